From an optimization exercise on the open Yosys and OpenROAD flow, aimed at small area and a short achievable clock period; shortcuts taken in it are not production practice. At most, simulation tests tie the RTL to the original design; equivalence was not proved. Runs are listed by start time; runs that overlapped did not see each other's results, and the first one shown may already differ from the original design. Not every run is shown, and edits may drop behaviour that the tests do not exercise. For runs 2 and 3, only the layout was checked, not whether the RTL still works. The flow treats the clock pin as an ideal source, which a real chip does not have. No activity file was given, so power comes from the tool's default toggle rates.

`flow/constraint.sdc`:
```
create_clock -name core_clock -period 11.0 [get_ports {clk}]
set_input_delay 2.2000 -clock core_clock [delete_from_list [all_inputs] [get_ports {clk}]]
set_output_delay 2.2000 -clock core_clock [all_outputs]
set_load 0.01 [all_outputs]
```
`flow/design.v`:
```
module CPU_16_TOP(
    input clk,
    input reset,
    input [15:0] Instruction,
    output [15:0] ALU_out,
    output [15:0] Program_cout, DATA_R1, DATA_R2,
    output [3:0] ALUop, Rd,
    output ALU_z, Read_Memory, B_int
    );
    wire [3:0] op = Instruction[15:12];
    wire [3:0] rd = Instruction[11:8];
    wire [3:0] rs = Instruction[7:4];
    wire [3:0] f  = Instruction[3:0];
    wire [15:0] imm = {{12{f[3]}}, f};
    wire is_r   = (op == 4'd0);
    wire is_lw  = (op == 4'd1);
    wire is_sw  = (op == 4'd2);
    wire is_adi = (op == 4'd3);
    wire is_beq = (op == 4'd4);
    wire is_bne = (op == 4'd5);
    wire is_j   = (op == 4'd6);
    wire use_imm = is_lw | is_sw | is_adi;
    wire [3:0] aluop = is_r ? ((f[3:2] == 2'b00) ? f : 4'd0)
                     : ((is_beq | is_bne) ? 4'd1 : 4'd0);
    wire reg_we = is_r | is_lw | is_adi;
    reg [15:0] R [0:15];
    wire [15:0] A = R[rs];
    wire [15:0] B = R[rd];
    wire [15:0] Bsel = use_imm ? imm : B;
    wire [15:0] sum  = A + Bsel;
    wire [15:0] diff = A - Bsel;
    wire [15:0] shl  = (|A[15:4]) ? 16'd0 : (Bsel << A[3:0]);
    wire [15:0] andv = A & Bsel;
    reg  [15:0] res;
    always @(*) begin
        case (aluop[1:0])
            2'd0: res = sum;
            2'd1: res = diff;
            2'd2: res = shl;
            default: res = andv;
        endcase
    end
    wire zero = (res == 16'd0);
    reg [7:0] E [0:127];    
    reg [7:0] O [0:127];    
    wire [7:0] a  = A[7:0] + imm[7:0];           
    wire [7:0] a1 = A[7:0] + imm[7:0] + 8'd1;    
    wire [6:0] orow = a[7:1];                    
    wire [6:0] erow = a1[7:1];                   
    wire [7:0] ob = O[orow];
    wire [7:0] eb = E[erow];
    wire [15:0] mword = a[0] ? {ob, eb} : {eb, ob};
    always @(posedge clk) begin
        if (is_sw) begin
            O[orow] <= a[0] ? B[15:8] : B[7:0];
            E[erow] <= a[0] ? B[7:0] : B[15:8];
        end
    end
    wire [15:0] wdata = is_lw ? mword : res;
    always @(posedge clk) begin
        if (reg_we)
            R[rd] <= wdata;
    end
    reg [15:0] pc;
    wire [15:0] pc2 = pc + 16'd2;
    wire [15:0] off = is_j ? {{3{Instruction[11]}}, Instruction[11:0], 1'b0}
                           : {{11{f[3]}}, f, 1'b0};
    wire [15:0] target = pc2 + off;
    wire taken = is_j | (is_beq & zero) | (is_bne & ~zero);
    always @(posedge clk) begin
        if (reset)
            pc <= 16'd0;
        else
            pc <= taken ? target : pc2;
    end
    assign ALU_out = res;
    assign Program_cout = pc;
    assign DATA_R1 = A;
    assign DATA_R2 = B;
    assign ALUop = aluop;
    assign Rd = rd;
    assign ALU_z = zero;
    assign Read_Memory = is_lw;
    assign B_int = is_beq;
endmodule
```
`flow/run.sh`:
```
#!/bin/bash
# synth_recipe.tcl (not shown) runs the flow's synth.tcl, then flattens the netlist and writes it again
# the make line also repeats each setting of config.mk as NAME=value (left out here)
make -C /OpenROAD-flow-scripts/flow DESIGN_CONFIG=/design/flow/config.mk WORK_HOME=/design/flow/orfs CLKGATE_MAP_FILE= SYNTH_SCRIPT=/design/flow/synth_recipe.tcl finish
```
`flow/config.mk`:
```
export PLATFORM = sky130hd
export DESIGN_NAME = CPU_16_TOP
export DESIGN_NICKNAME = CPU_16_TOP
export VERILOG_FILES = /design/flow/design.v
export SDC_FILE = /design/flow/constraint.sdc
export NUM_CORES = 4
export LEC_CHECK = 0
export CAP_MARGIN = 20
export CORE_MARGIN = 2
export CORE_UTILIZATION = 30
export PLACE_DENSITY = 0.4
export SLEW_MARGIN = 20
```
==> impl_metrics.env, run 1 <==
export IMPL_status="no timing/DRC/antenna violations"
export IMPL_clk_insertion_delay_late_ps=900
export IMPL_numPortBuffers=89
export IMPL_drive_gt1_frac=0.172
export IMPL_cts_setup_buffers=0
export IMPL_power_switching_mw=8.91
export IMPL_holdWs_ps=658
export IMPL_cts_hold_buffers=0
export IMPL_path_max_fanout=7
export IMPL_p_comb_frac=0.278
export IMPL_initial_core_util=0.301
export IMPL_clockBufferDepth=4
export IMPL_powerDensity_mw_per_mm2=235
export IMPL_die_y_microns=569
export IMPL_antenna_found_initial=15
export IMPL_critPathLaunch="Instruction[15]"
export IMPL_syn_inst=5974
export IMPL_place_gp_congestion=0.912
export IMPL_area_growth_pct=17.4
export IMPL_die_x_microns=569
export IMPL_cts_tree="built"
export IMPL_crit_top_cell="a21oi_1"
export IMPL_die_area_sq_mm=0.324
export IMPL_min_period_ps=10500
export IMPL_dp_slack_ps=280
export IMPL_nNetsFinal=6352
export IMPL_yosys_area_top_type="edfxtp_1"
export IMPL_grt_usage=0.208
export IMPL_ys_flop_type="edfxtp_1"
export IMPL_clk_pin_slew_ps=60
export IMPL_synth_warnings=1
export IMPL_clockRootBuffer="clkbuf_16"
export IMPL_routed_via_density=5.48
export IMPL_grt_ovfl_total=0
export IMPL_synth_seq_area_share=0.725
export IMPL_finalSetupViolCount=0
export IMPL_min_path_type="flop to flop"
export IMPL_final_area_sq_mm=0.112
export IMPL_clock_fmax_mhz=95.3
export IMPL_grt_first_pass_wirelength_microns=479000
export IMPL_final_hold_viol_count=0
export IMPL_routed_wl_microns=344000
export IMPL_fill_cells=30200
export IMPL_ys_ff_latch=2319
export IMPL_worstHoldStart="pc[15]"
export IMPL_ant_nets=0
export IMPL_drt_pass1_iterations=6
export IMPL_async_flop_share=0
export IMPL_setup_slack_ps=503
export IMPL_avgSynthCellArea_sq_um=16.0
export IMPL_slew_viol_final=0
export IMPL_critPathCaptureType="output pin"
export IMPL_pwr_share_seq=0.390
export IMPL_routedWlPerCell_microns=32.2
export IMPL_swShare=0.338
export IMPL_cp_slowest_stage_delay_ps=560
export IMPL_drt_iter0_drc=6262
export IMPL_synthTopCellsByArea="edfxtp_1 (72%), mux4_2 (4.5%), mux2i_1 (2.7%), a22oi_1 (2.0%), a221oi_1 (1.7%)"
export IMPL_cp_cell_sequence="clkdlybuf4s50_1 > or2_1 > o21ai_1 > buf_4 > a21oi_1 > o21ai_0 > a211oi_2 > nor2b_1 > a21oi_1 > xnor2_1 > a21oi_1 > ha_1 > a2111oi_0 > nand3_1 > a41oi_1 > o21bai_1 > xor2_1 > a32oi_1 > nand3_1 > nor4_2 > and4_1 > clkdlybuf4s50_1"
export IMPL_regToRegStartpoint="R[11][2]"
export IMPL_grt_max_degree=89
export IMPL_crit_type="input pin to output pin"
export IMPL_tns_ps=0
export IMPL_multi_input_area_sq_mm=0.0251
export IMPL_h_tree_depth=5
export IMPL_synth_edf_count=2304
export IMPL_crit_path_start_kind="input pin"
export IMPL_place_area_sq_mm=0.104
export IMPL_clock_sinks=2319
export IMPL_synth_top_cell_area_share=0.722
export IMPL_fin_worst_skew_ps=84.4
export IMPL_p_clk_frac=0.332
export IMPL_worst_ep_required_time_ps=8800
export IMPL_seq_area_sq_mm=0.0695
export IMPL_ir_drop_mv=0.126
export IMPL_grt_pass1_vias=58100
export IMPL_crit_arrival_ps=8300
export IMPL_p_int_mw=17.5
export IMPL_slew_headroom=0.235
export IMPL_drcViolationCount=0
export IMPL_rsz0062_at_grt="false"
export IMPL_drv_cap=0
export IMPL_dp_hpwl_microns=221000
export IMPL_final_common_cell="edfxtp_1"
export IMPL_period_share=0.954
export IMPL_crit_slowest_cell="clkdlybuf4s50_1"
export IMPL_rows=207
export IMPL_core_sq_mm=0.318
export IMPL_ctsResizeCount=0
export IMPL_ys_types=105
export IMPL_numCtsBuffers=275
export IMPL_most_common_layout_cells="edfxtp_1 (2304), nand2_1 (398), nor2_1 (391)"
export IMPL_worst_pin_slew_ps=1140
export IMPL_synthesis_area_sq_mm=0.0958
export IMPL_p_leak_nw=35.7
export IMPL_via_count=58500
export IMPL_ios=93
-- sequential cells by signal (all words and copies together) (netlist names) --
name / flops
E: 1024
pc: 15
O: 1024
R: 256
-- through the flow --
step                       util  power [mW]  cells
final                     0.354        26.4  10700
after global routing      0.354        27.3  10700
after CTS                 0.354        26.6  10700
after detailed placement  0.327        17.8  10200
after global placement    0.327        17.8  10200
after floorplan               -        14.1   5976
-- layer usage --
layer / track usage / share of wire / wire length, microns / up-vias
met5: 0 / 0.000099 / 34 / -
met4: 0.0504 / 0.024 / 8360 / 6
met3: 0.0300 / 0.057 / 19500 / 439
met2: 0.332 / 0.47 / 160000 / 2006
met1: 0.296 / 0.45 / 156000 / 31100
li1: - / - / - / 25000
-- kinds of logic after synthesis --
family	Yosys count	share of synthesized area
AOI/OAI and AO/OA	1386	0.109
xor gates and xnor gates	70	0.00670
adders and majority gates	46	0.00624
buffers and inverters	456	0.0205
DFF	2319	0.725
muxes	487	0.0769
other	1	0.0000391
and+or+nand+nor	1209	0.0556
-- power groups by stage --
stage | sequential [mW] | combinational, mW | clock, mW
after detailed placement | 10.5 | 7.35 | 0
after CTS | 10.3 | 7.37 | 8.93
after global routing | 10.3 | 7.71 | 9.26
final | 10.3 | 7.34 | 8.75
after global placement | 10.5 | 7.35 | 0
after floorplan | 10.6 | 3.50 | 0
-- final cells by class --
class                   count  area share
repair buffers            442      0.0352
inverters                  49     0.00168
flip-flops and latches   2319       0.618
diodes                      1   0.0000223
clock inverters           143      0.0112
clock buffers             339      0.0639
well taps                4180      0.0465
multi-input cells        3201       0.223
-- worst max-delay path: cells and delay by family --
kind | cells | cell delay [ps]
adder cells (fa/ha/maj) | 1 | 230
AND/OR/NAND/NOR | 6 | 1960
AO/OA/AOI/OAI | 10 | 2300
XOR/XNOR | 2 | 290
buffers and inverters | 3 | 1300
-- synth_stat cells, types with 39 or more instances --
cell type / count
a222oi_1: 45
nand3_1: 153
nor3_1: 43
a21oi_1: 210
a211oi_1: 39
o22ai_1: 63
a31oi_1: 39
o21ai_0: 111
clkbuf_1: 284
a221oi_1: 189
mux2i_1: 260
buf_1: 60
nand4_1: 47
a22o_1: 110
xnor2_1: 46
mux4_2: 192
edfxtp_1: 2304
a22oi_1: 254
inv_1: 43
ha_1: 43
nor2_1: 427
nand2_1: 404
-- worst paths after layout --
check,to,slack [ps],cells past startpoint
worst max-delay path,ALU_z,500,22
worst min-delay path,pc[15],660,3
worst max register to register,R[10][10],2720,18
worst min register to register,pc[15],660,3
==> run 2: changes to the inputs <==
--- a/flow/design.v
+++ b/flow/design.v
@@ -41,5 +41,19 @@
         endcase
     end
-    wire zero = (res == 16'd0);
+    wire z_add = ((A ^ Bsel) == {A[14:0] | Bsel[14:0], 1'b0});
+    wire z_sub = (A == Bsel);
+    wire [15:0] keep = 16'hffff >> A[3:0];       
+    wire z_shl = (|A[15:4]) | ((Bsel & keep) == 16'd0);
+    wire z_and = (andv == 16'd0);
+    reg zero;
+    always @(*) begin
+        case (aluop[1:0])
+            2'd0: zero = z_add;
+            2'd1: zero = z_sub;
+            2'd2: zero = z_shl;
+            default: zero = z_and;
+        endcase
+    end
+    wire eq = (A == B);                          
     reg [7:0] E [0:127];    
     reg [7:0] O [0:127];    
@@ -67,5 +81,5 @@
                            : {{11{f[3]}}, f, 1'b0};
     wire [15:0] target = pc2 + off;
-    wire taken = is_j | (is_beq & zero) | (is_bne & ~zero);
+    wire taken = is_j | (is_beq & eq) | (is_bne & ~eq);
     always @(posedge clk) begin
         if (reset)
==> flow/flow/run.sh (new file) <==
#!/bin/bash
# Standard synthesis, then the standard ORFS layout with cell resizing not
# limited to same-footprint cells and a capped timing-repair effort.
set -uo pipefail
D=$(pwd)
H=$D/flow/hook.tcl
bash standard.sh synth > $D/synth.log 2>&1 || exit 1
bash standard.sh MATCH_CELL_FOOTPRINT=0 PRE_FLOORPLAN_TCL=$H PRE_CTS_TCL=$H PRE_GLOBAL_ROUTE_TCL=$H finish > $D/layout.log 2>&1
==> flow/flow/hook.tcl (new file) <==
# Timing repair as ORFS does it, with a cap on its iterations so that an
# unreachable setup margin does not keep it searching.
proc repair_timing_helper { args } {
  set additional_args {}
  append_env_var additional_args SETUP_SLACK_MARGIN -setup_margin 1
  append_env_var additional_args HOLD_SLACK_MARGIN -hold_margin 1
  append_env_var additional_args SETUP_MOVE_SEQUENCE -sequence 1
  append_env_var additional_args TNS_END_PERCENT -repair_tns 1
  append_env_var additional_args SKIP_PIN_SWAP -skip_pin_swap 0
  append_env_var additional_args SKIP_GATE_CLONING -skip_gate_cloning 0
  append_env_var additional_args SKIP_BUFFER_REMOVAL -skip_buffer_removal 0
  append_env_var additional_args SKIP_LAST_GASP -skip_last_gasp 0
  append_env_var additional_args SKIP_VT_SWAP -skip_vt_swap 0
  append_env_var additional_args SKIP_CRIT_VT_SWAP -skip_crit_vt_swap 0
  append_env_var additional_args MATCH_CELL_FOOTPRINT -match_cell_footprint 0
  lappend additional_args {*}$args -max_iterations 1500 -verbose
  log_cmd repair_timing {*}$additional_args
}
==> flow/standard.sh (new file) <==
#!/bin/bash
# synth_recipe.tcl (not shown) runs the flow's synth.tcl, then flattens the netlist and writes it again
# the make line also repeats each setting of config.mk as NAME=value (left out here)
make -C /OpenROAD-flow-scripts/flow DESIGN_CONFIG=/design/flow/config.mk WORK_HOME=/design/flow/orfs CLKGATE_MAP_FILE= SYNTH_SCRIPT=/design/flow/synth_recipe.tcl "${@:-finish}"
--- a/flow/config.mk
+++ b/flow/config.mk
@@ -8,5 +8,9 @@
 export CAP_MARGIN = 20
 export CORE_MARGIN = 2
-export CORE_UTILIZATION = 30
-export PLACE_DENSITY = 0.4
+export CORE_UTILIZATION = 55
+export CTS_CLUSTER_DIAMETER = 60
+export CTS_CLUSTER_SIZE = 30
+export PLACE_DENSITY = 0.65
+export SETUP_SLACK_MARGIN = 4
 export SLEW_MARGIN = 20
+export TNS_END_PERCENT = 5
removed: flow/run.sh
==> run 2 against run 1 <==
  * Critical path type unchanged
  * Flip-flop and latch count unchanged
  * Setup slack improved by 2100 ps
  * Utilization increased by 29 points
  * Sequential share of layout area shrank 2.0 points
  * Largest cell class unchanged
  * Clock skew fell by 37 ps
  * Synthesized cell count is 9.4% higher
  * Worst hold slack better by 48 ps
  * Global-route usage up 13 points
==> impl_metrics.env, run 2 <==
export IMPL_grt_usage=0.340
export IMPL_clk_insertion_delay_late_ps=870
export IMPL_crit_top_cell="buf_4"
export IMPL_reg_top3="E: 1024 flops, O: 1024 flops, R: 256 flops"
export IMPL_ios=93
export IMPL_via_count=65500
export IMPL_regToRegStartpoint="R[3][1]"
export IMPL_slew_headroom=0.159
export IMPL_final_common_cell="edfxtp_1"
export IMPL_syn_inst=6537
export IMPL_ir_drop_mv=0.209
export IMPL_die_area_sq_mm=0.186
export IMPL_ant_nets=0
export IMPL_synth_edf_count=2304
export IMPL_final_hold_viol_count=0
export IMPL_core_sq_mm=0.181
export IMPL_drt_pass1_iterations=6
export IMPL_clock_fmax_mhz=118
export IMPL_worstHoldStart="pc[15]"
export IMPL_synth_seq_area_share=0.692
export IMPL_fin_worst_skew_ps=47.2
export IMPL_place_area_sq_mm=0.106
export IMPL_antenna_found_initial=8
export IMPL_rows=156
export IMPL_period_share=0.768
export IMPL_stdcell_count=9516
export IMPL_area_growth_pct=15.7
export IMPL_cp_cell_sequence="buf_16 > buf_4 > buf_6 > clkbuf_16 > buf_4 > mux4_2 > mux2i_1 > o21a_4 > ha_4 > or2_2 > or3_1 > o2111a_2 > or2_4 > a221o_1 > nand2_2 > o221ai_2 > nor2_1 > nor2_2 > buf_2"
export IMPL_total_power_mw=24.5
export IMPL_post_route_util=0.641
export IMPL_avgSynthCellArea_sq_um=15.4
export IMPL_critPathCaptureType="output pin"
export IMPL_async_flop_share=0
export IMPL_numPortBuffers=89
export IMPL_path_max_fanout=9
export IMPL_routedWlPerCell_microns=34.0
export IMPL_drive_gt1_frac=0.242
export IMPL_nNetsFinal=7115
export IMPL_grt_pass1_vias=61700
export IMPL_dp_slack_ps=657
export IMPL_clk_pin_slew_ps=70
export IMPL_initial_core_util=0.554
export IMPL_cts_tree="built"
export IMPL_crit_slowest_cell="mux4_2"
export IMPL_final_area_sq_mm=0.116
export IMPL_die_x_microns=431
export IMPL_min_period_ps=8450
export IMPL_rsz0062_at_grt="true"
export IMPL_drv_cap=0
export IMPL_fill_cells=12900
export IMPL_clock_sinks=2319
export IMPL_grt_first_pass_wirelength_microns=454000
export IMPL_crit_type="input pin to output pin"
export IMPL_dp_cells=8999
export IMPL_ys_types=109
export IMPL_ys_ff_latch=2319
export IMPL_tns_ps=0
export IMPL_most_common_layout_cells="edfxtp_1 (2304), nand2_1 (583), buf_4 (580)"
export IMPL_routed_via_density=6.89
export IMPL_critPathLaunch="Instruction[8]"
export IMPL_slew_viol_final=0
export IMPL_setup_slack_ps=2550
export IMPL_holdWs_ps=706
export IMPL_synthesis_area_sq_mm=0.100
export IMPL_place_gp_congestion=0.979
export IMPL_synth_warnings=1
export IMPL_drt_iter0_drc=9922
export IMPL_yosys_area_top_type="edfxtp_1"
export IMPL_grt_max_degree=129
export IMPL_grt_ovfl_total=0
export IMPL_yosysMostFrequentCell="edfxtp_1"
export IMPL_cp_slowest_stage_delay_ps=500
export IMPL_min_path_type="flop to flop"
export IMPL_status="no timing/DRC/antenna violations"
export IMPL_synthTopCellsByArea="edfxtp_1 (69%), mux4_2 (6.7%), mux2i_1 (3.2%), nand2_1 (2.2%), nor2_1 (1.4%)"
export IMPL_powerDensity_mw_per_mm2=211
export IMPL_dp_hpwl_microns=203000
export IMPL_synth_commonest_cells="edfxtp_1 (2304), nand2_1 (597), nor2_1 (383), mux2i_1 (321), mux4_2 (299)"
export IMPL_numCtsBuffers=140
export IMPL_finalSetupViolCount=0
export IMPL_crit_path_start_kind="input pin"
export IMPL_routed_wl_microns=324000
export IMPL_drcViolationCount=0
export IMPL_worst_ep_required_time_ps=8800
export IMPL_die_y_microns=431
export IMPL_ys_flop_type="edfxtp_1"
export IMPL_synth_top_cell_area_share=0.689
export IMPL_crit_arrival_ps=6250
export IMPL_p_leak_nw=38.5
export IMPL_worst_pin_slew_ps=1250
-- run 2: changes by cell type after synthesis, sizes merged, moves of 42 or more --
cell / previous run / this run
and3: 35 / 81
a22o: 110 / 17
nor2: 429 / 383
a31oi: 39 / 81
nand2: 404 / 597
buf: 123 / 245
nor3: 43 / 145
o21ai: 123 / 215
a22oi: 254 / 64
clkbuf: 284 / 212
a21oi: 213 / 280
mux4: 192 / 306
a221oi: 194 / 54
mux2i: 263 / 323
-- run 2: path summary, 6_finish.rpt --
path	endpoint	slack, ps	cells past startpoint
worst min register to register	pc[15]	710	3
worst max-delay path	ALU_out[10]	2550	19
worst max register to register	R[13][7]	3890	21
worst min-delay path	pc[15]	710	3
-- run 2: power breakdown --
group | switching, mW | internal (mW) | leakage, nW | total (mW)
Clock | 3.22 | 2.82 | 2.42 | 6.04
Sequential | 0.0131 | 10.2 | 20.9 | 10.3
Combinational | 5.40 | 2.79 | 15.2 | 8.19
Total | 8.64 | 15.8 | 38.5 | 24.5
-- run 2: logic make-up (layout without fill, tap and decap cells) --
group	Yosys count	count (layout)	synth area share
flip-flops	2319	2319	0.692
buffers and inverters	533	1131	0.0244
other	1	8	0.0000373
AO/OA/AOI/OAI	1247	1249	0.0863
XOR/XNOR	80	81	0.00755
adder cells (fa/ha/maj)	74	74	0.00944
multiplexers	698	698	0.109
AND/OR/NAND/NOR	1585	1586	0.0713
-- run 2: area by class of cell --
type | count | area (sq um) | share of cell area
Tap cell | 2370 | 2970 | 0.0255
Clock inverter | 116 | 1460 | 0.0126
Clock buffer | 144 | 3560 | 0.0307
Timing Repair Buffer | 795 | 7480 | 0.0643
Multi-Input combinational cell | 3691 | 30900 | 0.266
Inverter | 76 | 312 | 0.00268
Sequential cell | 2319 | 69500 | 0.598
Antenna cell | 5 | 12.5 | 0.000108
-- run 2: routing by layer --
layer  track usage  routed length [microns]
met1         0.494                   124000
met5             0                       57
met2         0.503                   143000
met4         0.135                    14900
met3        0.0799                    41600
-- run 2: worst max-delay path: cells and delay by family --
family	cells	cell delay (ps)
fa+ha+maj	1	240
simple gates	6	1260
buf+inv	6	770
compound gates	4	960
mux	2	770
-- run 2: what timing repair did --
| action | in CTS | in global routing |
|---|---|---|
| setup buffers | 157 | 66 |
| hold buffers | 0 | 0 |
| pin swaps | 93 | 65 |
| resized for setup | 376 | 161 |
| setup endpoints to repair | 2873 | 2098 |
| cloned | 16 | 11 |
==> run 3: changes to the inputs <==
--- a/flow/design.v
+++ b/flow/design.v
@@ -1,2 +1,85 @@
+module g_nand2(input a, b, output y);      assign y = ~(a & b);            endmodule
+module g_nor2(input a, b, output y);       assign y = ~(a | b);            endmodule
+module g_nand2b(input a, bn, output y);    assign y = ~(a & ~bn);          endmodule
+module g_nor2b(input a, bn, output y);     assign y = ~(a | ~bn);          endmodule
+module g_inv(input a, output y);           assign y = ~a;                  endmodule
+module g_xor2(input a, b, output y);       assign y = a ^ b;               endmodule
+module g_xnor2(input a, b, output y);      assign y = ~(a ^ b);            endmodule
+module g_aoi21(input a1, a2, b1, output y); assign y = ~((a1 & a2) | b1);  endmodule
+module g_oai21(input a1, a2, b1, output y); assign y = ~((a1 | a2) & b1);  endmodule
+module g_o221ai(input a1, a2, b1, b2, c1, output y);
+    assign y = ~((a1 | a2) & (b1 | b2) & c1);
+endmodule
+module g_aoi22(input a1, a2, b1, b2, output y);
+    assign y = ~((a1 & a2) | (b1 & b2));
+endmodule
+module ks_adder #(parameter L = 4, parameter CIN = 0, parameter INVB = 0, parameter OUTN = 0) (
+    input  [(1<<L)-1:0] a,
+    input  [(1<<L)-1:0] b,
+    output [(1<<L)-1:0] s
+    );
+    localparam W = 1 << L;
+    wire [W-1:0] gq [0:L];
+    wire [W-1:0] pq [0:L];
+    wire [W-1:0] x;
+    genvar i, k;
+    generate
+        for (i = 0; i < W; i = i + 1) begin : lv0
+            if (INVB) begin : nb
+                if (i == 0 && CIN) begin : c0
+                    g_nor2b ug (.a(a[i]), .bn(b[i]), .y(gq[0][i]));    
+                end else begin : g
+                    g_nand2b ug (.a(a[i]), .bn(b[i]), .y(gq[0][i]));
+                end
+                g_nor2b up (.a(a[i]), .bn(b[i]), .y(pq[0][i]));
+                g_xnor2 ux (.a(a[i]), .b(b[i]), .y(x[i]));
+            end else begin : pb
+                if (i == 0 && CIN) begin : c0
+                    g_nor2 ug (.a(a[i]), .b(b[i]), .y(gq[0][i]));
+                end else begin : g
+                    g_nand2 ug (.a(a[i]), .b(b[i]), .y(gq[0][i]));
+                end
+                g_nor2 up (.a(a[i]), .b(b[i]), .y(pq[0][i]));
+                g_xor2 ux (.a(a[i]), .b(b[i]), .y(x[i]));
+            end
+        end
+        for (k = 1; k <= L; k = k + 1) begin : lv
+            localparam D = 1 << (k - 1);
+            for (i = 0; i < W; i = i + 1) begin : n
+                if (i < D) begin : pass
+                    g_inv ug (.a(gq[k-1][i]), .y(gq[k][i]));
+                    assign pq[k][i] = 1'b0;
+                end else if (k % 2 == 1) begin : odd
+                    g_oai21 ug (.a1(pq[k-1][i]), .a2(gq[k-1][i-D]), .b1(gq[k-1][i]), .y(gq[k][i]));
+                    if (i >= 2 * D) begin : p
+                        g_nor2 up (.a(pq[k-1][i]), .b(pq[k-1][i-D]), .y(pq[k][i]));
+                    end else begin : np
+                        assign pq[k][i] = 1'b0;
+                    end
+                end else begin : even
+                    g_aoi21 ug (.a1(pq[k-1][i]), .a2(gq[k-1][i-D]), .b1(gq[k-1][i]), .y(gq[k][i]));
+                    if (i >= 2 * D) begin : p
+                        g_nand2 up (.a(pq[k-1][i]), .b(pq[k-1][i-D]), .y(pq[k][i]));
+                    end else begin : np
+                        assign pq[k][i] = 1'b1;
+                    end
+                end
+            end
+        end
+        for (i = 0; i < W; i = i + 1) begin : sm
+            if (i == 0) begin : b0
+                if ((CIN != 0) != (OUTN != 0)) begin : f
+                    g_inv ui (.a(x[0]), .y(s[0]));
+                end else begin : t
+                    assign s[0] = x[0];
+                end
+            end else if ((L % 2 == 0) != (OUTN != 0)) begin : xn
+                g_xnor2 us (.a(x[i]), .b(gq[L][i-1]), .y(s[i]));
+            end else begin : xr
+                g_xor2 us (.a(x[i]), .b(gq[L][i-1]), .y(s[i]));
+            end
+        end
+    endgenerate
+endmodule
 module CPU_16_TOP(
     input clk,
@@ -25,22 +108,47 @@
     wire reg_we = is_r | is_lw | is_adi;
     reg [15:0] R [0:15];
-    wire [15:0] A = R[rs];
-    wire [15:0] B = R[rd];
+    wire [15:0] rs_sel = 16'd1 << rs;
+    wire [15:0] rd_sel = 16'd1 << rd;
+    wire [15:0] A, B;
+    genvar gb, gk;
+    generate
+        for (gb = 0; gb < 16; gb = gb + 1) begin : rrd
+            wire [5:0] na, nb;
+            for (gk = 0; gk < 6; gk = gk + 1) begin : t
+                if (gk < 5) begin : full
+                    aoi222 ua (.a0(R[3*gk][gb]), .s0(rs_sel[3*gk]), .a1(R[3*gk+1][gb]), .s1(rs_sel[3*gk+1]),
+                               .a2(R[3*gk+2][gb]), .s2(rs_sel[3*gk+2]), .y(na[gk]));
+                    aoi222 ub (.a0(R[3*gk][gb]), .s0(rd_sel[3*gk]), .a1(R[3*gk+1][gb]), .s1(rd_sel[3*gk+1]),
+                               .a2(R[3*gk+2][gb]), .s2(rd_sel[3*gk+2]), .y(nb[gk]));
+                end else begin : last
+                    assign na[gk] = ~(R[15][gb] & rs_sel[15]);
+                    assign nb[gk] = ~(R[15][gb] & rd_sel[15]);
+                end
+            end
+            assign A[gb] = ~&na;
+            assign B[gb] = ~&nb;
+        end
+    endgenerate
     wire [15:0] Bsel = use_imm ? imm : B;
-    wire [15:0] sum  = A + Bsel;
-    wire [15:0] diff = A - Bsel;
+    wire [15:0] sum_n, diff_n;
+    ks_adder #(.L(4), .CIN(0), .INVB(0), .OUTN(1)) add_u (.a(A), .b(Bsel), .s(sum_n));
+    ks_adder #(.L(4), .CIN(1), .INVB(1), .OUTN(1)) sub_u (.a(A), .b(Bsel), .s(diff_n));
     wire [15:0] shl  = (|A[15:4]) ? 16'd0 : (Bsel << A[3:0]);
     wire [15:0] andv = A & Bsel;
-    reg  [15:0] res;
-    always @(*) begin
-        case (aluop[1:0])
-            2'd0: res = sum;
-            2'd1: res = diff;
-            2'd2: res = shl;
-            default: res = andv;
-        endcase
-    end
-    wire z_add = ((A ^ Bsel) == {A[14:0] | Bsel[14:0], 1'b0});
-    wire z_sub = (A == Bsel);
+    wire sel_add = (aluop[1:0] == 2'd0);
+    wire sel_sub = (aluop[1:0] == 2'd1);
+    wire sel_shl = (aluop[1:0] == 2'd2);
+    wire sel_and = (aluop[1:0] == 2'd3);
+    wire [15:0] other_n, res;
+    genvar gr;
+    generate
+        for (gr = 0; gr < 16; gr = gr + 1) begin : rmux
+            g_aoi22 uo (.a1(shl[gr]), .a2(sel_shl), .b1(andv[gr]), .b2(sel_and), .y(other_n[gr]));
+            g_o221ai ur (.a1(sum_n[gr]), .a2(~sel_add), .b1(diff_n[gr]), .b2(~sel_sub), .c1(other_n[gr]), .y(res[gr]));
+        end
+    endgenerate
+    wire z_add = (((A ^ {A[14:0] | Bsel[14:0], 1'b0}) ^ Bsel) == 16'd0);
+    wire eq = (A == B);            
+    wire z_sub = eq;               
     wire [15:0] keep = 16'hffff >> A[3:0];       
     wire z_shl = (|A[15:4]) | ((Bsel & keep) == 16'd0);
@@ -55,13 +163,32 @@
         endcase
     end
-    wire eq = (A == B);                          
     reg [7:0] E [0:127];    
     reg [7:0] O [0:127];    
-    wire [7:0] a  = A[7:0] + imm[7:0];           
-    wire [7:0] a1 = A[7:0] + imm[7:0] + 8'd1;    
+    wire [7:0] a, a1;                            
+    ks_adder #(.L(3), .CIN(0), .INVB(0), .OUTN(0)) adr_u  (.a(A[7:0]), .b(imm[7:0]), .s(a));
+    ks_adder #(.L(3), .CIN(1), .INVB(0), .OUTN(0)) adr1_u (.a(A[7:0]), .b(imm[7:0]), .s(a1));
     wire [6:0] orow = a[7:1];                    
     wire [6:0] erow = a1[7:1];                   
-    wire [7:0] ob = O[orow];
-    wire [7:0] eb = E[erow];
+    wire [127:0] osel = 128'd1 << orow;
+    wire [127:0] esel = 128'd1 << erow;
+    wire [7:0] ob, eb;
+    generate
+        for (gb = 0; gb < 8; gb = gb + 1) begin : mrd
+            wire [42:0] no, ne;
+            for (gk = 0; gk < 43; gk = gk + 1) begin : t
+                if (gk < 42) begin : full
+                    aoi222 uo (.a0(O[3*gk][gb]), .s0(osel[3*gk]), .a1(O[3*gk+1][gb]), .s1(osel[3*gk+1]),
+                               .a2(O[3*gk+2][gb]), .s2(osel[3*gk+2]), .y(no[gk]));
+                    aoi222 ue (.a0(E[3*gk][gb]), .s0(esel[3*gk]), .a1(E[3*gk+1][gb]), .s1(esel[3*gk+1]),
+                               .a2(E[3*gk+2][gb]), .s2(esel[3*gk+2]), .y(ne[gk]));
+                end else begin : last
+                    assign no[gk] = ~((O[126][gb] & osel[126]) | (O[127][gb] & osel[127]));
+                    assign ne[gk] = ~((E[126][gb] & esel[126]) | (E[127][gb] & esel[127]));
+                end
+            end
+            assign ob[gb] = ~&no;
+            assign eb[gb] = ~&ne;
+        end
+    endgenerate
     wire [15:0] mword = a[0] ? {ob, eb} : {eb, ob};
     always @(posedge clk) begin
@@ -98,2 +225,8 @@
     assign B_int = is_beq;
 endmodule
+module aoi222(
+    input a0, s0, a1, s1, a2, s2,
+    output y
+    );
+    assign y = ~((a0 & s0) | (a1 & s1) | (a2 & s2));
+endmodule
--- a/flow/config.mk
+++ b/flow/config.mk
@@ -14,3 +14,5 @@
 export SETUP_SLACK_MARGIN = 4
 export SLEW_MARGIN = 20
+export SYNTH_HIERARCHICAL = 1
+export SYNTH_MINIMUM_KEEP_SIZE = 0
 export TNS_END_PERCENT = 5
==> run 3 against run 2 <==
  * Largest cell class unchanged
  * Critical path type unchanged
  * Maximum frequency increased by 1.0%
  * Clock-buffer cell count is 1 lower
  * Cell area shrank 9.2%
  * Power fell by 14%
  * Sequential power hardly changed
  * Clock skew hardly changed
  * Still clean on timing, DRC and antenna
==> impl_metrics.env, run 3 <==
export IMPL_status="no timing/DRC/antenna violations"
export IMPL_nNetsFinal=6010
export IMPL_via_count=58200
export IMPL_final_hold_viol_count=0
export IMPL_critPathLaunch="Instruction[10]"
export IMPL_rr_endpoint="R[13][8]"
export IMPL_drive_gt1_frac=0.226
export IMPL_antenna_cells=0
export IMPL_syn_inst=5428
export IMPL_rows=148
export IMPL_reg_top3="E: 1024 flops, O: 1024 flops, R: 256 flops"
export IMPL_critPathCaptureType="output pin"
export IMPL_synth_warnings=11
export IMPL_regToRegStartpoint="R[3][1]"
export IMPL_place_gp_congestion=0.952
export IMPL_period_share=0.760
export IMPL_min_path_cells=2
export IMPL_initial_core_util=0.555
export IMPL_ir_drop_mv=0.161
export IMPL_numPortBuffers=89
export IMPL_total_power_mw=21.0
export IMPL_area_growth_pct=16.6
export IMPL_routed_wl_microns=263000
export IMPL_grt_ovfl_total=0
export IMPL_min_path_type="flop to flop"
export IMPL_powerDensity_mw_per_mm2=199
export IMPL_ios=93
export IMPL_p_leak_nw=33.2
export IMPL_grt_usage=0.306
export IMPL_clock_sinks=2319
export IMPL_drv_cap=0
export IMPL_crit_slowest_cell="a222oi_1"
export IMPL_slew_headroom=0.284
export IMPL_seq_area_sq_mm=0.0695
export IMPL_core_sq_mm=0.163
export IMPL_rsz0062_at_grt="true"
export IMPL_cp_cell_sequence="buf_12 > buf_8 > nand2b_4 > nor2_4 > buf_4 > a222oi_1 > nand3_2 > buf_4 > a211o_4 > o21ai_0 > buf_4 > clkinvlp_4 > nor4_2 > o21ai_1 > or4_4 > o211ai_1 > a21boi_4 > buf_6"
export IMPL_tns_ps=0
export IMPL_dp_hpwl_microns=164000
export IMPL_drt_iter0_drc=12200
export IMPL_antenna_found_initial=8
export IMPL_cts_hold_buffers=0
export IMPL_min_period_ps=8360
export IMPL_drt_pass1_iterations=17
export IMPL_crit_path_start_kind="input pin"
export IMPL_numCtsBuffers=137
export IMPL_multi_input_area_sq_mm=0.0230
export IMPL_grt_max_degree=129
export IMPL_fill_cells=11200
export IMPL_worst_ep_required_time_ps=8800
export IMPL_avgSynthCellArea_sq_um=16.7
export IMPL_die_x_microns=410
export IMPL_path_max_fanout=6
export IMPL_ff2ff_path_depth=23
export IMPL_worst_pin_slew_ps=1070
export IMPL_whs_endpoint="pc[1]"
export IMPL_crit_type="input pin to output pin"
export IMPL_clock_fmax_mhz=120
export IMPL_clk_insertion_delay_late_ps=810
export IMPL_routed_via_density=7.04
export IMPL_cts_tree="built"
export IMPL_final_common_cell="edfxtp_1"
export IMPL_cp_slowest_stage_delay_ps=800
export IMPL_die_area_sq_mm=0.168
export IMPL_ant_nets=0
export IMPL_grt_pass1_vias=55300
export IMPL_path_delay_family="compound AO/OA/AOI/OAI gates"
export IMPL_synthesis_area_sq_mm=0.0905
export IMPL_regToRegSetupSlack_ps=4050
export IMPL_finalSetupViolCount=0
export IMPL_most_common_layout_cells="edfxtp_1 (2304), a222oi_1 (832), nor2_1 (501)"
export IMPL_fin_worst_skew_ps=47.3
export IMPL_slew_viol_final=0
export IMPL_grt_first_pass_wirelength_microns=379000
export IMPL_die_y_microns=410
export IMPL_drcViolationCount=0
export IMPL_worstHoldStart="pc[1]"
export IMPL_cp_num_buf_inv=7
export IMPL_crit_top_cell="buf_4"
export IMPL_clk_pin_slew_ps=70
export IMPL_crit_arrival_ps=6160
export IMPL_routedWlPerCell_microns=31.8
export IMPL_holdWs_ps=655
==> run 3: layer usage <==
layer	global-route usage	wire [microns]	up-vias
met5	0	11	-
met4	0.0967	8680	2
met3	0.0562	31400	451
met2	0.467	121000	3873
met1	0.450	102000	29400
li1	-	-	24500
==> run 3: timing repair <==
action / in CTS / in global routing
buffers inserted: 214 / 95
gates resized for setup: 525 / 214
endpoints found under the setup margin: 3387 / 669
pin swaps: 136 / 111
cloned: 6 / 1
==> run 3: worst reg2reg max path: stages, from the launching register on <==
cell and delay [ps]:
edfxtp_1 390, a222oi_1 840, nand3_2 290, a211oi_4 270, buf_4 170, clkinvlp_4 130, buf_6 150, buf_6 130
nand2_1 90, o21ai_1 150, a21oi_2 130, o21ai_1 100, xor2_2 390, nor2b_4 160, nand3_2 320, buf_4 260
nor2_2 100, a222oi_1 550, nand4_1 420, nor4_1 660, and4_1 470, mux2_2 260, o21ai_4 70, buf_12 180
==> run 3: where the power goes <==
| group | internal [mW] | leakage (nW) | switching (mW) |
|---|---|---|---|
| Combinational | 1.44 | 10.0 | 3.31 |
| Sequential | 10.4 | 20.9 | 0.0155 |
| Clock | 2.74 | 2.36 | 3.10 |
==> run 3: layout make-up <==
cell class,instances,area share
multi-input combinational,2876,0.218
timing repair buffer,544,0.0479
clock inverter,109,0.0129
clock buffer,143,0.0333
inverter,95,0.00394
tap,2175,0.0258
sequential,2319,0.658
==> run 3: worst max-delay path by stage <==
stage / cells past startpoint / to
detailed placement: 23 / R[5][9]
CTS: 18 / ALU_out[15]
global placement: 21 / R[3][9]
floorplan: 15 / ALU_z
global route: 19 / ALU_z
finish: 18 / ALU_z
==> run 3: through the flow <==
stage                     setup WS, ps  std cells  utilization  instance area [sq um]
after floorplan                   3670       5430            -                  91200
after global placement             102       7692        0.584                  95300
after detailed placement           140       7692        0.584                  95300
after CTS                         2790       8164        0.637                 104000
after global routing              2640       8261        0.647                 106000
final                             2640       8261        0.647                 106000
==> run 4: changes to the inputs <==
--- a/flow/design.v
+++ b/flow/design.v
@@ -11,4 +11,13 @@
     assign y = ~((a1 | a2) & (b1 | b2) & c1);
 endmodule
+module g_nand3(input a, b, c, output y);  assign y = ~(a & b & c);        endmodule
+module g_nor3(input a, b, c, output y);   assign y = ~(a | b | c);        endmodule
+module g_or2(input a, b, output y);        assign y = a | b;               endmodule
+module g_a221oi(input a1, a2, b1, b2, c1, output y);
+    assign y = ~((a1 & a2) | (b1 & b2) | c1);
+endmodule
+module g_mux4(input a0, a1, a2, a3, s0, s1, output y);
+    assign y = s1 ? (s0 ? a3 : a2) : (s0 ? a1 : a0);
+endmodule
 module g_aoi22(input a1, a2, b1, b2, output y);
     assign y = ~((a1 & a2) | (b1 & b2));
@@ -17,5 +26,7 @@
     input  [(1<<L)-1:0] a,
     input  [(1<<L)-1:0] b,
-    output [(1<<L)-1:0] s
+    output [(1<<L)-1:0] s,
+    output [(1<<L)-1:0] xo,      
+    output [(1<<L)-1:0] pno      
     );
     localparam W = 1 << L;
@@ -67,4 +78,6 @@
             end
         end
+        assign xo = x;
+        assign pno = pq[0];
         for (i = 0; i < W; i = i + 1) begin : sm
             if (i == 0) begin : b0
@@ -110,47 +123,85 @@
     wire [15:0] rs_sel = 16'd1 << rs;
     wire [15:0] rd_sel = 16'd1 << rd;
-    wire [15:0] A, B;
+    wire [16:0] rcol [0:15];
     genvar gb, gk;
     generate
-        for (gb = 0; gb < 16; gb = gb + 1) begin : rrd
+        for (gk = 0; gk < 16; gk = gk + 1) begin : rc
+            assign rcol[gk] = {|R[gk][15:4], R[gk]};
+        end
+    endgenerate
+    wire nu = ~use_imm;
+    wire [15:0] A, B, Bseln;
+    wire bigA;
+    generate
+        for (gb = 0; gb < 17; gb = gb + 1) begin : rrd
             wire [5:0] na, nb;
+            wire ha1, ha2, hb1, hb2;
             for (gk = 0; gk < 6; gk = gk + 1) begin : t
                 if (gk < 5) begin : full
-                    aoi222 ua (.a0(R[3*gk][gb]), .s0(rs_sel[3*gk]), .a1(R[3*gk+1][gb]), .s1(rs_sel[3*gk+1]),
-                               .a2(R[3*gk+2][gb]), .s2(rs_sel[3*gk+2]), .y(na[gk]));
-                    aoi222 ub (.a0(R[3*gk][gb]), .s0(rd_sel[3*gk]), .a1(R[3*gk+1][gb]), .s1(rd_sel[3*gk+1]),
-                               .a2(R[3*gk+2][gb]), .s2(rd_sel[3*gk+2]), .y(nb[gk]));
+                    aoi222 ua (.a0(rcol[3*gk][gb]), .s0(rs_sel[3*gk]), .a1(rcol[3*gk+1][gb]), .s1(rs_sel[3*gk+1]),
+                               .a2(rcol[3*gk+2][gb]), .s2(rs_sel[3*gk+2]), .y(na[gk]));
+                    if (gb < 16) begin : bp
+                        aoi222 ub (.a0(rcol[3*gk][gb]), .s0(rd_sel[3*gk]), .a1(rcol[3*gk+1][gb]), .s1(rd_sel[3*gk+1]),
+                                   .a2(rcol[3*gk+2][gb]), .s2(rd_sel[3*gk+2]), .y(nb[gk]));
+                    end
                 end else begin : last
-                    assign na[gk] = ~(R[15][gb] & rs_sel[15]);
-                    assign nb[gk] = ~(R[15][gb] & rd_sel[15]);
-                end
-            end
-            assign A[gb] = ~&na;
-            assign B[gb] = ~&nb;
-        end
-    endgenerate
-    wire [15:0] Bsel = use_imm ? imm : B;
-    wire [15:0] sum_n, diff_n;
-    ks_adder #(.L(4), .CIN(0), .INVB(0), .OUTN(1)) add_u (.a(A), .b(Bsel), .s(sum_n));
-    ks_adder #(.L(4), .CIN(1), .INVB(1), .OUTN(1)) sub_u (.a(A), .b(Bsel), .s(diff_n));
-    wire [15:0] shl  = (|A[15:4]) ? 16'd0 : (Bsel << A[3:0]);
-    wire [15:0] andv = A & Bsel;
+                    g_nand2 ua (.a(rcol[15][gb]), .b(rs_sel[15]), .y(na[gk]));
+                    if (gb < 16) begin : bp
+                        g_nand2 ub (.a(rcol[15][gb]), .b(rd_sel[15]), .y(nb[gk]));
+                    end
+                end
+            end
+            g_nand3 ua1 (.a(na[0]), .b(na[1]), .c(na[2]), .y(ha1));
+            g_nand3 ua2 (.a(na[3]), .b(na[4]), .c(na[5]), .y(ha2));
+            if (gb < 16) begin : ab
+                g_or2 uao (.a(ha1), .b(ha2), .y(A[gb]));
+                g_nand3 ub1 (.a(nb[0]), .b(nb[1]), .c(nb[2]), .y(hb1));
+                g_nand3 ub2 (.a(nb[3]), .b(nb[4]), .c(nb[5]), .y(hb2));
+                g_or2 ubo (.a(hb1), .b(hb2), .y(B[gb]));
+                g_a221oi ubs (.a1(hb1), .a2(nu), .b1(hb2), .b2(nu), .c1(imm[gb] & use_imm), .y(Bseln[gb]));
+            end else begin : big
+                g_or2 uao (.a(ha1), .b(ha2), .y(bigA));
+            end
+        end
+    endgenerate
+    wire [15:0] sum_n, diff_n, x_add, pn_add, x_sub, pn_sub;
+    ks_adder #(.L(4), .CIN(0), .INVB(1), .OUTN(1)) add_u (.a(A), .b(Bseln), .s(sum_n), .xo(x_add), .pno(pn_add));
+    ks_adder #(.L(4), .CIN(1), .INVB(1), .OUTN(1)) sub_u (.a(A), .b(B), .s(diff_n), .xo(x_sub), .pno(pn_sub));
+    wire [15:0] sh1, shl;
+    generate
+        for (gb = 0; gb < 16; gb = gb + 1) begin : shf
+            g_mux4 u1 (.a0(B[gb]), .a1(gb >= 1 ? B[(gb+15)%16] : 1'b0),
+                       .a2(gb >= 2 ? B[(gb+14)%16] : 1'b0), .a3(gb >= 3 ? B[(gb+13)%16] : 1'b0),
+                       .s0(A[0]), .s1(A[1]), .y(sh1[gb]));
+            g_mux4 u2 (.a0(sh1[gb]), .a1(gb >= 4 ? sh1[(gb+12)%16] : 1'b0),
+                       .a2(gb >= 8 ? sh1[(gb+8)%16] : 1'b0), .a3(gb >= 12 ? sh1[(gb+4)%16] : 1'b0),
+                       .s0(A[2]), .s1(A[3]), .y(shl[gb]));
+        end
+    endgenerate
+    wire [15:0] andv = A & B;
     wire sel_add = (aluop[1:0] == 2'd0);
     wire sel_sub = (aluop[1:0] == 2'd1);
     wire sel_shl = (aluop[1:0] == 2'd2);
     wire sel_and = (aluop[1:0] == 2'd3);
+    wire shl_on = sel_shl & ~bigA;
     wire [15:0] other_n, res;
-    genvar gr;
-    generate
-        for (gr = 0; gr < 16; gr = gr + 1) begin : rmux
-            g_aoi22 uo (.a1(shl[gr]), .a2(sel_shl), .b1(andv[gr]), .b2(sel_and), .y(other_n[gr]));
-            g_o221ai ur (.a1(sum_n[gr]), .a2(~sel_add), .b1(diff_n[gr]), .b2(~sel_sub), .c1(other_n[gr]), .y(res[gr]));
-        end
-    endgenerate
-    wire z_add = (((A ^ {A[14:0] | Bsel[14:0], 1'b0}) ^ Bsel) == 16'd0);
-    wire eq = (A == B);            
-    wire z_sub = eq;               
+    generate
+        for (gb = 0; gb < 16; gb = gb + 1) begin : rmux
+            g_aoi22 uo (.a1(shl[gb]), .a2(shl_on), .b1(andv[gb]), .b2(sel_and), .y(other_n[gb]));
+            g_o221ai ur (.a1(sum_n[gb]), .a2(~sel_add), .b1(diff_n[gb]), .b2(~sel_sub), .c1(other_n[gb]), .y(res[gb]));
+        end
+    endgenerate
+    wire [15:0] t_add;
+    assign t_add[0] = x_add[0];
+    generate
+        for (gb = 1; gb < 16; gb = gb + 1) begin : za
+            g_xnor2 ut (.a(x_add[gb]), .b(pn_add[gb-1]), .y(t_add[gb]));
+        end
+    endgenerate
+    wire z_add = ~|t_add;
+    wire eq = &x_sub;
+    wire z_sub = eq;
     wire [15:0] keep = 16'hffff >> A[3:0];       
-    wire z_shl = (|A[15:4]) | ((Bsel & keep) == 16'd0);
+    wire z_shl = bigA | ((B & keep) == 16'd0);
     wire z_and = (andv == 16'd0);
     reg zero;
@@ -187,6 +238,6 @@
                 end
             end
-            assign ob[gb] = ~&no;
-            assign eb[gb] = ~&ne;
+            mor43 co (.n(no), .y(ob[gb]));
+            mor43 ce (.n(ne), .y(eb[gb]));
         end
     endgenerate
@@ -231,2 +282,23 @@
     assign y = ~((a0 & s0) | (a1 & s1) | (a2 & s2));
 endmodule
+module mor43(
+    input [42:0] n,
+    output y
+    );
+    wire [14:0] h;
+    wire [4:0] m;
+    wire [1:0] q;
+    genvar i;
+    generate
+        for (i = 0; i < 14; i = i + 1) begin : l1
+            g_nand3 u (.a(n[3*i]), .b(n[3*i+1]), .c(n[3*i+2]), .y(h[i]));
+        end
+        g_inv u14 (.a(n[42]), .y(h[14]));
+        for (i = 0; i < 5; i = i + 1) begin : l2
+            g_nor3 u (.a(h[3*i]), .b(h[3*i+1]), .c(h[3*i+2]), .y(m[i]));
+        end
+    endgenerate
+    g_nand3 u30 (.a(m[0]), .b(m[1]), .c(m[2]), .y(q[0]));
+    g_nand2 u31 (.a(m[3]), .b(m[4]), .y(q[1]));
+    g_or2 u4 (.a(q[0]), .b(q[1]), .y(y));
+endmodule
==> run 4 against run 3 <==
  * Die area rose by 0.37%
  * Via count fell by 1.2%
  * Clock skew rose by 7.6 ps
==> impl_metrics.env, run 4 <==
export IMPL_status="no timing/DRC/antenna violations"
export IMPL_slew_viol_final=0
export IMPL_numPortBuffers=89
export IMPL_cts_tree="built"
export IMPL_grt_ovfl_total=0
export IMPL_dp_hpwl_microns=165000
export IMPL_worst_ep_required_time_ps=8800
export IMPL_min_path_type="flop to flop"
export IMPL_synthesis_area_sq_mm=0.0908
export IMPL_die_area_sq_mm=0.168
export IMPL_grt_first_pass_wirelength_microns=375000
export IMPL_slew_headroom=0.195
export IMPL_reg_top3="E: 1024 flops, O: 1024 flops, R: 256 flops"
export IMPL_drive_gt1_frac=0.176
export IMPL_drt_iter0_drc=11300
export IMPL_power_switching_mw=5.99
export IMPL_rows=149
export IMPL_antenna_found_initial=1
export IMPL_swShare=0.296
export IMPL_via_count=57500
export IMPL_synth_warnings=11
export IMPL_clk_pin_slew_ps=80
export IMPL_period_share=0.722
export IMPL_total_power_mw=20.2
export IMPL_critPathCaptureType="output pin"
export IMPL_crit_type="input pin to output pin"
export IMPL_numCtsBuffers=139
export IMPL_nNetsFinal=5869
export IMPL_p_leak_nw=33.0
export IMPL_most_common_layout_cells="edfxtp_1 (2304), a222oi_1 (837), nor2_1 (631)"
export IMPL_grt_usage=0.304
export IMPL_grt_max_degree=129
export IMPL_syn_inst=5365
export IMPL_p_int_mw=14.2
export IMPL_p_clk_frac=0.292
export IMPL_clk_insertion_delay_late_ps=830
export IMPL_ios=93
export IMPL_die_x_microns=410
export IMPL_ant_nets=0
export IMPL_ir_drop_mv=0.175
export IMPL_pwr_share_seq=0.512
export IMPL_worst_pin_slew_ps=1210
export IMPL_drcViolationCount=0
export IMPL_p_comb_frac=0.196
export IMPL_area_growth_pct=13.8
export IMPL_avgSynthCellArea_sq_um=16.9
export IMPL_place_gp_congestion=1.00
export IMPL_final_common_cell="edfxtp_1"
export IMPL_routed_via_density=7.06
export IMPL_drv_cap=0
export IMPL_powerDensity_mw_per_mm2=195
export IMPL_rsz0062_at_grt="true"
export IMPL_clock_sinks=2319
export IMPL_final_hold_viol_count=0
export IMPL_core_sq_mm=0.164
export IMPL_crit_path_start_kind="input pin"
export IMPL_routed_wl_microns=260000
export IMPL_grt_pass1_vias=54600
export IMPL_die_y_microns=410
export IMPL_clock_fmax_mhz=126
export IMPL_finalSetupViolCount=0
export IMPL_tns_ps=0
export IMPL_min_period_ps=7940
export IMPL_routedWlPerCell_microns=31.9
export IMPL_initial_core_util=0.552
export IMPL_crit_arrival_ps=5740
export IMPL_path_max_fanout=7
export IMPL_fin_worst_skew_ps=54.9
export IMPL_drt_pass1_iterations=20
-- run 4: per-layer routing --
metal,GRT usage,vias up,part of all wire
met4,0.118,0,0.043
met3,0.0631,642,0.12
met5,0,-,0
met2,0.461,3916,0.46
met1,0.436,28900,0.38
li1,-,24000,-
-- run 4: critical path: stages --
cell,delay [ps]
buf_12,100
or2_4,180
buf_6,110
nor2_4,50
buf_6,140
a222oi_1,520
nand3_2,300
a221oi_4,430
buf_4,180
nor2b_4,210
xnor2_2,80
nor4_2,310
nand4_1,330
nor2_1,200
a211oi_1,80
a21oi_2,150
buf_2,150
-- run 4: area by class of cell --
class                           count  area [sq um]
Inverter                           85           319
Antenna cell                        1          2.50
Tap cell                         2189          2740
Multi-Input combinational cell   2884         22200
Sequential cell                  2319         69500
Clock buffer                      151          3630
Clock inverter                    106          1320
Fill cell                       11800         61100
Timing Repair Buffer              407          3670
-- run 4: stage by stage --
| step | instances | instance area (sq um) | hold slack (ps) | utilization | worst slack [ps] |
|---|---|---|---|---|---|
| 6_report | 8142 | 103000 | 666 | 0.629 | 3060 |
| 5_1_grt | 8142 | 103000 | 667 | 0.629 | 3080 |
| 4_1_cts | 8135 | 103000 | 652 | 0.627 | 3230 |
| 3_5_place_dp | 7755 | 96000 | 638 | 0.584 | 970 |
| 3_3_place_gp | 7752 | 96000 | 642 | 0.584 | 1120 |
| 2_1_floorplan | 5397 | 91200 | 613 | - | 3950 |
-- run 4: final timing paths --
kind,slack [ps],cells past startpoint,endpoint,start
setup / recovery,3060,17,ALU_z,Instruction[11]
hold / removal,670,3,pc[14],pc[14]
setup reg to reg,4870,19,R[0][1],R[9][6]
hold reg to reg,670,3,pc[14],pc[14]
-- run 4: repair_timing --
item	4_1_cts	5_1_grt
setup endpoints to repair	1604	274
resized for setup	327	27
hold buffers	0	0
cloned	2	0
setup buffers	121	5
pin swaps	114	29
-- run 4: power by group through the flow --
stage | registers [mW] | logic (mW) | clock network (mW)
after floorplan | 10.6 | 1.81 | 0
after global placement | 10.6 | 3.44 | 0
after detailed placement | 10.6 | 3.51 | 0
after CTS | 10.3 | 3.84 | 5.95
after global routing | 10.4 | 4.11 | 6.25
final | 10.3 | 3.96 | 5.89
==> run 5: changes to the inputs <==
--- a/flow/design.v
+++ b/flow/design.v
@@ -20,15 +20,20 @@
     assign y = s1 ? (s0 ? a3 : a2) : (s0 ? a1 : a0);
 endmodule
+module g_a2bb2oi(input a1n, a2n, b1, b2, output y);
+    assign y = ~((~a1n & ~a2n) | (b1 & b2));
+endmodule
 module g_aoi22(input a1, a2, b1, b2, output y);
     assign y = ~((a1 & a2) | (b1 & b2));
 endmodule
-module ks_adder #(parameter L = 4, parameter CIN = 0, parameter INVB = 0, parameter OUTN = 0) (
+module ks_adder #(parameter L = 4, parameter CIN = 0, parameter INVA = 0, parameter INVB = 0,
+                  parameter OUTN = 0) (
     input  [(1<<L)-1:0] a,
     input  [(1<<L)-1:0] b,
     output [(1<<L)-1:0] s,
-    output [(1<<L)-1:0] xo,      
-    output [(1<<L)-1:0] pno      
+    output [(1<<L)-1:0] xo,
+    output [(1<<L)-1:0] pq0o
     );
     localparam W = 1 << L;
+    localparam POL0 = (INVA != 0 && INVB != 0) ? 0 : 1;
     wire [W-1:0] gq [0:L];
     wire [W-1:0] pq [0:L];
@@ -37,13 +42,23 @@
     generate
         for (i = 0; i < W; i = i + 1) begin : lv0
-            if (INVB) begin : nb
+            if (INVA != 0 && INVB != 0) begin : nn
                 if (i == 0 && CIN) begin : c0
-                    g_nor2b ug (.a(a[i]), .bn(b[i]), .y(gq[0][i]));    
+                    g_nand2 ug (.a(a[i]), .b(b[i]), .y(gq[0][i]));
                 end else begin : g
-                    g_nand2b ug (.a(a[i]), .bn(b[i]), .y(gq[0][i]));
+                    g_nor2 ug (.a(a[i]), .b(b[i]), .y(gq[0][i]));
                 end
-                g_nor2b up (.a(a[i]), .bn(b[i]), .y(pq[0][i]));
-                g_xnor2 ux (.a(a[i]), .b(b[i]), .y(x[i]));
-            end else begin : pb
+                g_nand2 up (.a(a[i]), .b(b[i]), .y(pq[0][i]));
+                g_xor2 ux (.a(a[i]), .b(b[i]), .y(x[i]));
+            end else if (INVA != 0 || INVB != 0) begin : np
+                wire u = INVA ? b[i] : a[i];
+                wire v = INVA ? a[i] : b[i];
+                if (i == 0 && CIN) begin : c0
+                    g_nor2b ug (.a(u), .bn(v), .y(gq[0][i]));
+                end else begin : g
+                    g_nand2b ug (.a(u), .bn(v), .y(gq[0][i]));
+                end
+                g_nor2b up (.a(u), .bn(v), .y(pq[0][i]));
+                g_xnor2 ux (.a(u), .b(v), .y(x[i]));
+            end else begin : pp
                 if (i == 0 && CIN) begin : c0
                     g_nor2 ug (.a(a[i]), .b(b[i]), .y(gq[0][i]));
@@ -57,9 +72,10 @@
         for (k = 1; k <= L; k = k + 1) begin : lv
             localparam D = 1 << (k - 1);
+            localparam INV_IN = POL0 ^ ((k - 1) % 2);
             for (i = 0; i < W; i = i + 1) begin : n
                 if (i < D) begin : pass
                     g_inv ug (.a(gq[k-1][i]), .y(gq[k][i]));
                     assign pq[k][i] = 1'b0;
-                end else if (k % 2 == 1) begin : odd
+                end else if (INV_IN) begin : odd
                     g_oai21 ug (.a1(pq[k-1][i]), .a2(gq[k-1][i-D]), .b1(gq[k-1][i]), .y(gq[k][i]));
                     if (i >= 2 * D) begin : p
@@ -79,5 +95,6 @@
         end
         assign xo = x;
-        assign pno = pq[0];
+        assign pq0o = pq[0];
+        localparam CINV = POL0 ^ (L % 2);    
         for (i = 0; i < W; i = i + 1) begin : sm
             if (i == 0) begin : b0
@@ -87,5 +104,5 @@
                     assign s[0] = x[0];
                 end
-            end else if ((L % 2 == 0) != (OUTN != 0)) begin : xn
+            end else if ((CINV != 0) != (OUTN != 0)) begin : xn
                 g_xnor2 us (.a(x[i]), .b(gq[L][i-1]), .y(s[i]));
             end else begin : xr
@@ -95,4 +112,25 @@
     endgenerate
 endmodule
+module g_and16(
+    input [15:0] a,
+    output y
+    );
+    wire [7:0] l1;
+    wire [3:0] l2;
+    wire [1:0] l3;
+    genvar i;
+    generate
+        for (i = 0; i < 8; i = i + 1) begin : a1
+            g_nand2 u (.a(a[2*i]), .b(a[2*i+1]), .y(l1[i]));
+        end
+        for (i = 0; i < 4; i = i + 1) begin : a2
+            g_nor2 u (.a(l1[2*i]), .b(l1[2*i+1]), .y(l2[i]));
+        end
+        for (i = 0; i < 2; i = i + 1) begin : a3
+            g_nand2 u (.a(l2[2*i]), .b(l2[2*i+1]), .y(l3[i]));
+        end
+    endgenerate
+    g_nor2 u4 (.a(l3[0]), .b(l3[1]), .y(y));
+endmodule
 module CPU_16_TOP(
     input clk,
@@ -131,5 +169,5 @@
     endgenerate
     wire nu = ~use_imm;
-    wire [15:0] A, B, Bseln;
+    wire [15:0] A, B, An, Bn, Bseln;
     wire bigA;
     generate
@@ -155,8 +193,10 @@
             g_nand3 ua2 (.a(na[3]), .b(na[4]), .c(na[5]), .y(ha2));
             if (gb < 16) begin : ab
-                g_or2 uao (.a(ha1), .b(ha2), .y(A[gb]));
+                g_nor2 uao (.a(ha1), .b(ha2), .y(An[gb]));
+                g_inv uai (.a(An[gb]), .y(A[gb]));
                 g_nand3 ub1 (.a(nb[0]), .b(nb[1]), .c(nb[2]), .y(hb1));
                 g_nand3 ub2 (.a(nb[3]), .b(nb[4]), .c(nb[5]), .y(hb2));
-                g_or2 ubo (.a(hb1), .b(hb2), .y(B[gb]));
+                g_nor2 ubo (.a(hb1), .b(hb2), .y(Bn[gb]));
+                g_inv ubi (.a(Bn[gb]), .y(B[gb]));
                 g_a221oi ubs (.a1(hb1), .a2(nu), .b1(hb2), .b2(nu), .c1(imm[gb] & use_imm), .y(Bseln[gb]));
             end else begin : big
@@ -165,58 +205,64 @@
         end
     endgenerate
-    wire [15:0] sum_n, diff_n, x_add, pn_add, x_sub, pn_sub;
-    ks_adder #(.L(4), .CIN(0), .INVB(1), .OUTN(1)) add_u (.a(A), .b(Bseln), .s(sum_n), .xo(x_add), .pno(pn_add));
-    ks_adder #(.L(4), .CIN(1), .INVB(1), .OUTN(1)) sub_u (.a(A), .b(B), .s(diff_n), .xo(x_sub), .pno(pn_sub));
-    wire [15:0] sh1, shl;
+    wire [15:0] sum_n, diff_n, x_add, p_add, x_sub, pn_sub;
+    ks_adder #(.L(4), .CIN(0), .INVA(1), .INVB(1), .OUTN(1)) add_u (.a(An), .b(Bseln), .s(sum_n), .xo(x_add), .pq0o(p_add));
+    ks_adder #(.L(4), .CIN(1), .INVA(1), .INVB(0), .OUTN(1)) sub_u (.a(An), .b(Bn), .s(diff_n), .xo(x_sub), .pq0o(pn_sub));
+    wire [15:0] sh1n, shln;
     generate
         for (gb = 0; gb < 16; gb = gb + 1) begin : shf
-            g_mux4 u1 (.a0(B[gb]), .a1(gb >= 1 ? B[(gb+15)%16] : 1'b0),
-                       .a2(gb >= 2 ? B[(gb+14)%16] : 1'b0), .a3(gb >= 3 ? B[(gb+13)%16] : 1'b0),
-                       .s0(A[0]), .s1(A[1]), .y(sh1[gb]));
-            g_mux4 u2 (.a0(sh1[gb]), .a1(gb >= 4 ? sh1[(gb+12)%16] : 1'b0),
-                       .a2(gb >= 8 ? sh1[(gb+8)%16] : 1'b0), .a3(gb >= 12 ? sh1[(gb+4)%16] : 1'b0),
-                       .s0(A[2]), .s1(A[3]), .y(shl[gb]));
+            g_mux4 u1 (.a3(Bn[gb]), .a2(gb >= 1 ? Bn[(gb+15)%16] : 1'b1),
+                       .a1(gb >= 2 ? Bn[(gb+14)%16] : 1'b1), .a0(gb >= 3 ? Bn[(gb+13)%16] : 1'b1),
+                       .s0(An[0]), .s1(An[1]), .y(sh1n[gb]));
+            g_mux4 u2 (.a3(sh1n[gb]), .a2(gb >= 4 ? sh1n[(gb+12)%16] : 1'b1),
+                       .a1(gb >= 8 ? sh1n[(gb+8)%16] : 1'b1), .a0(gb >= 12 ? sh1n[(gb+4)%16] : 1'b1),
+                       .s0(An[2]), .s1(An[3]), .y(shln[gb]));
         end
     endgenerate
-    wire [15:0] andv = A & B;
+    wire [15:0] andv;
     wire sel_add = (aluop[1:0] == 2'd0);
     wire sel_sub = (aluop[1:0] == 2'd1);
     wire sel_shl = (aluop[1:0] == 2'd2);
     wire sel_and = (aluop[1:0] == 2'd3);
-    wire shl_on = sel_shl & ~bigA;
+    wire shl_off = ~sel_shl | bigA;
     wire [15:0] other_n, res;
     generate
         for (gb = 0; gb < 16; gb = gb + 1) begin : rmux
-            g_aoi22 uo (.a1(shl[gb]), .a2(shl_on), .b1(andv[gb]), .b2(sel_and), .y(other_n[gb]));
+            g_nor2 ua (.a(An[gb]), .b(Bn[gb]), .y(andv[gb]));
+            g_a2bb2oi uo (.a1n(shln[gb]), .a2n(shl_off), .b1(andv[gb]), .b2(sel_and), .y(other_n[gb]));
             g_o221ai ur (.a1(sum_n[gb]), .a2(~sel_add), .b1(diff_n[gb]), .b2(~sel_sub), .c1(other_n[gb]), .y(res[gb]));
         end
     endgenerate
-    wire [15:0] t_add;
-    assign t_add[0] = x_add[0];
+    wire [15:0] t_add_n, w_shl, w_and;
+    g_inv ut0 (.a(x_add[0]), .y(t_add_n[0]));
     generate
         for (gb = 1; gb < 16; gb = gb + 1) begin : za
-            g_xnor2 ut (.a(x_add[gb]), .b(pn_add[gb-1]), .y(t_add[gb]));
+            g_xnor2 ut (.a(x_add[gb]), .b(p_add[gb-1]), .y(t_add_n[gb]));
         end
     endgenerate
-    wire z_add = ~|t_add;
-    wire eq = &x_sub;
+    wire z_add;
+    g_and16 uza (.a(t_add_n), .y(z_add));
+    wire eq;
+    g_and16 uzs (.a(x_sub), .y(eq));
     wire z_sub = eq;
-    wire [15:0] keep = 16'hffff >> A[3:0];       
-    wire z_shl = bigA | ((B & keep) == 16'd0);
-    wire z_and = (andv == 16'd0);
-    reg zero;
-    always @(*) begin
-        case (aluop[1:0])
-            2'd0: zero = z_add;
-            2'd1: zero = z_sub;
-            2'd2: zero = z_shl;
-            default: zero = z_and;
-        endcase
-    end
+    wire [15:0] keep = 16'hffff >> ~An[3:0];
+    wire z_shl_lo, z_and;
+    generate
+        for (gb = 0; gb < 16; gb = gb + 1) begin : zs
+            g_nand2b uk (.a(keep[gb]), .bn(Bn[gb]), .y(w_shl[gb]));
+            g_or2 un (.a(An[gb]), .b(Bn[gb]), .y(w_and[gb]));
+        end
+    endgenerate
+    g_and16 uzh (.a(w_shl), .y(z_shl_lo));
+    g_and16 uzn (.a(w_and), .y(z_and));
+    wire z_shl = bigA | z_shl_lo;
+    wire zn1, zn2, zero;
+    g_aoi22 uz1 (.a1(z_add), .a2(sel_add), .b1(z_sub), .b2(sel_sub), .y(zn1));
+    assign zn2 = ~((z_shl & sel_shl) | (z_and & sel_and));
+    g_nand2 uz (.a(zn1), .b(zn2), .y(zero));
     reg [7:0] E [0:127];    
     reg [7:0] O [0:127];    
     wire [7:0] a, a1;                            
-    ks_adder #(.L(3), .CIN(0), .INVB(0), .OUTN(0)) adr_u  (.a(A[7:0]), .b(imm[7:0]), .s(a));
-    ks_adder #(.L(3), .CIN(1), .INVB(0), .OUTN(0)) adr1_u (.a(A[7:0]), .b(imm[7:0]), .s(a1));
+    ks_adder #(.L(3), .CIN(0), .INVA(1), .OUTN(0)) adr_u  (.a(An[7:0]), .b(imm[7:0]), .s(a), .xo(), .pq0o());
+    ks_adder #(.L(3), .CIN(1), .INVA(1), .OUTN(0)) adr1_u (.a(An[7:0]), .b(imm[7:0]), .s(a1), .xo(), .pq0o());
     wire [6:0] orow = a[7:1];                    
     wire [6:0] erow = a1[7:1];                   
--- a/flow/config.mk
+++ b/flow/config.mk
@@ -8,8 +8,8 @@
 export CAP_MARGIN = 20
 export CORE_MARGIN = 2
-export CORE_UTILIZATION = 55
+export CORE_UTILIZATION = 65
 export CTS_CLUSTER_DIAMETER = 60
 export CTS_CLUSTER_SIZE = 30
-export PLACE_DENSITY = 0.65
+export PLACE_DENSITY = 0.75
 export SETUP_SLACK_MARGIN = 4
 export SLEW_MARGIN = 20
==> run 5 against run 4 <==
  * Area after synthesis increased by 0.52%
  * Sequential power is essentially flat
  * Synthesized cell count is 2.2% higher
  * Critical path type unchanged
==> impl_metrics.env, run 5 <==
export IMPL_drive_gt1_frac=0.205
export IMPL_nNetsFinal=5996
export IMPL_ant_nets=0
export IMPL_grt_first_pass_wirelength_microns=369000
export IMPL_min_period_ps=7660
export IMPL_ff2ff_path_depth=21
export IMPL_final_common_cell="edfxtp_1"
export IMPL_rr_endpoint="R[9][12]"
export IMPL_status="no timing/DRC/antenna violations"
export IMPL_p_clk_frac=0.274
export IMPL_tns_ps=0
export IMPL_dp_hpwl_microns=159000
export IMPL_swShare=0.302
export IMPL_ios=93
export IMPL_clk_pin_slew_ps=80
export IMPL_synthesis_area_sq_mm=0.0913
export IMPL_crit_path_start_kind="input pin"
export IMPL_final_hold_viol_count=0
export IMPL_path_max_fanout=8
export IMPL_place_gp_congestion=0.977
export IMPL_final_area_sq_mm=0.104
export IMPL_drcViolationCount=0
export IMPL_place_area_sq_mm=0.0956
export IMPL_p_int_mw=14.2
export IMPL_reg_top3="E: 1024 flops, O: 1024 flops, R: 256 flops"
export IMPL_whs_endpoint="pc[15]"
export IMPL_numCtsBuffers=131
export IMPL_rows=137
export IMPL_cp_num_buf_inv=5
export IMPL_die_x_microns=379
export IMPL_crit_arrival_ps=5460
export IMPL_slew_viol_final=0
export IMPL_p_leak_nw=33.6
export IMPL_clock_fmax_mhz=131
export IMPL_drt_iter0_drc=12900
export IMPL_die_area_sq_mm=0.143
export IMPL_routed_wl_microns=257000
export IMPL_regToRegStartpoint="R[0][0]"
export IMPL_core_sq_mm=0.140
export IMPL_routedWlPerCell_microns=32.3
export IMPL_post_route_util=0.747
export IMPL_cp_slowest_stage_delay_ps=540
export IMPL_grt_pass1_vias=56000
export IMPL_cts_tree="built"
export IMPL_finalSetupViolCount=0
export IMPL_fin_worst_skew_ps=53.9
export IMPL_grt_usage=0.351
export IMPL_avgSynthCellArea_sq_um=16.7
export IMPL_routed_via_density=7.44
export IMPL_syn_inst=5483
export IMPL_min_path_cells=3
export IMPL_cp_cell_sequence="buf_8 > nand2b_4 > nor3_4 > a222oi_1 > nand3_2 > nor2_4 > buf_12 > buf_4 > mux4_2 > mux4_2 > a2bb2oi_2 > o221ai_2 > buf_6 > buf_6"
export IMPL_antenna_found_initial=3
export IMPL_slew_headroom=0.239
export IMPL_worst_ep_required_time_ps=8800
export IMPL_regToRegSetupSlack_ps=4860
export IMPL_worst_pin_slew_ps=1140
export IMPL_drv_cap=0
export IMPL_path_delay_family="multiplexers"
export IMPL_crit_slowest_cell="mux4_2"
export IMPL_cts_hold_buffers=0
export IMPL_grt_ovfl_total=0
export IMPL_area_growth_pct=14.1
export IMPL_worstHoldStart="pc[15]"
export IMPL_min_path_type="flop to flop"
export IMPL_via_count=59200
export IMPL_stdcell_count=7948
export IMPL_p_comb_frac=0.218
export IMPL_clock_sinks=2319
export IMPL_pwr_share_seq=0.508
export IMPL_numPortBuffers=89
export IMPL_critPathCaptureType="output pin"
export IMPL_clk_insertion_delay_late_ps=820
export IMPL_powerDensity_mw_per_mm2=195
export IMPL_die_y_microns=379
export IMPL_initial_core_util=0.654
export IMPL_crit_type="input pin to output pin"
export IMPL_drt_pass1_iterations=22
export IMPL_synth_warnings=11
export IMPL_rsz0062_at_grt="true"
export IMPL_dp_cells=7508
export IMPL_ir_drop_mv=0.165
export IMPL_period_share=0.696
export IMPL_most_common_layout_cells="edfxtp_1 (2304), a222oi_1 (837), nor2_1 (517)"
export IMPL_grt_max_degree=96
export IMPL_power_switching_mw=6.15
[run 5: cell type report]
type | instances | area, sq um
fillers | 8179 | 35300
diodes | 3 | 7.51
clock buffers | 143 | 3430
clock inverters | 96 | 1110
well taps | 1876 | 2350
multi-input cells | 2970 | 23300
inverters | 117 | 439
flip-flops and latches | 2319 | 69500
repair buffers | 424 | 4100
[run 5: worst max-delay path by stage]
stage	from	endpoint	slack, ps	depth (start not counted)
floorplan	Instruction[7]	ALU_out[1]	3730	10
finish	Instruction[6]	ALU_out[10]	3340	14
detailed placement	Instruction[4]	R[6][13]	1210	22
global route	Instruction[11]	ALU_out[14]	3300	15
CTS	Instruction[4]	ALU_out[13]	3490	13
global placement	Instruction[4]	R[8][13]	1320	22
[run 5: repair_timing]
action	in CTS	in global routing
pin swaps	114	59
buffers inserted	132	53
endpoints found under the setup margin	1961	274
cloned	9	3
gates resized for setup	531	105
[run 5: metrics by stage]
stage	power, mW	setup slack, ps	hold WS [ps]
CTS	20.0	3490	657
detailed placement	14.1	1210	630
finish	20.4	3340	648
global placement	14.0	1320	605
global route	20.8	3300	702
floorplan	12.4	3730	615
[run 5: per-layer routing]
metal	vias up	global-route usage	share of wire
met3	718	0.0877	0.15
met4	4	0.139	0.045
met2	4990	0.523	0.45
li1	24300	-	-
met5	-	0	0.00053
met1	29200	0.505	0.35
[run 5: worst register-to-register path, delay by kind of cell (launching register included)]
kind	cells	cell delay (ps)
flops	1	420
xor+xnor	1	350
mux	1	420
compound gates	4	1350
simple gates	10	2570
buf+inv	5	710
[run 5: power groups by stage]
stage	registers (mW)	clock network, mW	logic (mW)
floorplan	10.6	0	1.87
global placement	10.5	0	3.47
detailed placement	10.6	0	3.53
CTS	10.3	5.58	4.05
global route	10.4	5.89	4.56
finish	10.3	5.57	4.44
==> run 6: changes to the inputs <==
--- a/flow/design.v
+++ b/flow/design.v
@@ -208,13 +208,16 @@
     ks_adder #(.L(4), .CIN(0), .INVA(1), .INVB(1), .OUTN(1)) add_u (.a(An), .b(Bseln), .s(sum_n), .xo(x_add), .pq0o(p_add));
     ks_adder #(.L(4), .CIN(1), .INVA(1), .INVB(0), .OUTN(1)) sub_u (.a(An), .b(Bn), .s(diff_n), .xo(x_sub), .pq0o(pn_sub));
-    wire [15:0] sh1n, shln;
+    wire [3:0] d1 = 4'd1 << ~An[1:0];
+    wire [3:0] d2 = (4'd1 << ~An[3:2]) & {4{~bigA}};
+    wire [15:0] sh1, shl, bz = B;
     generate
         for (gb = 0; gb < 16; gb = gb + 1) begin : shf
-            g_mux4 u1 (.a3(Bn[gb]), .a2(gb >= 1 ? Bn[(gb+15)%16] : 1'b1),
-                       .a1(gb >= 2 ? Bn[(gb+14)%16] : 1'b1), .a0(gb >= 3 ? Bn[(gb+13)%16] : 1'b1),
-                       .s0(An[0]), .s1(An[1]), .y(sh1n[gb]));
-            g_mux4 u2 (.a3(sh1n[gb]), .a2(gb >= 4 ? sh1n[(gb+12)%16] : 1'b1),
-                       .a1(gb >= 8 ? sh1n[(gb+8)%16] : 1'b1), .a0(gb >= 12 ? sh1n[(gb+4)%16] : 1'b1),
-                       .s0(An[2]), .s1(An[3]), .y(shln[gb]));
+            wire p0, p1, q0, q1;
+            g_aoi22 u1a (.a1(bz[gb]), .a2(d1[0]), .b1(gb >= 1 ? bz[(gb+15)%16] : 1'b0), .b2(d1[1]), .y(p0));
+            g_aoi22 u1b (.a1(gb >= 2 ? bz[(gb+14)%16] : 1'b0), .a2(d1[2]), .b1(gb >= 3 ? bz[(gb+13)%16] : 1'b0), .b2(d1[3]), .y(p1));
+            g_nand2 u1 (.a(p0), .b(p1), .y(sh1[gb]));
+            g_aoi22 u2a (.a1(sh1[gb]), .a2(d2[0]), .b1(gb >= 4 ? sh1[(gb+12)%16] : 1'b0), .b2(d2[1]), .y(q0));
+            g_aoi22 u2b (.a1(gb >= 8 ? sh1[(gb+8)%16] : 1'b0), .a2(d2[2]), .b1(gb >= 12 ? sh1[(gb+4)%16] : 1'b0), .b2(d2[3]), .y(q1));
+            g_nand2 u2 (.a(q0), .b(q1), .y(shl[gb]));
         end
     endgenerate
@@ -224,10 +227,9 @@
     wire sel_shl = (aluop[1:0] == 2'd2);
     wire sel_and = (aluop[1:0] == 2'd3);
-    wire shl_off = ~sel_shl | bigA;
     wire [15:0] other_n, res;
     generate
         for (gb = 0; gb < 16; gb = gb + 1) begin : rmux
             g_nor2 ua (.a(An[gb]), .b(Bn[gb]), .y(andv[gb]));
-            g_a2bb2oi uo (.a1n(shln[gb]), .a2n(shl_off), .b1(andv[gb]), .b2(sel_and), .y(other_n[gb]));
+            g_aoi22 uo (.a1(shl[gb]), .a2(sel_shl), .b1(andv[gb]), .b2(sel_and), .y(other_n[gb]));
             g_o221ai ur (.a1(sum_n[gb]), .a2(~sel_add), .b1(diff_n[gb]), .b2(~sel_sub), .c1(other_n[gb]), .y(res[gb]));
         end
==> run 6 against run 5 <==
  * Maximum frequency is 0.56% higher
  * Cell area is 0.33% higher
  * Still clean on timing, DRC and antenna
  * Die area is 0.23% higher
  * Largest cell class unchanged
  * Highest routed layer unchanged
==> impl_metrics.env, run 6 <==
export IMPL_crit_slowest_cell="a222oi_1"
export IMPL_worst_ep_required_time_ps=8800
export IMPL_fill_cells=8138
export IMPL_tns_ps=0
export IMPL_dp_hpwl_microns=159000
export IMPL_via_count=59300
export IMPL_drcViolationCount=0
export IMPL_min_period_ps=7610
export IMPL_numPortBuffers=89
export IMPL_ir_drop_mv=0.163
export IMPL_ff2ff_path_depth=22
export IMPL_cp_slowest_stage_delay_ps=490
export IMPL_place_area_sq_mm=0.0960
export IMPL_routed_via_density=7.35
export IMPL_p_clk_frac=0.278
export IMPL_worstHoldStart="pc[1]"
export IMPL_cp_num_buf_inv=5
export IMPL_rr_endpoint="R[10][9]"
export IMPL_regToRegStartpoint="R[6][1]"
export IMPL_worst_path_stages=18
export IMPL_place_gp_congestion=0.980
export IMPL_synthesis_area_sq_mm=0.0915
export IMPL_p_comb_frac=0.205
export IMPL_final_common_cell="edfxtp_1"
export IMPL_antenna_found_initial=3
export IMPL_final_hold_viol_count=0
export IMPL_cts_tree="built"
export IMPL_swShare=0.299
export IMPL_ios=93
export IMPL_drv_cap=0
export IMPL_rows=137
export IMPL_grt_max_degree=99
export IMPL_period_share=0.692
export IMPL_cp_cell_sequence="buf_12 > nand2b_4 > nor2_1 > buf_6 > a222oi_1 > nand3_1 > buf_4 > a221oi_4 > buf_4 > xor2_2 > xnor2_2 > nand2_1 > nor2_2 > nand2_1 > nor2_2 > a22oi_2 > nand2_2 > buf_6"
export IMPL_numCtsBuffers=130
export IMPL_slew_headroom=0.223
export IMPL_nNetsFinal=6116
export IMPL_most_common_layout_cells="edfxtp_1 (2304), a222oi_1 (837), nor2_1 (584)"
export IMPL_drive_gt1_frac=0.208
export IMPL_reg_top3="E: 1024 flops, O: 1024 flops, R: 256 flops"
export IMPL_drt_iter0_drc=13500
export IMPL_syn_inst=5546
export IMPL_powerDensity_mw_per_mm2=191
export IMPL_ant_nets=0
export IMPL_final_area_sq_mm=0.105
export IMPL_path_delay_family="simple AND/OR/NAND/NOR gates"
export IMPL_core_sq_mm=0.140
export IMPL_drt_pass1_iterations=12
export IMPL_rsz0062_at_grt="true"
export IMPL_die_x_microns=379
export IMPL_clock_sinks=2319
export IMPL_min_path_type="flop to flop"
export IMPL_slew_viol_final=0
export IMPL_p_leak_nw=33.9
export IMPL_area_growth_pct=14.3
export IMPL_die_y_microns=379
export IMPL_grt_usage=0.350
export IMPL_crit_arrival_ps=5410
export IMPL_regToRegSetupSlack_ps=4970
export IMPL_grt_first_pass_wirelength_microns=367000
export IMPL_power_switching_mw=5.99
export IMPL_p_int_mw=14.0
export IMPL_min_path_cells=1
export IMPL_synth_warnings=11
export IMPL_clk_pin_slew_ps=70
export IMPL_die_area_sq_mm=0.144
export IMPL_clock_fmax_mhz=131
export IMPL_crit_type="input pin to output pin"
export IMPL_avgSynthCellArea_sq_um=16.5
export IMPL_fin_worst_skew_ps=60.4
export IMPL_initial_core_util=0.655
export IMPL_routedWlPerCell_microns=31.6
export IMPL_critPathLaunch="Instruction[10]"
export IMPL_holdWs_ps=611
export IMPL_cts_hold_buffers=0
export IMPL_grt_ovfl_total=0
export IMPL_path_max_fanout=16
export IMPL_status="no timing/DRC/antenna violations"
export IMPL_clk_insertion_delay_late_ps=830
export IMPL_multi_input_area_sq_mm=0.0233
export IMPL_pwr_share_seq=0.517
export IMPL_routed_wl_microns=255000
export IMPL_endpoint="ALU_z"
export IMPL_seq_area_sq_mm=0.0695
export IMPL_finalSetupViolCount=0
export IMPL_grt_pass1_vias=55600
export IMPL_worst_pin_slew_ps=1150
export IMPL_crit_path_start_kind="input pin"
export IMPL_critPathCaptureType="output pin"
[run 6: cell type report]
| class | count | share of cell area |
|---|---|---|
| flip-flops and latches | 2319 | 0.665 |
| multi-input cells | 3029 | 0.222 |
| repair buffers | 489 | 0.0424 |
| clock buffers | 139 | 0.0325 |
| well taps | 1876 | 0.0224 |
| clock inverters | 99 | 0.0113 |
| inverters | 114 | 0.00438 |
| diodes | 1 | 0.0000239 |
[run 6: worst reg2reg max path, cell delays in order, from the launching register on]
cell,delay [ps]
edfxtp_1,400
a222oi_1,400
nand3_1,290
nor2_4,280
buf_4,160
buf_4,120
nor2b_4,140
o21ai_1,100
inv_1,120
inv_1,80
xor2_2,370
nor2_1,150
nand2_4,260
buf_4,340
nor2_2,180
a222oi_1,710
nand3_1,240
nor3_2,290
nand3_1,260
or2_1,350
mux2i_1,160
a21oi_1,100
buf_4,240
[run 6: worst min-delay path by stage]
stage / slack (ps) / endpoint
after CTS: 610 / pc[1]
final: 610 / pc[1]
after floorplan: 610 / pc[1]
after global placement: 600 / pc[1]
after global routing: 660 / pc[1]
after detailed placement: 600 / pc[1]
[run 6: per-layer routing]
metal,GRT usage,part of all wire,vias up
li1,-,-,24600
met4,0.115,0.039,6
met2,0.532,0.46,4749
met1,0.511,0.36,29300
met5,0,0.00028,-
met3,0.0767,0.14,617
[run 6: through the flow]
stage	cells	setup WS [ps]	total power, mW	util
6_report	8066	3390	20.0	0.748
4_1_cts	8037	3660	19.7	0.743
5_1_grt	8065	3400	20.5	0.748
3_5_place_dp	7588	1180	14.0	0.687
3_3_place_gp	7587	876	14.0	0.687
2_1_floorplan	5578	4040	12.4	-
[run 6: timing repair]
item / in CTS / in global routing
cloned: 5 / 0
buffers inserted: 206 / 28
pin swaps: 180 / 84
resized for setup: 430 / 121
setup endpoints to repair: 1849 / 275
[run 6: power by group through the flow]
stage | Combinational [mW] | Clock (mW) | Sequential, mW
after global placement | 3.41 | 0 | 10.5
final | 4.10 | 5.57 | 10.3
after detailed placement | 3.48 | 0 | 10.5
after global routing | 4.25 | 5.87 | 10.3
after floorplan | 1.85 | 0 | 10.6
after CTS | 3.82 | 5.58 | 10.3
==> run 7: changes to the inputs <==
--- a/flow/flow/hook.tcl
+++ b/flow/flow/hook.tcl
@@ -14,5 +14,5 @@
   append_env_var additional_args SKIP_CRIT_VT_SWAP -skip_crit_vt_swap 0
   append_env_var additional_args MATCH_CELL_FOOTPRINT -match_cell_footprint 0
-  lappend additional_args {*}$args -max_iterations 1500 -verbose
+  lappend additional_args {*}$args -max_iterations 3000 -verbose
   log_cmd repair_timing {*}$additional_args
 }
==> run 7 against run 6 <==
  * Critical path depth decreased by 1
  * Highest routed layer unchanged
  * Sequential power about the same
  * Clock-buffer cell count unchanged
  * Utilization increased by 0.11 points
  * Maximum frequency increased by 0.84%
  * Power increased by 0.58%
  * Largest cell class unchanged
  * Flip-flop and latch count unchanged
  * Register-to-register slack improved by 50 ps
  * Still clean on timing, DRC and antenna
  * Final cell count increased by 0.22%
==> impl_metrics.env, run 7 <==
export IMPL_area_growth_pct=14.4
export IMPL_cts_tree="built"
export IMPL_routed_via_density=7.36
export IMPL_most_common_layout_cells="edfxtp_1 (2304), a222oi_1 (837), nor2_1 (594)"
export IMPL_synthesis_area_sq_mm=0.0915
export IMPL_reg_top3="E: 1024 flops, O: 1024 flops, R: 256 flops"
export IMPL_nNetsFinal=6132
export IMPL_regToRegStartpoint="R[0][1]"
export IMPL_die_y_microns=379
export IMPL_swShare=0.301
export IMPL_critPathCaptureType="output pin"
export IMPL_drive_gt1_frac=0.211
export IMPL_antenna_found_initial=8
export IMPL_crit_path_start_kind="input pin"
export IMPL_p_comb_frac=0.209
export IMPL_dp_hpwl_microns=159000
export IMPL_min_path_type="flop to flop"
export IMPL_syn_inst=5546
export IMPL_path_max_fanout=12
export IMPL_grt_ovfl_total=0
export IMPL_rr_endpoint="R[5][3]"
export IMPL_pwr_share_seq=0.514
export IMPL_clk_insertion_delay_late_ps=830
export IMPL_clock_fmax_mhz=132
export IMPL_worst_pin_slew_ps=1060
export IMPL_ant_nets=0
export IMPL_slew_headroom=0.285
export IMPL_cts_hold_buffers=0
export IMPL_clk_pin_slew_ps=70
export IMPL_p_clk_frac=0.277
export IMPL_fin_worst_skew_ps=60.6
export IMPL_setup_slack_ps=3450
export IMPL_avgSynthCellArea_sq_um=16.5
export IMPL_finalSetupViolCount=0
export IMPL_synth_warnings=11
export IMPL_dp_slack_ps=1180
export IMPL_initial_core_util=0.655
export IMPL_post_route_util=0.750
export IMPL_total_power_mw=20.1
export IMPL_drcViolationCount=0
export IMPL_clock_sinks=2319
export IMPL_critPathLaunch="Instruction[4]"
export IMPL_tns_ps=0
export IMPL_grt_usage=0.352
export IMPL_final_hold_viol_count=0
export IMPL_crit_arrival_ps=5350
export IMPL_slew_viol_final=0
export IMPL_ff2ff_path_depth=20
export IMPL_grt_first_pass_wirelength_microns=369000
export IMPL_min_period_ps=7550
export IMPL_ir_drop_mv=0.162
export IMPL_p_int_mw=14.1
export IMPL_numCtsBuffers=130
export IMPL_rsz0062_at_grt="true"
export IMPL_powerDensity_mw_per_mm2=192
export IMPL_ios=93
export IMPL_die_area_sq_mm=0.144
export IMPL_status="no timing/DRC/antenna violations"
export IMPL_p_leak_nw=34.0
export IMPL_numPortBuffers=89
export IMPL_die_x_microns=379
export IMPL_power_switching_mw=6.05
export IMPL_routedWlPerCell_microns=31.7
export IMPL_grt_max_degree=99
export IMPL_period_share=0.686
export IMPL_crit_type="input pin to output pin"
export IMPL_via_count=59500
export IMPL_holdWs_ps=613
export IMPL_routed_wl_microns=257000
export IMPL_regToRegSetupSlack_ps=5020
export IMPL_worst_ep_required_time_ps=8800
export IMPL_rows=137
export IMPL_final_common_cell="edfxtp_1"
export IMPL_place_gp_congestion=0.980
export IMPL_grt_pass1_vias=55800
export IMPL_drt_pass1_iterations=23
export IMPL_drv_cap=0
export IMPL_core_sq_mm=0.140
export IMPL_endpoint="ALU_z"
export IMPL_drt_iter0_drc=13300
[run 7: worst min path at each step]
stage                from  slack [ps]     to  cells after the start
finish              pc[1]         610  pc[1]                      1
global route        pc[1]         660  pc[1]                      1
detailed placement  pc[1]         600  pc[1]                      1
floorplan           pc[1]         610  pc[1]                      1
CTS                 pc[1]         610  pc[1]                      1
global placement    pc[1]         600  pc[1]                      1
[run 7: final cells by class]
class / count / area, sq um
multi-input cells: 3030 / 23300
fillers: 8093 / 35000
well taps: 1876 / 2350
clock buffers: 139 / 3390
clock inverters: 99 / 1180
diodes: 3 / 7.51
flip-flops and latches: 2319 / 69500
repair buffers: 504 / 4560
inverters: 114 / 458
[run 7: stage by stage]
step	cells	area, sq um
6_report	8084	105000
2_1_floorplan	5578	91900
4_1_cts	8052	104000
3_5_place_dp	7588	96000
5_1_grt	8083	105000
3_3_place_gp	7587	96000
[run 7: power groups by stage]
| stage | logic, mW | registers [mW] | clock network, mW |
|---|---|---|---|
| after floorplan | 1.85 | 10.6 | 0 |
| after detailed placement | 3.48 | 10.5 | 0 |
| after global placement | 3.41 | 10.5 | 0 |
| after global routing | 4.35 | 10.3 | 5.87 |
| final | 4.21 | 10.3 | 5.57 |
| after CTS | 3.93 | 10.3 | 5.58 |
[run 7: what timing repair did]
| item | in CTS | in global routing |
|---|---|---|
| endpoints found under the setup margin | 1849 | 275 |
| pin swaps | 197 | 66 |
| cloned | 7 | 3 |
| resized for setup | 486 | 72 |
| buffers inserted | 219 | 26 |
[run 7: routing by layer]
| layer | wire, microns | global-route usage | vias up |
|---|---|---|---|
| li1 | - | - | 24600 |
| met1 | 92600 | 0.512 | 29300 |
| met2 | 116000 | 0.532 | 4867 |
| met3 | 37200 | 0.0814 | 632 |
| met4 | 10400 | 0.119 | 8 |
| met5 | 34 | 0 | - |
[run 7: worst max-delay path, cell delays in order]
cell,delay (ps)
buf_8,150
nand2b_4,220
buf_12,120
nor2_4,70
buf_4,150
a222oi_1,290
nand3_1,300
nor2_4,410
xor2_1,350
xnor2_1,170
nand2_1,80
nor2_1,100
nand2_1,140
nor2_2,160
a22oi_2,90
nand2_2,190
buf_6,130

==> static timing again, ports no longer ideal <==
In the flow no input, the clock included, has a driving cell. The finished layouts below were timed again as built, in two steps.
Step 1, drivers: a clkbuf_16 drives clk and a buf_2 each remaining input, both assumed.
Step 2 times the ports against the registers' clock, not the clock port: input delays grow and output delays shrink by t, the midpoint of the rising clock arrivals with the driver on.
Slacks: no drivers / after step 1 / after step 2; pairs: no drivers / after step 1.
| run | shift t [ns] | slack for setup (ns) | worst setup path at the end | worst slew at a driven data input, ns | pins driven straight from the clock port |
|---|---|---|---|---|---|
| run 1 | 0.957 | 0.503 / 0.479 / 0.359 | input to register | 0.09 | 1 |
| run 2 | 0.932 | 2.554 / 2.345 / 1.622 | input to register | 0.22 | 1 |
| run 3 | 0.865 | 2.641 / 2.576 / 1.789 | input to register | 0.09 | 1 |
| run 4 | 0.881 | 3.059 / 2.973 / 2.576 | input to register | 0.09 | 1 |
| run 5 | 0.867 | 3.344 / 3.266 / 2.561 | input to register | 0.13 | 1 |
| run 6 | 0.891 | 3.386 / 3.241 / 2.682 | input to register | 0.14 | 1 |
| run 7 | 0.887 | 3.450 / 3.258 / 2.750 | input to register | 0.21 | 1 |
After both steps every run listed still meets setup and hold. For run 2, which loses most, drivers alone change the setup slack by -0.209 ns; drivers and shift together by -0.932 ns.
